This is an optimization exercise on Yosys and OpenROAD, whose aim is small area, not a production implementation.
RTL that was checked went through simulation tests only; none was proved equivalent to the original.
The runs stand in the order in which they began. Some may have run side by side, so a run need not build on the results above it, and the first need not be the original design.
Some runs may be left out. An edit can pass the tests and still lose a function that they never use.
The RTL of runs 5, 6 and 9 was laid out without a check of its function.
No driver is modelled on the clock port, so clock power and skew are understated where the tree is cut down; a real chip needs a root buffer or a tree.

## design/flow/design.v

```verilog
module psdsqrt(
    input clock,
    input reset,
    input start,
    input stop,
    input [NBITS-1:0] xin,
    output reg [NBITS/2-1:0] sqrt
);
parameter NBITS = 32;
reg [NBITS-1:0] reg_xin;
reg [NBITS/2-1:0] tempsqrt_A, tempsqrt_B;
wire [NBITS-1:0] sqtestsqrt;
wire [NBITS/2-1:0] mux1, mux2, mux3, testsqrt;
wire comparator;
assign mux1 = comparator ? testsqrt : tempsqrt_A;
assign mux2 = start ? 'h0 : mux1;
assign mux3 = start ? (1<<NBITS/2-1) : (tempsqrt_B >> 1);
assign testsqrt = tempsqrt_A | tempsqrt_B;
assign sqtestsqrt = testsqrt * testsqrt;
assign comparator = (reg_xin >= sqtestsqrt);
always @(posedge clock) begin
    if(reset) begin
        tempsqrt_B <= 'b0;
        tempsqrt_A <= 'b0;
    end
    else begin
        tempsqrt_A <= mux2;
        tempsqrt_B <= mux3;
    end
end
always @(posedge clock) begin
    if(reset)
        reg_xin <= 'b0;
    else if (start)
        reg_xin <= xin;
end
always @(posedge clock) begin
    if(reset)
        sqrt <= 'b0;
    else if (stop)
        sqrt <= tempsqrt_A;
end
endmodule
```

## design/flow/run.sh

```bash
#!/bin/bash
# synth_recipe.tcl (not shown) runs the flow's synth.tcl, then flattens the netlist and writes it again
# the make line also repeats each setting of config.mk as NAME=value (left out here)
make -C /OpenROAD-flow-scripts/flow DESIGN_CONFIG=/design/flow/config.mk WORK_HOME=/design/flow/orfs CLKGATE_MAP_FILE= SYNTH_SCRIPT=/design/flow/synth_recipe.tcl finish
```

## design/flow/config.mk

```make
export PLATFORM = sky130hd
export DESIGN_NAME = psdsqrt
export DESIGN_NICKNAME = psdsqrt
export VERILOG_FILES = /design/flow/design.v
export SDC_FILE = /design/flow/constraint.sdc
export NUM_CORES = 4
export LEC_CHECK = 0
export CAP_MARGIN = 20
export CORE_MARGIN = 2
export CORE_UTILIZATION = 40
export SLEW_MARGIN = 20
```

## design/flow/constraint.sdc

```tcl
create_clock -name core_clock -period 9.0 [get_ports {clock}]
set_input_delay 1.8000 -clock core_clock [delete_from_list [all_inputs] [get_ports {clock}]]
set_output_delay 1.8000 -clock core_clock [all_outputs]
set_load 0.01 [all_outputs]
```

==> impl_results.md, run 1 <==
* Outcome: timing/DRC/antenna clean
* Initial antenna violation count at 0
* Cts bufs inserted at 9
* Crit-path max cell delay at around 0.54 ns
* Setup slack, reg-to-reg at roughly 0.85 ns
* Yosys reg bits at 80
* CP Data Arrival Time at approximately 8.4 ns
* Setup Viol. Count Final at 0
* Register area share after synthesis at about 15%
* Crit path time final at 8.15 ns
* Gr ovfl total at 0
* CP delay by family, top: adder cells
* DRT Wirelength at approximately 25000 um
* Post-synth ARST share at 0%
* DP HPWL at 20800 um
* Drt wl/cell at about 16 um
* Slowest cell on crit path: fa_1
* Initial DRT Pass Iterations at 5
* Max-cap violations at 0
* Mux contribution to synthesized area at under 10%
* Nets at approximately 1500
* P&R area growth vs syn at 11.5%
* IO Port Bufs at 51
* Simple-Gate Fraction of Synth Area at 12.1%
* Core area at 25800 um2
* Critical R2R Capture: tempsqrt_A[9]
* Antenna-violating nets left at 0
* Sum Neg Setup Slack at 0 ns
* Main synth FF type: dfxtp_1
* Clk slew on worst S/H paths at 0.06 ns
* WP buf/inv at 7
* I/O Pins at 52
* H-tree Lvls at 3
* Vias at between 7000 and 8000
* CTS tree: yes
* Slew HR at 33.7%
* Setup repair bufs after CTS at 0
* HP Start: tempsqrt_B[7]
* Max Slew Vio Count at 0
* FP Rows at 59
* Adder-Cell Fraction of Synth Area at 46.2%
* R2R cell count at 31
* Cells taking the most area after synthesis: fa_1 (31%), ha_1 (16%), dfxtp_1 (15%)
* WHS Endpoint: tempsqrt_B[6]
* Filler instances at 2581
* CTS Hold Bufs at 0
* Clock latency (worst-skew pair) at approximately 0.34 ns
* Hold Crit Depth at 1
* Avg Inst Size Synth at 9.11 um2
* Largest net degree at the start of global routing at 51
* Endpoints failing hold at 0
* Post-synth EDFFs at 0
* Buffer depth of the longest clock path at 2
* Residual DRC at 0
* GRT Total Usage at between 10% and 20%
* Synth top area share at between 30 and 40%
* Unrepaired setup endpoints after global routing: false
* CP Max Fanout at 15
* Clock sinks at 80
* Routed vias/inst at roughly 5.0
* Synth Net Count at ~1500
* RR Startpoint: tempsqrt_A[8]
* Synth cell types at 58
* Most common cell in the netlist: inv_1
* FMAX at approximately 0.12 GHz
* Largest family of logic cells by synthesized area: adder cells
* First-pass GRT wire length at between 40000 and 50000 um
* Die height at 165 um
* Post-Syn Area at 10400 um2
* Clock Skew at 0.0103 ns
* Kind of capture point of the worst setup path: register
* Die Area at 27400 um2
* Root Buffer: clkbuf_16
* Kind of critical path: register to register
* CTS resizes at 0
* Final worst path period share at about nine tenths
* Share of layout cells above drive strength 1 at 5.03%
* Syn Inst Count at approximately 1100
* CP required at just over 9 ns
* Slew @ Worst Pin at 0.991 ns
* Complex-gate fraction of the synthesized area at 8.60%
* Syn. warnings at 1
* DRT iter0 DRCs at roughly 450
* Starting density of the core at 40.4%
* Startpoint types: register
* Die W at 165 um
* Hold/Removal Path Class: register to register
* Post-synth top area cell: fa_1
* RePlAce Congestion at 0.903
* Synth Area in XOR/XNOR at under 10%
* Top cells by count, synth: inv_1 (230), fa_1 (159), nor2_1 (137)
* Number of global-route vias before repair at ~8000
* Diode count at 0
layout make-up:
cell class,count,area [um2],area share (%)
multi-input combinational,794,7800,67.2
sequential,80,1600,13.8
inverter,236,886,7.62
timing repair buffer,66,613,5.28
tap,335,419,3.61
clock buffer,10,229,1.97
clock inverter,6,68.8,0.592
how the worst max path moves through the flow:
stage	slack, ns	startpoint	cells after the start	endpoint
after floorplan	1.60	tempsqrt_A[3]	33	tempsqrt_A[10]
after global placement	1.06	tempsqrt_A[13]	29	tempsqrt_A[1]
after detailed placement	0.88	tempsqrt_A[8]	31	tempsqrt_A[4]
after CTS	0.87	tempsqrt_A[8]	31	tempsqrt_A[9]
after global routing	0.31	tempsqrt_A[8]	31	tempsqrt_A[4]
final	0.85	tempsqrt_A[8]	31	tempsqrt_A[9]
logic make-up after synthesis:
| logic type | count (synthesis) |
|---|---|
| xor+xnor | 39 |
| fa+ha+maj | 290 |
| mux | 48 |
| buf+inv | 270 |
| flops | 80 |
| compound gates | 124 |
| simple gates | 293 |
placed cells by master (no fill, tap or decap), types with 6 or more instances in the layout:
master and count:
xor2_1 17, xnor2_1 22, nand4_1 7, dfxtp_1 80
nor2_1 137, clkbuf_16 9, clkinv_1 6, a21oi_2 6
buf_4 15, or2_2 9, fa_1 159, a21o_1 12
ha_1 130, nor2b_1 6, nand3_1 10, and2_1 17
clkdlybuf4s50_1 49, mux2i_1 48, a21oi_1 35, inv_1 230
o21ai_0 14, nand2_1 90, a22o_1 15
state kept, by name, indices dropped and copies added, names as in the netlist:
signal / flops
reg_xin: 32
tempsqrt_B: 16
tempsqrt_A: 16
sqrt: 16
per-layer routing:
metal / part of all wire [%] / track usage [%] / vias to the layer above
met5: 0 / 0 / -
met4: 1.6 / 3.57 / 0
met3: 4.2 / 2.40 / 33
met2: 49 / 33.0 / 175
met1: 45 / 26.4 / 3801
li1: - / - / 3677
per-stage QoR:
stage,instance area [um2],cells,util [%],hold slack [ns],setup WS (ns)
3_5_place_dp,11300,1511,43.8,0.466,0.885
5_1_grt,11600,1527,45.0,0.497,0.310
4_1_cts,11600,1527,45.0,0.476,0.872
2_1_floorplan,10400,1144,-,0.445,1.60
6_report,11600,1527,45.0,0.476,0.851
3_3_place_gp,11300,1511,43.8,0.455,1.06
Power of run 1 is not shown: the default activity estimate is doubtful for this run.
==> run 2, diff against run 1 <==
==> design/flow/design.v (replaced) <==
module psdsqrt(
    input clock,
    input reset,
    input start,
    input stop,
    input [31:0] xin,
    output reg [15:0] sqrt
);
reg [32:1] w;
reg [15:0] ql;
reg [3:0]  cnt;          
integer i;
wire [14:0] dec;
genvar g;
generate for (g = 0; g < 15; g = g + 1) begin : gdec
    assign dec[g] = (cnt == g);
end endgenerate
wire [16:0] d;
assign d[16:15] = ql[15:14];
generate for (g = 0; g < 15; g = g + 1) begin : gd
    if (g == 0) begin : z
        assign d[0] = dec[14];
    end else begin : nz
        assign d[g] = ql[g-1] | dec[14-g];
    end
end endgenerate
wire [17:0] diff = {1'b0, w[32:15]} - {1'b0, d};
wire s = ~diff[17] | w[32];
wire [31:15] sel = s ? diff[16:0] : w[31:15];
wire s0 = xin[31] | xin[30];
always @(posedge clock) begin
    if (start) begin
        w   <= {xin[31] & xin[30], xin[31] & ~xin[30], xin[29:0]};
        ql  <= {s0, 15'b0};
        cnt <= 4'd0;
    end else begin
        w   <= {sel, w[14:1], 1'b0};
        if (cnt != 4'd15)
            cnt <= cnt + 4'd1;
        for (i = 0; i < 15; i = i + 1)
            if (dec[14-i]) ql[i] <= s;
    end
end
always @(posedge clock) begin
    if (reset)
        sqrt <= 16'b0;
    else if (stop)
        sqrt <= ql;
end
endmodule
==> run 2 against run 1 <==
  * Register-to-register slack gained 4.3 ns
  * Hold slack lost 0.019 ns
  * Synthesized cell count shrank 65%
  * First-iteration DRC count shrank 75%
  * Die area shrank 64%
  * Via count shrank 62%
==> impl_results.md, run 2 <==
* Outcome: timing/DRC/antenna clean
* Kind of capture point of the worst setup path: register
* Startpoint types: register
* Die height at 99.3 um (-40%)
* Cts bufs inserted at 9 (unchanged)
* Max-cap violations at 0 (unchanged)
* Die W at 99.3 um (-40%)
* Synth Net Count at 460 (-69%)
* Gr ovfl total at 0 (unchanged)
* Post-Syn Area at 3630 um2 (-65%)
* Slew @ Worst Pin at 0.992 ns (+0.00106 ns)
* Commonest non-fill, non-tap cell in the layout: dfxtp_1
* P&R area growth vs syn at 20.2%
* Largest registers: w (32), ql (16), sqrt (16)
* GRT met3 Usage at 3.87% (+1.5 points)
* Syn Inst Count at 402 (-65%)
* Clock sinks at 68 (-15%)
* R2R cell count at 9 (-71%)
* FP Rows at 34 (-42%)
* Synth cell types at 54 (-6.9%)
* Avg Inst Size Synth at 9.04 um2 (-0.79%)
* Kind of critical path: register to register
* Design area at 4370 um2 (-62%)
* Nets at 496 (-67%)
* CP delay by family, top: compound AO/OA/AOI/OAI gates
* Max Slew Vio Count at 0 (unchanged)
* Setup Viol. Count Final at 0 (unchanged)
* Vias at 2917 (-62%)
* Cells taking the most area after synthesis: dfxtp_1 (37%), mux2i_1 (7.4%), ha_1 (7.2%)
* Clock Skew at 0.0101 ns (-0.000164 ns)
* Slowest cell on crit path: a31oi_4
* Max reg flops at 32 (unchanged)
* Commonest cells after routing, fill and taps aside: dfxtp_1 (67), clkdlybuf4s50_1 (50), nand2_1 (46)
* Register area share after synthesis at 37.7% (+22 points)
* First-pass GRT wire length at 13600 um (-67%)
* Simple-Gate Fraction of Synth Area at 16.1% (+4.0 points)
* Final worst path period share at 42.7% (-48 points)
* DRT Wirelength at 8010 um (-67%)
* Routed vias/inst at 5.29 (+5.2%)
* Mux contribution to synthesized area at 11.8% (+7.2 points)
* Worst hold slack at 0.457 ns (-0.0191 ns)
* Share of layout cells above drive strength 1 at 12.2% (+7.2 points)
* WHS Endpoint: w[4]
* Yosys reg bits at 68 (-15%)
* Largest Register: w
* Hold/Removal Path Class: register to register
* HP Start: w[3]
* Number of global-route vias before repair at 2896 (-64%)
* Synth Area in XOR/XNOR at 3.13% (-0.14 points)
* Root Buffer: clkbuf_8
* DP HPWL at 5750 um (-72%)
* Residual DRC at 0 (unchanged)
* CTS resizes at 0 (unchanged)
* CP Max Fanout at 29 (+14)
* Met1 Use GR at 23.1% (-3.2 points)
* Synth top area share at 36.9% (+6.4 points)
* Top cells by count, synth: dfxtp_1 (67), nand2_1 (46), nor2_1 (35)
* H-tree Lvls at 3 (unchanged)
* Die Area at 9870 um2 (-64%)
* Crit path time final at 3.84 ns (-4.31 ns)
* Largest net degree at the start of global routing at 60 (+18%)
* IO Port Bufs at 51 (unchanged)
* Most common cell in the netlist: dfxtp_1
* Buffer depth of the longest clock path at 2 (unchanged)
* Sum Neg Setup Slack at 0 ns (unchanged)
* Complex-gate fraction of the synthesized area at 18.7% (+10 points)
* Setup repair bufs after CTS at 0 (unchanged)
* I/O Pins at 52 (unchanged)
* Drt wl/cell at 14.5 um (-9.4%)
* Main synth FF type: dfxtp_1
* Core area at 8760 um2 (-66%)
* Crit-path cells: nor2b_1 -> a21oi_1 -> ha_1 -> nand4_1 -> o22ai_1 -> a211oi_4 -> a31oi_4 -> nand2_1 -> o211ai_1
* Clock latency (worst-skew pair) at 0.35 ns (about the same)
* Area after DPL at 4140 um2 (-63%)
* CP Data Arrival Time at 4.11 ns (-4.26 ns)
* Largest family of logic cells by synthesized area: compound AO/OA/AOI/OAI gates
* Clk slew on worst S/H paths at 0.07 ns (about the same)
* Crit-path max cell delay at 0.79 ns (+0.25 ns)
* Endpoints failing hold at 0 (unchanged)
* Initial antenna violation count at 0 (unchanged)
* Post-synth ARST share at 0% (unchanged)
* Post-synth top area cell: dfxtp_1
* Syn. warnings at 1 (unchanged)
* Diode count at 0 (unchanged)
* DRT iter0 DRCs at 115 (-75%)
* Slew HR at 33.9% (+0.14 points)
* Initial DRT Pass Iterations at 5 (unchanged)
* RR Startpoint: cnt[2]
* Grt peak-use layer: met2
* Unrepaired setup endpoints after global routing: false
* CTS Hold Bufs at 0 (unchanged)
* FMAX at 0.260 GHz (+110%)
* Adder-Cell Fraction of Synth Area at 7.78% (-38 points)
* RePlAce Congestion at 0.943 (+4.4%)
* Post-synth EDFFs at 1 (+1)
* Antenna-violating nets left at 0 (unchanged)
* Critical R2R Capture: w[29]
* WP buf/inv at 0 (-7)
* Setup slack, reg-to-reg at 5.16 ns (+4.31 ns)
* CTS tree: yes
* Starting density of the core at 41.5% (+1.1 points)
* Routing usage on met2 at 26.9% (-6.0 points)
* GRT Total Usage at 17.2% (-2.1 points)
* Hold Crit Depth at 1 (unchanged)
* CP required at 9.27 ns (+0.05 ns)
run 2: changes by cell type after synthesis, sizes merged, moves of 21 or more:
cell / before / now
ha: 130 / 21
nor2: 137 / 35
nand2: 91 / 46
mux2i: 48 / 27
inv: 230 / 9
fa: 159 / 1
run 2: how the worst max path moves through the flow:
stage | cells past startpoint | start | end | slack, ns
after floorplan | 4 | stop | sqrt[10] | 6.15
after CTS | 9 | cnt[2] | w[29] | 5.16
final | 9 | cnt[2] | w[29] | 5.16
after global routing | 9 | cnt[2] | w[29] | 4.81
after detailed placement | 9 | cnt[2] | w[32] | 5.21
after global placement | 9 | cnt[2] | w[28] | 5.33
run 2: stage by stage:
step	worst slack, ns	utilization, %	cells
global placement	5.33	47.3	535
finish	5.16	49.8	551
global route	4.81	49.8	551
floorplan	6.15	-	402
detailed placement	5.21	47.3	535
CTS	5.16	49.8	551
run 2: cell type report:
cell class | instances | area, um2
multi-input combinational | 298 | 2090
inverter | 9 | 33.8
timing repair buffer | 52 | 513
clock inverter | 6 | 86.3
clock buffer | 10 | 138
tap | 108 | 135
sequential | 68 | 1370
fill | 871 | 4400
run 2: cells by family (layout without fill, tap and decap cells):
logic type	Yosys count	after routing
xor+xnor	13	13
buf+inv	36	77
fa+ha+maj	22	22
flops	68	68
simple gates	125	125
mux	41	41
compound gates	97	97
run 2: worst register-to-register path: cells and delay by family (launching register included):
family          cells  cell delay [ns]
compound gates      5             1.58
simple gates        3             1.14
flops               1             0.52
fa+ha+maj           1             0.52
run 2: layer usage:
metal / share of wire [%] / wire, um / vias to the layer above
li1: - / - / 1505
met1: 49 / 3920 / 1340
met2: 46 / 3660 / 60
met3: 3.7 / 295 / 12
met4: 1.7 / 133 / 0
met5: 0 / 0 / -
Power of run 2 is not shown: the default activity estimate is doubtful for this run.
==> run 3, diff against run 2 <==
==> design/flow/design.v (replaced) <==
module psdsqrt(
    input clock,
    input reset,
    input start,
    input stop,
    input [31:0] xin,
    output reg [15:0] sqrt
);
reg [32:1] w;
reg [17:0] dm;           
wire [17:0] y;           
assign y[0] = 1'b1;
genvar g;
generate for (g = 1; g < 18; g = g + 1) begin : gy
    assign y[g] = y[g-1] & ~dm[g-1];
end endgenerate
wire [16:0] d = dm[17:1];
wire [17:0] sa = w[32:15];
wire [17:0] sb = ~{1'b0, d};
wire [18:0] cy;
wire [17:0] diff;
assign cy[0] = 1'b1;
generate for (g = 0; g < 18; g = g + 1) begin : gsub
    assign diff[g] = sa[g] ^ sb[g] ^ cy[g];
    assign cy[g+1] = (sa[g] & sb[g]) | (sa[g] & cy[g]) | (sb[g] & cy[g]);
end endgenerate
wire s = cy[18];
wire [31:15] sel = s ? diff[16:0] : w[31:15];
wire s0 = xin[31] | xin[30];
reg [17:0] dn;
integer i;
always @* begin
    dn[0] = dm[0] | dm[1];
    for (i = 1; i < 18; i = i + 1)
        dn[i] = y[i] ? (i < 17 ? dm[i+1] : 1'b0) : (y[i-1] ? s : dm[i]);
end
always @(posedge clock) begin
    if (start) begin
        w  <= {xin[31] & xin[30], xin[31] & ~xin[30], xin[29:0]};
        dm <= {s0, 1'b0, 1'b1, 15'b0};
    end else begin
        w  <= {sel, w[14:1], 1'b0};
        dm <= dn;
    end
end
always @(posedge clock) begin
    if (reset)
        sqrt <= 16'b0;
    else if (stop)
        sqrt <= dm[17:2];
end
endmodule
==> run 3 against run 2 <==
  * Final cell count shrank 14%
  * Critical path type unchanged
  * Via count shrank 22%
  * Hold slack lost 0.0016 ns
  * Die area shrank 16%
  * First-iteration DRC count shrank 31%
  * Flip-flop and latch count shrank 2
  * Routed wire length shrank 28%
  * Still clean
  * Synthesized area shrank 16%
  * Clock skew is essentially flat
  * Maximum frequency shrank 49%
  * Critical path depth grew 13
==> impl_results.md, run 3 <==
* Outcome: timing/DRC/antenna clean
* Endpoints failing hold at 0 (unchanged)
* DRT Wirelength at 5750 um (-28%)
* Synth cell types at 38 (-30%)
* Hold/Removal Path Class: register to register
* Final worst path period share at 83.3% (+41 points)
* Kind of critical path: register to register
* Synth Net Count at 379 (-18%)
* Max reg flops at 32 (unchanged)
* Unrepaired setup endpoints after global routing: false
* Setup repair bufs after CTS at 0 (unchanged)
* Antenna-violating nets left at 0 (unchanged)
* DP HPWL at 3960 um (-31%)
* Initial DRT Pass Iterations at 4 (-1)
* Die W at 91.2 um (-8.2%)
* Yosys reg bits at 66 (-2.9%)
* CP required at 9.26 ns (about the same)
* Hold Crit Depth at 1 (unchanged)
* Post-synth top area cell: dfxtp_1
* RR Startpoint: dm[1]
* Setup Viol. Count Final at 0 (unchanged)
* Diode count at 0 (unchanged)
* Vias at 2285 (-22%)
* Clock latency (worst-skew pair) at 0.34 ns (about the same)
* Post-synth ARST share at 0% (unchanged)
* Max-cap violations at 0 (unchanged)
* Commonest non-fill, non-tap cell in the layout: dfxtp_1
* CP Data Arrival Time at 7.75 ns (+3.64 ns)
* Clock sinks at 66 (-2.9%)
* H-tree Lvls at 3 (unchanged)
* Main synth FF type: dfxtp_1
* I/O Pins at 52 (unchanged)
* RePlAce Congestion at 0.765 (-19%)
* Synth top area share at 42.8% (+5.9 points)
* Slew @ Worst Pin at 0.917 ns (-0.0746 ns)
* Crit path time final at 7.49 ns (+3.65 ns)
* Buffer depth of the longest clock path at 2 (unchanged)
* Clk slew on worst S/H paths at 0.07 ns (about the same)
* Core area at 7290 um2 (-17%)
* Commonest cells after routing, fill and taps aside: dfxtp_1 (65), clkdlybuf4s50_1 (50), nor2_1 (41)
* Drt wl/cell at 12.2 um (-16%)
* Largest Register: w
* CP Max Fanout at 19 (-34%)
* Residual DRC at 0 (unchanged)
* Crit path capture: dm[6]
* Post-synth EDFFs at 1 (unchanged)
* Gr ovfl total at 0 (unchanged)
* CTS tree: yes
* FP Rows at 31 (-8.8%)
* Number of global-route vias before repair at 2135 (-26%)
* First-pass GRT wire length at 9870 um (-27%)
* Die Area at 8320 um2 (-16%)
* Top cells by count, synth: dfxtp_1 (65), nor2_1 (41), nand2_1 (40)
* Clock Skew at 0.00962 ns (-0.000493 ns)
* DRT iter0 DRCs at 79 (-31%)
* P&R area growth vs syn at 25.7%
* Die height at 91.2 um (-8.2%)
* Nets at 421 (-15%)
* Post-Syn Area at 3040 um2 (-16%)
* Start point of the critical path: dm[1]
* Kind of capture point of the worst setup path: register
* GRT Total Usage at 14.8% (-2.4 points)
* Starting density of the core at 41.7% (+0.24 points)
* Register area share after synthesis at 43.8% (+6.0 points)
* Most common cell in the netlist: dfxtp_1
* IO Port Bufs at 51 (unchanged)
* Startpoint types: register
* Initial antenna violation count at 0 (unchanged)
* Largest net degree at the start of global routing at 74 (+23%)
* Slew HR at 38.6% (+4.8 points)
* CTS resizes at 0 (unchanged)
* Largest registers: w (32), dm (18), sqrt (16)
* Critical R2R Capture: dm[6]
* Cts bufs inserted at 9 (unchanged)
* CTS Hold Bufs at 0 (unchanged)
* R2R cell count at 22 (+13)
* Share of layout cells above drive strength 1 at 10.2% (-2.0 points)
* Root Buffer: clkbuf_8
* Syn Inst Count at 326 (-19%)
* Avg Inst Size Synth at 9.33 um2 (+3.2%)
* Syn. warnings at 1 (unchanged)
* Max Slew Vio Count at 0 (unchanged)
* Setup slack, reg-to-reg at 1.51 ns (-3.65 ns)
* Routed vias/inst at 4.84 (-8.6%)
* Cells taking the most area after synthesis: dfxtp_1 (43%), fa_1 (11%), mux2i_1 (7.2%)
* FMAX at 0.133 GHz (-49%)
* Sum Neg Setup Slack at 0 ns (unchanged)
-- run 3: cell types whose count changed after synthesis, sizes merged, moves of 9 or more --
cell,change
o21ai,+27
a21oi,-26
ha,-20
nand3,-17
fa,+15
buf,-12
a31oi,-10
inv,+9
-- run 3: through the flow --
step	hold WS [ns]	std cells	setup slack (ns)	instance area [um2]	utilization, %
4_1_cts	0.458	472	1.48	3820	52.4
3_3_place_gp	0.437	456	1.61	3600	49.4
2_1_floorplan	0.434	326	1.81	3040	-
3_5_place_dp	0.444	456	1.51	3600	49.4
6_report	0.455	472	1.51	3820	52.4
5_1_grt	0.472	472	1.15	3820	52.4
-- run 3: routing by layer --
metal	global-route usage (%)	vias to the layer above	routed length [um]
met2	23.3	27	2770
li1	-	1187	-
met5	0	-	0
met3	4.32	9	187
met4	6.06	0	86
met1	19.0	1062	2710
-- run 3: worst max-delay path, cell delays in order (launching register included) --
cell,delay (ns)
dfxtp_1,0.39
ha_1,0.24
fa_1,0.37
fa_1,0.38
fa_1,0.39
fa_1,0.38
fa_1,0.39
fa_1,0.38
fa_1,0.38
fa_1,0.38
fa_1,0.38
fa_1,0.39
fa_1,0.38
fa_1,0.38
fa_1,0.38
fa_1,0.39
fa_1,0.37
inv_1,0.07
fa_1,0.18
nor2_1,0.05
buf_4,0.19
a2111o_1,0.42
a21oi_1,0.13
-- run 3: final cells by class --
cell class / instances / area, um2
Timing Repair Buffer: 53 / 520
Inverter: 18 / 67.6
Tap cell: 99 / 124
Clock buffer: 11 / 141
Sequential cell: 66 / 1330
Multi-Input combinational cell: 220 / 1560
Clock inverter: 5 / 77.6
Fill cell: 723 / 3470
-- run 3: logic make-up after synthesis --
family / synth area share [%]
mux: 12.4
flops: 43.8
simple gates: 15.1
buf+inv: 4.94
compound gates: 12.9
fa+ha+maj: 10.9
-- run 3: how the worst min path moves through the flow --
| stage | endpoint | from | slack (ns) |
|---|---|---|---|
| global route | w[13] | w[12] | 0.47 |
| CTS | w[5] | w[4] | 0.46 |
| floorplan | w[10] | w[9] | 0.43 |
| global placement | w[12] | w[11] | 0.44 |
| detailed placement | w[6] | w[5] | 0.44 |
| finish | w[7] | w[6] | 0.45 |
Power of run 3 is not shown: the default activity estimate is doubtful for this run.
==> run 4, diff against run 3 <==
--- a/design/flow/config.mk
+++ b/design/flow/config.mk
@@ -8,4 +8,5 @@
 export CAP_MARGIN = 20
 export CORE_MARGIN = 2
 export CORE_UTILIZATION = 40
+export CTS_BUF_LIST = sky130_fd_sc_hd__clkbuf_2 sky130_fd_sc_hd__clkbuf_4
 export SLEW_MARGIN = 20
==> run 4 against run 3 <==
  * Largest cell class unchanged
  * Count of clock-buffer cells in the layout fell by 1
  * Clock skew rose by 0.00080 ns
  * Global-route usage fell by 0.053 points
  * Worst setup slack got worse by 0.0056 ns
  * Maximum frequency barely moved
  * Non-clock buffer count did not move
  * Utilization fell by 0.86 points
  * Synthesized cell count did not move
  * Hold slack improved by 0.010 ns
  * Die area did not move
  * Still clean on timing, DRC and antenna
  * Register-to-register slack barely moved
==> impl_results.md, run 4 <==
* Outcome: timing/DRC/antenna clean
* Crit path time final at 7.50 ns (+0.00557 ns)
* Share of layout cells above drive strength 1 at 10.2% (unchanged)
* CP required at 9.34 ns (+0.08 ns)
* Setup Viol. Count Final at 0 (unchanged)
* Starting density of the core at 41.7% (unchanged)
* Synth cell types at 38 (unchanged)
* RR Startpoint: dm[1]
* Clock latency (worst-skew pair) at 0.41 ns (+0.07 ns)
* Slew @ Worst Pin at 0.914 ns (-0.00361 ns)
* Slew HR at 38.9% (+0.24 points)
* Post-synth top area cell: dfxtp_1
* Largest net degree at the start of global routing at 74 (unchanged)
* P&R area growth vs syn at 23.6%
* CTS tree: yes
* Syn Inst Count at 326 (unchanged)
* IO Port Bufs at 51 (unchanged)
* Buffer depth of the longest clock path at 2 (unchanged)
* Endpoints failing hold at 0 (unchanged)
* DP HPWL at 3960 um (unchanged)
* Die W at 91.2 um (unchanged)
* CTS Hold Bufs at 0 (unchanged)
* RePlAce Congestion at 0.765 (unchanged)
* Drt wl/cell at 12.2 um (-0.31%)
* Startpoint types: register
* Hold/Removal Path Class: register to register
* I/O Pins at 52 (unchanged)
* Vias at 2298 (+0.57%)
* Syn. warnings at 1 (unchanged)
* CTS resizes at 0 (unchanged)
* Max-cap violations at 0 (unchanged)
* DRT iter0 DRCs at 60 (-24%)
* Core area at 7290 um2 (unchanged)
* Clock sinks at 66 (unchanged)
* Main synth FF type: dfxtp_1
* GRT Total Usage at 14.7% (-0.053 points)
* Residual DRC at 0 (unchanged)
* Largest registers: w (32), dm (18), sqrt (16)
* Yosys reg bits at 66 (unchanged)
* FP Rows at 31 (unchanged)
* Initial DRT Pass Iterations at 4 (unchanged)
* Max Slew Vio Count at 0 (unchanged)
* Gr ovfl total at 0 (unchanged)
* R2R cell count at 22 (unchanged)
* Setup slack, reg-to-reg at 1.50 ns (about the same)
* Cts bufs inserted at 9 (unchanged)
* H-tree Lvls at 3 (unchanged)
* Final worst path period share at 83.3% (about the same)
* CP Data Arrival Time at 7.83 ns (+0.08 ns)
* Cells taking the most area after synthesis: dfxtp_1 (43%), fa_1 (11%), mux2i_1 (7.2%)
* Top cells by count, synth: dfxtp_1 (65), nor2_1 (41), nand2_1 (40)
* Die height at 91.2 um (unchanged)
* Die Area at 8320 um2 (unchanged)
* Max reg flops at 32 (unchanged)
* Crit path capture: dm[6]
* Kind of critical path: register to register
* Clk slew on worst S/H paths at 0.10 ns (+0.03 ns)
* Start point of the critical path: dm[1]
* Final core occ at 51.6% (-0.86 points)
* Most common cell in the netlist: dfxtp_1
* FMAX at 0.133 GHz (about the same)
* Nets at 421 (unchanged)
* DRT Wirelength at 5740 um (-0.31%)
* Synth top area share at 42.8% (unchanged)
* Clock Skew at 0.0104 ns (+0.000804 ns)
* Critical R2R Capture: dm[6]
* Number of global-route vias before repair at 2117 (-0.84%)
* Post-Syn Area at 3040 um2 (unchanged)
* Sum Neg Setup Slack at 0 ns (unchanged)
* Post-synth EDFFs at 1 (unchanged)
* Diode count at 0 (unchanged)
* Register area share after synthesis at 43.8% (unchanged)
* Routed vias/inst at 4.87 (+0.57%)
* Commonest cells after routing, fill and taps aside: dfxtp_1 (65), clkdlybuf4s50_1 (50), nor2_1 (41)
* Initial antenna violation count at 0 (unchanged)
* Synth Net Count at 379 (unchanged)
* Commonest non-fill, non-tap cell in the layout: dfxtp_1
* Kind of capture point of the worst setup path: register
* CP Max Fanout at 19 (unchanged)
* Antenna-violating nets left at 0 (unchanged)
* Avg Inst Size Synth at 9.33 um2 (unchanged)
* Largest Register: w
* Setup repair bufs after CTS at 0 (unchanged)
* Post-synth ARST share at 0% (unchanged)
* First-pass GRT wire length at 9760 um (-1.1%)
* Root Buffer: clkbuf_4
* Unrepaired setup endpoints after global routing: false
==> run 4: cell counts after synthesis <==
Identical to the previous run, type by type.
==> run 4: stage by stage <==
stage               setup WS (ns)  instance area [um2]  std cells  hold WS [ns]
floorplan                    1.81                 3040        326         0.434
global placement             1.61                 3600        456         0.437
detailed placement           1.51                 3600        456         0.444
CTS                          1.47                 3760        472         0.464
global route                 1.14                 3760        472         0.475
finish                       1.50                 3760        472         0.465
==> run 4: layer usage <==
metal / global-route usage, % / part of all wire, %
met2: 22.7 / 47
met4: 6.06 / 1.6
met3: 4.81 / 3.5
met1: 19.0 / 48
met5: 0 / 0
==> run 4: worst min path at each step <==
stage	start	endpoint	slack [ns]	cells past startpoint
2_1_floorplan	w[9]	w[10]	0.43	1
3_3_place_gp	w[11]	w[12]	0.44	1
3_5_place_dp	w[5]	w[6]	0.44	1
4_1_cts	w[4]	w[5]	0.46	1
5_1_grt	w[7]	w[8]	0.47	1
6_report	w[6]	w[7]	0.46	1
==> run 4: kinds of logic after synthesis <==
group,Yosys count,share of synthesized area (%)
adder cells (fa/ha/maj),17,10.9
flip-flops,66,43.8
AO/OA/AOI/OAI,67,12.9
multiplexers,36,12.4
buffers and inverters,40,4.94
AND/OR/NAND/NOR,100,15.1
==> run 4: worst max-delay path, stage by stage, from the launching register on <==
cell and delay, ns:
dfxtp_1 0.40, ha_1 0.24, fa_1 0.37, fa_1 0.38, fa_1 0.39, fa_1 0.38
fa_1 0.39, fa_1 0.38, fa_1 0.38, fa_1 0.38, fa_1 0.38, fa_1 0.39
fa_1 0.38, fa_1 0.38, fa_1 0.38, fa_1 0.39, fa_1 0.37, inv_1 0.07
fa_1 0.18, nor2_1 0.05, buf_4 0.19, a2111o_1 0.41, a21oi_1 0.13
==> run 4: cell type report <==
type	count	area [um2]
tap	99	124
fill	724	3530
timing repair buffer	53	520
clock buffer	10	75.1
sequential	66	1330
clock inverter	6	81.3
inverter	18	67.6
multi-input combinational	220	1560
Power of run 4 is not shown: the default activity estimate is doubtful for this run.
==> run 5, diff against run 4 <==
==> design/flow/design.v (replaced) <==
module psdsqrt(
    input clock,
    input reset,
    input start,
    input stop,
    input [31:0] xin,
    output reg [15:0] sqrt
);
reg [32:0] w;
reg [15:0] ql;
wire [15:0] z;
wire [14:0] m;
assign z[0] = 1'b1;
genvar g;
generate for (g = 0; g < 15; g = g + 1) begin : gm
    assign m[g]   = w[g] & z[g];
    assign z[g+1] = z[g] & ~w[g];
end endgenerate
wire [16:0] d;
assign d[0] = m[14];
generate for (g = 1; g < 15; g = g + 1) begin : gd
    assign d[g] = ql[g-1] | m[14-g];
end endgenerate
assign d[16:15] = ql[15:14];
wire [17:0] sa = w[32:15];
wire [17:0] sb = ~{1'b0, d};
wire [18:0] cy;
wire [17:0] diff;
assign cy[0] = 1'b1;
generate for (g = 0; g < 18; g = g + 1) begin : gsub
    assign diff[g]  = sa[g] ^ sb[g] ^ cy[g];
    assign cy[g+1] = (sa[g] & sb[g]) | (sa[g] & cy[g]) | (sb[g] & cy[g]);
end endgenerate
wire s = cy[18];
wire [31:15] sel = s ? diff[16:0] : w[31:15];
wire s0 = xin[31] | xin[30];
integer i;
always @(posedge clock) begin
    if (start) begin
        w  <= {xin[31] & xin[30], xin[31] & ~xin[30], xin[29:0], 1'b1};
        ql <= {s0, 15'b0};
    end else begin
        w  <= {sel, w[14:0], 1'b0};
        for (i = 0; i < 15; i = i + 1)
            if (m[14-i]) ql[i] <= s;
    end
end
always @(posedge clock) begin
    if (reset)
        sqrt <= 16'b0;
    else if (stop)
        sqrt <= ql;
end
endmodule
==> design/flow/flow/run.sh (new file) <==
#!/bin/bash
# Standard ORFS layout with two changes: port buffers use the smallest buffer
# cell, and clock tree synthesis uses small clock buffers and no dummy loads.
# Settings are in flow/extra.mk, appended to the standard flow's config.mk.
set -e
cat flow/extra.mk >> config.mk
bash standard.sh > standard.log 2>&1
==> design/flow/flow/extra.mk (new file) <==
export BUFFER_PORTS_ARGS = -buffer_cell sky130_fd_sc_hd__buf_1
export CTS_ARGS = -sink_clustering_enable -repair_clock_nets -buf_list sky130_fd_sc_hd__clkbuf_4 -root_buf sky130_fd_sc_hd__clkbuf_4 -sink_clustering_size 25 -sink_clustering_max_diameter 200 -dont_use_dummy_load
==> design/flow/standard.sh (new file) <==
#!/bin/bash
# synth_recipe.tcl (not shown) runs the flow's synth.tcl, then flattens the netlist and writes it again
# the make line also repeats each setting of config.mk as NAME=value (left out here)
make -C /OpenROAD-flow-scripts/flow DESIGN_CONFIG=/design/flow/config.mk WORK_HOME=/design/flow/orfs CLKGATE_MAP_FILE= SYNTH_SCRIPT=/design/flow/synth_recipe.tcl "${@:-finish}"
--- a/design/flow/config.mk
+++ b/design/flow/config.mk
@@ -8,5 +8,6 @@
 export CAP_MARGIN = 20
 export CORE_MARGIN = 2
 export CORE_UTILIZATION = 40
-export CTS_BUF_LIST = sky130_fd_sc_hd__clkbuf_2 sky130_fd_sc_hd__clkbuf_4
 export SLEW_MARGIN = 20
+export BUFFER_PORTS_ARGS = -buffer_cell sky130_fd_sc_hd__buf_1
+export CTS_ARGS = -sink_clustering_enable -repair_clock_nets -buf_list sky130_fd_sc_hd__clkbuf_4 -root_buf sky130_fd_sc_hd__clkbuf_4 -sink_clustering_size 25 -sink_clustering_max_diameter 200 -dont_use_dummy_load
removed: design/flow/run.sh
==> run 5 against run 4 <==
  * Critical path depth increased by 5
  * Flip-flop and latch count is 1 lower
  * Via count down 6.3%
  * Synthesized cell count down 14%
  * Worst setup slack got worse by 1.2 ns
  * Still clean
  * Design area is 8.0% lower
  * Critical path type unchanged
  * Critical endpoint is now w[31]
  * Clock skew grew 0.0071 ns
  * Hold slack better by 0.034 ns
  * Non-clock buffer count increased by 13
==> impl_results.md, run 5 <==
* Outcome: timing/DRC/antenna clean
* CP delay by family, top: adder cells
* FP Rows at 31 (unchanged)
* DRT iter0 DRCs at 143 (+140%)
* Nets at 394 (-6.4%)
* IO Port Bufs at 51 (unchanged)
* Die W at 90.6 um (-0.71%)
* Slew @ Worst Pin at 0.881 ns (-0.0325 ns)
* Vias at 2153 (-6.3%)
* Number of cells after detailed placement at 427 (-6.4%)
* CP required at 9.25 ns (-0.09 ns)
* HP Start: sqrt[8]
* Drt wl/cell at 14.5 um (+20%)
* Kind of critical path: register to register
* Largest Register: w
* Synth top area share at 42.8% (about the same)
* Share of layout cells above drive strength 1 at 18.3% (+8.1 points)
* Residual DRC at 0 (unchanged)
* Filler instances at 734 (+1.4%)
* I/O Pins at 52 (unchanged)
* H-tree Lvls at 3 (unchanged)
* Clk slew on worst S/H paths at 0.09 ns (about the same)
* Cells taking the most area after synthesis: dfxtp_1 (43%), mux2i_1 (12%), fa_1 (11%)
* Area after DPL at 3320 um2 (-7.7%)
* Gr ovfl total at 0 (unchanged)
* Syn. warnings at 1 (unchanged)
* RR Startpoint: w[4]
* DP HPWL at 4420 um (+12%)
* Commonest non-fill, non-tap cell in the layout: dfxtp_1
* Antenna-violating nets left at 0 (unchanged)
* FMAX at 0.115 GHz (-13%)
* Initial DRT Pass Iterations at 4 (unchanged)
* Clock Skew at 0.0176 ns (+0.00714 ns)
* Diode count at 0 (unchanged)
* Slew HR at 41.2% (+2.4 points)
* Startpoint types: register
* Root Buffer: clkbuf_4
* Cts bufs inserted at 9 (unchanged)
* DRT Wirelength at 6360 um (+11%)
* Core area at 7250 um2 (-0.53%)
* Setup Viol. Count Final at 0 (unchanged)
* Die Area at 8200 um2 (-1.4%)
* Largest net degree at the start of global routing at 68 (-8.1%)
* RePlAce Congestion at 0.778 (+1.7%)
* Design area at 3460 um2 (-8.0%)
* Max reg flops at 33 (+3.1%)
* Syn Inst Count at 281 (-14%)
* GRT Total Usage at 16.4% (+1.7 points)
* Endpoints failing hold at 0 (unchanged)
* Max Slew Vio Count at 0 (unchanged)
* Main synth FF type: dfxtp_1
* Post-Syn Area at 3000 um2 (-1.5%)
* Yosys reg bits at 65 (-1.5%)
* Post-synth EDFFs at 1 (unchanged)
* Top cells by count, synth: dfxtp_1 (64), mux2i_1 (36), nor2_1 (27)
* Slowest cell on crit path: or4_4
* Starting density of the core at 41.3% (-0.40 points)
* Register area share after synthesis at 43.8% (about the same)
* CP Max Fanout at 3 (-16)
* P&R area growth vs syn at 15.5%
* Final core occ at 47.7% (-3.8 points)
* Crit-path max cell delay at 0.56 ns (+0.15 ns)
* Commonest cells after routing, fill and taps aside: dfxtp_1 (64), buf_1 (50), mux2i_1 (36)
* Max-cap violations at 0 (unchanged)
* WP buf/inv at 4 (+2)
* Start point of the critical path: w[4]
* Post-synth ARST share at 0% (unchanged)
* Number of global-route vias before repair at 2122 (+0.24%)
* Post-synth top area cell: dfxtp_1
* Avg Inst Size Synth at 10.7 um2 (+14%)
* Final Instance Count excl. Fillers at 438 (-7.2%)
* Final worst path period share at 96.3% (+13 points)
* Synth Net Count at 334 (-12%)
* Buffer depth of the longest clock path at 2 (unchanged)
* Largest registers: w (33), ql (16), sqrt (16)
* Crit path time final at 8.67 ns (+1.17 ns)
* Hold/Removal Path Class: register to register
* Most common cell in the netlist: dfxtp_1
* Routed vias/inst at 4.92 (+0.96%)
* Clock latency (worst-skew pair) at 0.40 ns (about the same)
* CTS tree: yes
* Initial antenna violation count at 0 (unchanged)
* Die height at 90.6 um (-0.71%)
* First-pass GRT wire length at 10500 um (+7.6%)
* Synth cell types at 37 (-2.6%)
* Clock sinks at 65 (-1.5%)
* CP Data Arrival Time at 8.92 ns (+1.09 ns)
* Kind of capture point of the worst setup path: register
==> run 5: path summary, 6_finish.rpt <==
check | endpoint | slack (ns) | cells after the start
worst max-delay path | w[31] | 0.33 | 27
worst min-delay path | sqrt[8] | 0.50 | 2
worst max register to register | w[31] | 0.33 | 27
worst min register to register | sqrt[8] | 0.50 | 2
==> run 5: cell families (layout without fill, tap and decap cells) <==
logic type / Yosys count / after routing / synth area share (%)
AND/OR/NAND/NOR: 81 / 81 / 15.2
multiplexers: 51 / 51 / 17.7
adder cells (fa/ha/maj): 17 / 17 / 11.1
flip-flops: 65 / 65 / 43.8
buffers and inverters: 24 / 82 / 3.76
AO/OA/AOI/OAI: 43 / 43 / 8.52
==> run 5: layer usage <==
| layer | track usage, % | up-vias | routed length, um |
|---|---|---|---|
| met5 | 0 | - | 0 |
| met4 | 8.85 | 0 | 152 |
| met3 | 3.26 | 12 | 178 |
| met1 | 23.4 | 1006 | 3250 |
| met2 | 23.4 | 35 | 2780 |
| li1 | - | 1100 | - |
==> run 5: area by class of cell <==
type                            count  area [um2]  area share (%)
Clock buffer                        9        67.6            1.95
Inverter                            7        26.3           0.759
Multi-Input combinational cell    192        1620            46.9
Sequential cell                    65        1310            37.9
Tap cell                           99         124            3.58
Timing Repair Buffer               66         310            8.97
==> run 5: worst min-delay path: stages (launching register included) <==
cell and delay, ns:
dfxtp_1 0.34, mux2i_1 0.06, nor2_1 0.07
==> run 5: through the flow <==
step | setup slack [ns] | hold slack [ns] | TNS [ns]
final | 0.335 | 0.499 | 0
after global routing | -0.0518 | 0.527 | -0.166
after CTS | 0.00296 | 0.506 | 0
after detailed placement | -0.0424 | 0.479 | -0.186
after global placement | 0.0405 | 0.470 | 0
after floorplan | 0.0302 | 0.464 | 0
==> run 5: timing repair <==
| action | in CTS | in global routing |
|---|---|---|
| endpoints found under the setup margin | 18 | 32 |
| gates resized for setup | 3 | 13 |
| pin swaps | 2 | 1 |
| hold buffers | 0 | 0 |
| gates cloned | 0 | 1 |
| buffers inserted | 1 | 0 |
Power of run 5 is not shown: the default activity estimate is doubtful for this run.
==> run 6, diff against run 5 <==
==> design/flow/flow/extra.mk (replaced) <==
export BUFFER_PORTS_ARGS = -buffer_cell sky130_fd_sc_hd__buf_1
export CTS_ARGS = -sink_clustering_enable -repair_clock_nets -buf_list sky130_fd_sc_hd__clkbuf_4 -root_buf sky130_fd_sc_hd__clkbuf_4 -dont_use_dummy_load
==> design/flow/config.mk (replaced) <==
export PLATFORM = sky130hd
export DESIGN_NAME = psdsqrt
export DESIGN_NICKNAME = psdsqrt
export VERILOG_FILES = /design/flow/design.v
export SDC_FILE = /design/flow/constraint.sdc
export NUM_CORES = 4
export LEC_CHECK = 0
export CAP_MARGIN = 20
export CORE_MARGIN = 2
export CORE_UTILIZATION = 40
export SLEW_MARGIN = 20
export BUFFER_PORTS_ARGS = -buffer_cell sky130_fd_sc_hd__buf_1
export CTS_ARGS = -sink_clustering_enable -repair_clock_nets -buf_list sky130_fd_sc_hd__clkbuf_4 -root_buf sky130_fd_sc_hd__clkbuf_4 -dont_use_dummy_load
==> run 6 against run 5 <==
  * Worst setup slack unchanged
  * Critical endpoint unchanged
  * Hold slack unchanged
  * Flip-flop and latch count unchanged
  * Via count unchanged
  * Non-clock buffer count unchanged
  * Maximum frequency unchanged
  * Utilization unchanged
  * Clock skew unchanged
  * Critical path depth unchanged
  * Still clean
==> impl_results.md, run 6 <==
* Commonest non-fill, non-tap cell in the layout: dfxtp_1
* Largest Register: w
* GRT Total Usage at 16.4% (unchanged)
* Die W at 90.6 um (unchanged)
* Commonest cells after routing, fill and taps aside: dfxtp_1 (64), buf_1 (50), mux2i_1 (36)
* Final core occ at 47.7% (unchanged)
* Buffer depth of the longest clock path at 2 (unchanged)
* Startpoint types: register
* Final Instance Count excl. Fillers at 438 (unchanged)
* Antenna-violating nets left at 0 (unchanged)
* Max-cap violations at 0 (unchanged)
* CP Max Fanout at 3 (unchanged)
* CTS tree: yes
* Top cells by count, synth: dfxtp_1 (64), mux2i_1 (36), nor2_1 (27)
* Clk slew on worst S/H paths at 0.09 ns (about the same)
* Largest net degree at the start of global routing at 68 (unchanged)
* Max reg flops at 33 (unchanged)
* Cells taking the most area after synthesis: dfxtp_1 (43%), mux2i_1 (12%), fa_1 (11%)
* FMAX at 0.115 GHz (unchanged)
* Routed vias/inst at 4.92 (unchanged)
* RePlAce Congestion at 0.778 (unchanged)
* Nets at 394 (unchanged)
* Core area at 7250 um2 (unchanged)
* Yosys reg bits at 65 (unchanged)
* Setup Viol. Count Final at 0 (unchanged)
* Largest registers: w (33), ql (16), sqrt (16)
* Kind of capture point of the worst setup path: register
* Synth top area share at 42.8% (unchanged)
* Worst slack, placed at -0.0424 ns (unchanged)
* Starting density of the core at 41.3% (unchanged)
* Clock sinks at 65 (unchanged)
* IO Port Bufs at 51 (unchanged)
* Number of cells after detailed placement at 427 (unchanged)
* Diode count at 0 (unchanged)
* Synth cell types at 37 (unchanged)
* Synth Net Count at 334 (unchanged)
* Post-synth EDFFs at 1 (unchanged)
* Drt wl/cell at 14.5 um (unchanged)
* Vias at 2153 (unchanged)
* Syn. warnings at 1 (unchanged)
* Root Buffer: clkbuf_4
* First-pass GRT wire length at 10500 um (unchanged)
* Clock Skew at 0.0176 ns (unchanged)
* Residual DRC at 0 (unchanged)
* Number of global-route vias before repair at 2122 (unchanged)
* Slew @ Worst Pin at 0.881 ns (unchanged)
* Outcome: timing/DRC/antenna clean
* Cts bufs inserted at 9 (unchanged)
* Slew HR at 41.2% (unchanged)
* Endpoints failing hold at 0 (unchanged)
* Clock latency (worst-skew pair) at 0.40 ns (about the same)
* P&R area growth vs syn at 15.5% (unchanged)
* H-tree Lvls at 3 (unchanged)
* Post-Syn Area at 3000 um2 (unchanged)
* DP HPWL at 4420 um (unchanged)
* FP Rows at 31 (unchanged)
* Die height at 90.6 um (unchanged)
* Syn Inst Count at 281 (unchanged)
* Avg Inst Size Synth at 10.7 um2 (unchanged)
* Most common cell in the netlist: dfxtp_1
* Worst hold slack at 0.499 ns (unchanged)
* Main synth FF type: dfxtp_1
* Initial DRT Pass Iterations at 4 (unchanged)
* Register area share after synthesis at 43.8% (unchanged)
* Kind of critical path: register to register
* Crit path time final at 8.67 ns (unchanged)
* Hold/Removal Path Class: register to register
* Initial antenna violation count at 0 (unchanged)
* DRT iter0 DRCs at 143 (unchanged)
* Die Area at 8200 um2 (unchanged)
* Post-synth top area cell: dfxtp_1
* DRT Wirelength at 6360 um (unchanged)
* Share of layout cells above drive strength 1 at 18.3% (unchanged)
* CP required at 9.25 ns (about the same)
* CP Data Arrival Time at 8.92 ns (about the same)
* Final worst path period share at 96.3% (unchanged)
* Gr ovfl total at 0 (unchanged)
* Max Slew Vio Count at 0 (unchanged)
* Post-synth ARST share at 0% (unchanged)
* I/O Pins at 52 (unchanged)
* Final WS setup at 0.335 ns (unchanged)
## run 6: cell counts after synthesis
No cell type changed its count.
## run 6: cells by family after synthesis
family | count (synthesis) | synth area share, %
compound gates | 43 | 8.52
simple gates | 81 | 15.2
flops | 65 | 43.8
mux | 51 | 17.7
fa+ha+maj | 17 | 11.1
buf+inv | 24 | 3.76
## run 6: final cells by class
| class | instances | area (um2) |
|---|---|---|
| Fill cell | 734 | 3790 |
| Multi-Input combinational cell | 192 | 1620 |
| Sequential cell | 65 | 1310 |
| Timing Repair Buffer | 66 | 310 |
| Tap cell | 99 | 124 |
| Clock buffer | 9 | 67.6 |
| Inverter | 7 | 26.3 |
## run 6: repair_timing
| item | CTS | global route |
|---|---|---|
| setup buffers | 1 | 0 |
| hold buffers | 0 | 0 |
| setup endpoints to repair | 18 | 32 |
| gates cloned | 0 | 1 |
| resized for setup | 3 | 13 |
| pin swaps | 2 | 1 |
## run 6: final timing paths
check,startpoint,to,slack (ns),cells past startpoint
worst min register to register,sqrt[8],sqrt[8],0.50,2
worst max-delay path,w[4],w[31],0.33,27
worst max register to register,w[4],w[31],0.33,27
worst min-delay path,sqrt[8],sqrt[8],0.50,2
## run 6: through the flow
stage	TNS [ns]	instance area [um2]
2_1_floorplan	0	3000
3_3_place_gp	0	3320
5_1_grt	-0.166	3460
6_report	0	3460
3_5_place_dp	-0.186	3320
4_1_cts	0	3410
## run 6: worst max-delay path: stages, from the launching register on
cell	delay (ns)
dfxtp_1	0.33
or4_4	0.56
nor4_4	0.29
and4_1	0.23
ha_1	0.14
inv_1	0.05
fa_1	0.41
fa_2	0.39
fa_2	0.38
fa_1	0.43
fa_2	0.38
fa_2	0.37
fa_1	0.43
fa_2	0.38
fa_2	0.38
fa_2	0.38
fa_1	0.42
fa_1	0.42
fa_1	0.42
fa_1	0.39
inv_1	0.07
fa_1	0.15
inv_1	0.05
fa_2	0.36
buf_4	0.15
or2_2	0.34
o21ai_1	0.14
o21ai_0	0.08
## run 6: metal layers
layer  part of all wire (%)  wire [um]  vias up  GRT usage, %
li1                       -          -     1100             -
met1                     51       3250     1006          23.4
met2                     44       2780       35          23.4
met3                    2.8        178       12          3.26
met4                    2.4        152        0          8.85
met5                      0          0        -             0
Power of run 6 is not shown: the default activity estimate is doubtful for this run.
==> run 7, diff against run 6 <==
==> design/flow/design.v (replaced) <==
module psdsqrt(
    input clock,
    input reset,
    input start,
    input stop,
    input [31:0] xin,
    output reg [15:0] sqrt
);
reg [32:1] w;
reg [17:0] dm;           
wire [17:0] y;           
assign y[0] = 1'b1;
genvar g;
generate for (g = 1; g < 18; g = g + 1) begin : gy
    assign y[g] = y[g-1] & ~dm[g-1];
end endgenerate
wire [16:0] d = dm[17:1];
wire [17:0] sa = w[32:15];
wire [17:0] sb = ~{1'b0, d};
wire [18:0] cy;
wire [17:0] diff;
assign cy[0] = 1'b1;
generate for (g = 0; g < 18; g = g + 1) begin : gsub
    assign diff[g] = sa[g] ^ sb[g] ^ cy[g];
    assign cy[g+1] = (sa[g] & sb[g]) | (sa[g] & cy[g]) | (sb[g] & cy[g]);
end endgenerate
wire s = cy[18];
wire [31:15] sel = s ? diff[16:0] : w[31:15];
wire s0 = xin[31] | xin[30];
reg [17:0] dn;
integer i;
always @* begin
    dn[0] = dm[0] | dm[1];
    for (i = 1; i < 18; i = i + 1)
        dn[i] = y[i] ? (i < 17 ? dm[i+1] : 1'b0) : (y[i-1] ? s : dm[i]);
end
always @(posedge clock) begin
    if (start) begin
        w  <= {xin[31] & xin[30], xin[31] & ~xin[30], xin[29:0]};
        dm <= {s0, 1'b0, 1'b1, 15'b0};
    end else begin
        w  <= {sel, w[14:1], 1'b0};
        dm <= dn;
    end
end
always @(posedge clock) begin
    if (reset)
        sqrt <= 16'b0;
    else if (stop)
        sqrt <= dm[17:2];
end
endmodule
==> run 7 against run 6 <==
  * Still clean on timing, DRC and antenna
  * First-iteration DRC count decreased by 51%
  * Count of clock-buffer cells in the layout did not move
  * Critical path type unchanged
  * Critical path depth shrank 5
  * Largest cell class unchanged
  * Utilization down 1.6 points
  * Worst setup slack gained 1.2 ns
  * Synthesized area is 1.5% higher
==> impl_results.md, run 7 <==
* Die Area at 8320 um2 (+1.4%)
* Cells taking the most area after synthesis: dfxtp_1 (43%), fa_1 (11%), mux2i_1 (7.2%)
* Post-synth EDFFs at 1 (unchanged)
* I/O Pins at 52 (unchanged)
* Clock latency (worst-skew pair) at 0.40 ns (about the same)
* Initial DRT Pass Iterations at 4 (unchanged)
* CTS tree: yes
* Residual DRC at 0 (unchanged)
* Starting density of the core at 41.7% (+0.40 points)
* CTS resizes at 0 (-3)
* Max reg flops at 32 (-3.0%)
* Slew HR at 53.3% (+12 points)
* Hold/Removal Path Class: register to register
* Vias at 2266 (+5.2%)
* DRT Wirelength at 5730 um (-9.9%)
* Clock sinks at 66 (+1.5%)
* First-pass GRT wire length at 9580 um (-8.9%)
* RePlAce Congestion at 0.819 (+5.2%)
* CP required at 9.31 ns (+0.06 ns)
* Cts bufs inserted at 9 (unchanged)
* FP Rows at 31 (unchanged)
* Slew @ Worst Pin at 0.701 ns (-0.181 ns)
* Drt wl/cell at 12.3 um (-15%)
* Routed vias/inst at 4.87 (-0.86%)
* DRT iter0 DRCs at 70 (-51%)
* Post-synth top area cell: dfxtp_1
* Kind of critical path: register to register
* Buffer depth of the longest clock path at 2 (unchanged)
* Root Buffer: clkbuf_4
* FMAX at 0.133 GHz (+15%)
* Syn. warnings at 1 (unchanged)
* Top cells by count, synth: dfxtp_1 (65), nor2_1 (41), nand2_1 (40)
* Synth top area share at 42.8% (about the same)
* Final worst path period share at 83.5% (-13 points)
* Diode count at 0 (unchanged)
* CTS Hold Bufs at 0 (unchanged)
* Endpoints failing hold at 0 (unchanged)
* Share of layout cells above drive strength 1 at 9.02% (-9.3 points)
* FF+latch area at 1330 um2 (+1.5%)
* Max-cap violations at 0 (unchanged)
* Avg Inst Size Synth at 9.33 um2 (-13%)
* CP Max Fanout at 19 (+16)
* Die W at 91.2 um (+0.71%)
* Commonest cells after routing, fill and taps aside: dfxtp_1 (65), buf_1 (49), nor2_1 (41)
* Number of global-route vias before repair at 2051 (-3.3%)
* Largest Register: w
* Crit path time final at 7.51 ns (-1.15 ns)
* Max Slew Vio Count at 0 (unchanged)
* Startpoint types: register
* Filler instances at 790 (+7.6%)
* Synth Net Count at 379 (+13%)
* Post-synth ARST share at 0% (unchanged)
* Antenna-violating nets left at 0 (unchanged)
* Setup repair bufs after CTS at 0 (-1)
* Core area at 7290 um2 (+0.53%)
* Largest registers: w (32), dm (18), sqrt (16)
* Clk slew on worst S/H paths at 0.10 ns (about the same)
* Main synth FF type: dfxtp_1
* Post-Syn Area at 3040 um2 (+1.5%)
* Clock Skew at 0.0268 ns (+0.00921 ns)
* Gr ovfl total at 0 (unchanged)
* Initial antenna violation count at 0 (unchanged)
* Synth cell types at 38 (+2.7%)
* Nets at 421 (+6.9%)
* Unrepaired setup endpoints after global routing: false
* Sum Neg Setup Slack at 0 ns (unchanged)
* Kind of capture point of the worst setup path: register
* H-tree Lvls at 3 (unchanged)
* CP Data Arrival Time at 7.82 ns (-1.10 ns)
* Setup Viol. Count Final at 0 (unchanged)
* Most common cell in the netlist: dfxtp_1
* Outcome: timing/DRC/antenna clean
* P&R area growth vs syn at 10.4%
* Largest net degree at the start of global routing at 74 (+8.8%)
* GRT Total Usage at 14.6% (-1.9 points)
* Yosys reg bits at 66 (+1.5%)
* Syn Inst Count at 326 (+16%)
* Multi-input gate area at 1560 um2 (-3.8%)
* DP HPWL at 3990 um (-9.7%)
* Die height at 91.2 um (+0.71%)
* Register area share after synthesis at 43.8% (about the same)
* IO Port Bufs at 51 (unchanged)
* Commonest non-fill, non-tap cell in the layout: dfxtp_1
run 7: cell types whose count changed after synthesis, moves of 6 or more:
cell	before	now
mux2i_1	36	22
nand2_1	15	40
inv_1	7	18
nor2_1	27	41
clkbuf_1	8	17
o21ai_0	19	37
buf_2	6	0
run 7: cells by family after synthesis:
kind of cell    count (synthesis)  synth area share (%)
fa+ha+maj                      17                  10.9
simple gates                  100                  15.1
compound gates                 67                  12.9
mux                            36                  12.4
flops                          66                  43.8
buf+inv                        40                  4.94
run 7: critical path, stage by stage, from the launching register on:
cell,delay (ns)
dfxtp_1,0.39
ha_1,0.24
fa_1,0.37
fa_1,0.39
fa_1,0.38
fa_1,0.38
fa_1,0.39
fa_1,0.38
fa_1,0.38
fa_1,0.38
fa_1,0.39
fa_1,0.40
fa_1,0.39
fa_1,0.39
fa_1,0.38
fa_1,0.38
fa_1,0.36
inv_1,0.08
fa_1,0.17
nor2_1,0.05
buf_4,0.20
a2111o_1,0.41
a21oi_1,0.13
run 7: final cells by class:
| cell class | instances | share of cell area [%] |
|---|---|---|
| inverters | 18 | 2.01 |
| repair buffers | 53 | 6.22 |
| well taps | 99 | 3.69 |
| clock buffers | 9 | 2.01 |
| flip-flops and latches | 66 | 39.6 |
| multi-input cells | 220 | 46.4 |
run 7: per-stage QoR:
step / instances / hold slack [ns] / area, um2 / utilization, % / setup WS [ns]
after floorplan: 326 / 0.434 / 3040 / - / 1.81
after global placement: 456 / 0.437 / 3290 / 45.1 / 1.60
after detailed placement: 456 / 0.444 / 3290 / 45.1 / 1.46
after CTS: 465 / 0.457 / 3360 / 46.1 / 1.45
after global routing: 465 / 0.477 / 3360 / 46.1 / 1.09
final: 465 / 0.452 / 3360 / 46.1 / 1.49
run 7: per-layer routing:
| metal | global-route usage, % | wire length [um] | up-vias |
|---|---|---|---|
| met5 | 0 | 0 | - |
| met4 | 8.71 | 104 | 0 |
| met3 | 3.24 | 188 | 10 |
| met2 | 22.2 | 2710 | 31 |
| met1 | 18.9 | 2730 | 1042 |
| li1 | - | - | 1183 |
run 7: path summary, 6_finish.rpt:
path                end  slack, ns  depth (start not counted)  startpoint
hold reg to reg   w[10]       0.45                          1        w[9]
setup / recovery  dm[6]       1.49                         22       dm[1]
hold / removal    w[10]       0.45                          1        w[9]
setup reg to reg  dm[6]       1.49                         22       dm[1]
Power of run 7 is not shown: the default activity estimate is doubtful for this run.
==> run 8, diff against run 7 <==
==> design/flow/design.v (replaced) <==
module psdsqrt(
    input clock,
    input reset,
    input start,
    input stop,
    input [31:0] xin,
    output reg [15:0] sqrt
);
reg [32:1] w;
reg [15:0] ql;
reg [3:0]  cnt;          
integer i;
wire [14:0] dec;
genvar g;
generate for (g = 0; g < 15; g = g + 1) begin : gdec
    assign dec[g] = (cnt == g);
end endgenerate
wire [16:0] d;
assign d[16:15] = ql[15:14];
generate for (g = 0; g < 15; g = g + 1) begin : gd
    if (g == 0) begin : z
        assign d[0] = dec[14];
    end else begin : nz
        assign d[g] = ql[g-1] | dec[14-g];
    end
end endgenerate
wire [17:0] sa = w[32:15];
wire [17:0] sb = ~{1'b0, d};
wire [18:0] cy;
wire [17:0] diff;
assign cy[0] = 1'b1;
generate for (g = 0; g < 18; g = g + 1) begin : gsub
    assign diff[g] = sa[g] ^ sb[g] ^ cy[g];
    assign cy[g+1] = (sa[g] & sb[g]) | (sa[g] & cy[g]) | (sb[g] & cy[g]);
end endgenerate
wire s = cy[18];
wire [31:15] sel = s ? diff[16:0] : w[31:15];
wire s0 = xin[31] | xin[30];
always @(posedge clock) begin
    if (start) begin
        w   <= {xin[31] & xin[30], xin[31] & ~xin[30], xin[29:0]};
        ql  <= {s0, 15'b0};
        cnt <= 4'd0;
    end else begin
        w   <= {sel, w[14:1], 1'b0};
        if (cnt != 4'd15)
            cnt <= cnt + 4'd1;
        for (i = 0; i < 15; i = i + 1)
            if (dec[14-i]) ql[i] <= s;
    end
end
always @(posedge clock) begin
    if (reset)
        sqrt <= 16'b0;
    else if (stop)
        sqrt <= ql;
end
endmodule
==> run 8 against run 7 <==
  * Synthesized cell count is 13% lower
  * Still clean
  * Critical path depth is 3 higher
  * First-iteration DRC count is 37% higher
  * Non-clock buffer count stayed put
  * Count of clock-buffer cells in the layout stayed put
  * Register-to-register slack worse by 0.75 ns
  * Final cell count is 8.2% lower
  * Worst setup slack worse by 0.75 ns
  * Hold slack better by 0.0039 ns
==> impl_results.md, run 8 <==
* CTS Hold Bufs at 0 (unchanged)
* Commonest non-fill, non-tap cell in the layout: dfxtp_1
* RePlAce Congestion at 0.815 (-0.49%)
* Final worst path period share at 91.8% (+8.4 points)
* Most common cell in the netlist: dfxtp_1
* Commonest cells after routing, fill and taps aside: dfxtp_1 (67), buf_1 (49), nor2_1 (48)
* Residual DRC at 0 (unchanged)
* Number of cells after detailed placement at 418 (-8.3%)
* I/O Pins at 52 (unchanged)
* Setup Viol. Count Final at 0 (unchanged)
* CTS resizes at 0 (unchanged)
* Cells taking the most area after synthesis: dfxtp_1 (44%), mux2i_1 (11%), fa_1 (11%)
* Syn. warnings at 1 (unchanged)
* Buffer depth of the longest clock path at 2 (unchanged)
* FMAX at 0.121 GHz (-9.1%)
* Synth Net Count at 339 (-11%)
* Kind of critical path: register to register
* Antenna-violating nets left at 0 (unchanged)
* WHS Endpoint: w[9]
* Clock latency (worst-skew pair) at 0.41 ns (about the same)
* Core area at 7290 um2 (unchanged)
* Cts bufs inserted at 9 (unchanged)
* Largest net degree at the start of global routing at 69 (-6.8%)
* RR Startpoint: cnt[2]
* Initial antenna violation count at 0 (unchanged)
* Critical R2R Capture: w[31]
* Max reg flops at 32 (unchanged)
* Slew @ Worst Pin at 0.725 ns (+0.0242 ns)
* Nets at 387 (-8.1%)
* H-tree Lvls at 3 (unchanged)
* Largest registers: w (32), ql (16), sqrt (16)
* Synth top area share at 44.1% (+1.3 points)
* Vias at 2003 (-12%)
* Diode count at 0 (unchanged)
* Clk slew on worst S/H paths at 0.10 ns (about the same)
* CTS tree: yes
* DP HPWL at 3900 um (-2.4%)
* Sum Neg Setup Slack at 0 ns (unchanged)
* Startpoint types: register
* Setup slack, reg-to-reg at 0.73 ns (-0.75 ns)
* GRT Total Usage at 14.6% (about the same)
* R2R cell count at 25 (+14%)
* Main synth FF type: dfxtp_1
* Die Area at 8320 um2 (about the same)
* Max-cap violations at 0 (unchanged)
* Filler instances at 743 (-5.9%)
* Slew HR at 51.7% (-1.6 points)
* Clock Skew at 0.0247 ns (-0.00204 ns)
* Post-synth EDFFs at 1 (unchanged)
* Final Instance Count excl. Fillers at 427 (-8.2%)
* Yosys reg bits at 68 (+3.0%)
* P&R area growth vs syn at 9.99%
* Synth cell types at 30 (-21%)
* Die W at 91.2 um (about the same)
* Unrepaired setup endpoints after global routing: false
* Post-synth ARST share at 0% (unchanged)
* Kind of capture point of the worst setup path: register
* Endpoints failing hold at 0 (unchanged)
* Register area share after synthesis at 45.1% (+1.3 points)
* IO Port Bufs at 51 (unchanged)
* Most common cell on crit path: fa_1
* HP Start: w[8]
* Routed vias/inst at 4.69 (-3.7%)
* Crit path time final at 8.27 ns (+0.752 ns)
* Initial DRT Pass Iterations at 4 (unchanged)
* Hold/Removal Path Class: register to register
* Share of layout cells above drive strength 1 at 11.9% (+2.9 points)
* Post-Syn Area at 3040 um2 (about the same)
* CP Max Fanout at 32 (+13)
* DRT iter0 DRCs at 96 (+37%)
* Starting density of the core at 41.7% (about the same)
* First-pass GRT wire length at 9350 um (-2.4%)
* DRT Wirelength at 5480 um (-4.4%)
* Die height at 91.2 um (about the same)
* Syn Inst Count at 282 (-13%)
* CP Data Arrival Time at 8.59 ns (+0.77 ns)
* FP Rows at 31 (unchanged)
* Root Buffer: clkbuf_4
* Number of global-route vias before repair at 1930 (-5.9%)
* Clock sinks at 68 (+3.0%)
* CP required at 9.33 ns (+0.02 ns)
* Top cells by count, synth: dfxtp_1 (67), nor2_1 (48), mux2i_1 (33)
* Avg Inst Size Synth at 10.8 um2 (+16%)
* Drt wl/cell at 12.8 um (+4.1%)
* Slowest cell on crit path: dfxtp_1
* Outcome: timing/DRC/antenna clean
* Hold Crit Depth at 1 (unchanged)
* Setup repair bufs after CTS at 0 (unchanged)
* Post-synth top area cell: dfxtp_1
* Gr ovfl total at 0 (unchanged)
* Crit-path max cell delay at 0.66 ns (+0.25 ns)
* Largest Register: w
* Max Slew Vio Count at 0 (unchanged)
## run 8: cell type report
cell class                 count  area (um2)  area share (%)
tap                           99         124            3.70
timing repair buffer          53         209            6.24
sequential                    68        1370            41.0
clock buffer                   9        67.6            2.02
inverter                       8        30.0           0.897
multi-input combinational    190        1550            46.2
## run 8: cells by family after synthesis
logic type / share of synthesized area (%)
AND/OR/NAND/NOR: 14.1
flip-flops: 45.1
multiplexers: 16.8
AO/OA/AOI/OAI: 7.07
buffers and inverters: 4.15
adder cells (fa/ha/maj): 12.6
XOR/XNOR: 0.288
## run 8: stage by stage
| stage | cell area, um2 | util, % | hold slack [ns] | worst slack, ns |
|---|---|---|---|---|
| after floorplan | 3040 | - | 0.434 | 1.34 |
| after global placement | 3280 | 45.0 | 0.436 | 0.878 |
| after detailed placement | 3280 | 45.0 | 0.444 | 0.732 |
| after CTS | 3350 | 45.9 | 0.457 | 0.688 |
| after global routing | 3350 | 45.9 | 0.470 | 0.364 |
| final | 3350 | 45.9 | 0.456 | 0.734 |
## run 8: metal layers
layer  track usage [%]  routed length, um  up-vias
li1                  -                  -     1044
met1              19.2               2730      910
met2              20.7               2390       42
met3              7.14                276        7
met4              4.92                 84        0
met5                 0                  0        -
## run 8: worst max-delay path by stage
stage | startpoint | end | cells past startpoint
2_1_floorplan | cnt[0] | w[22] | 27
3_3_place_gp | cnt[2] | w[31] | 25
3_5_place_dp | cnt[2] | w[31] | 25
4_1_cts | cnt[2] | w[31] | 25
5_1_grt | cnt[2] | w[31] | 25
6_report | cnt[2] | w[31] | 25
## run 8: worst max-delay path: cells and delay by family (launching register included)
kind,cells,cell delay [ns]
AO/OA/AOI/OAI,1,0.11
adder cells (fa/ha/maj),17,6.03
buffers and inverters,4,0.56
flip-flops,1,0.66
multiplexers,1,0.39
AND/OR/NAND/NOR,2,0.39
Power of run 8 is not shown: the default activity estimate is doubtful for this run.
==> run 9, diff against run 8 <==
==> design/flow/design.v (replaced) <==
module psdsqrt(
    input clock,
    input reset,
    input start,
    input stop,
    input [31:0] xin,
    output reg [15:0] sqrt
);
reg [32:15] w;
reg [15:0]  qx;
reg [3:0]   cnt;         
wire [14:0] e, v;
genvar g;
generate for (g = 0; g < 15; g = g + 1) begin : gdec
    assign e[g] = (cnt == 14 - g);
    assign v[g] = (cnt >= 15 - g);
end endgenerate
wire [16:0] d;
assign d[0] = e[0];
generate for (g = 1; g < 15; g = g + 1) begin : gd
    assign d[g] = (qx[g-1] & v[g-1]) | e[g];
end endgenerate
assign d[16:15] = {qx[15], qx[14] & v[14]};
wire [17:0] sa = w[32:15];
wire [17:0] sb = ~{1'b0, d};
wire [18:0] cy;
wire [17:0] diff;
assign cy[0] = 1'b1;
generate for (g = 0; g < 18; g = g + 1) begin : gsub
    assign diff[g]  = sa[g] ^ sb[g] ^ cy[g];
    assign cy[g+1] = (sa[g] & sb[g]) | (sa[g] & cy[g]) | (sb[g] & cy[g]);
end endgenerate
wire s = cy[18];
wire [31:15] sel = s ? diff[16:0] : w[31:15];
wire rd = ~|(e & qx[14:0]);    
wire s0 = xin[31] | xin[30];
integer i;
always @(posedge clock) begin
    if (start) begin
        w   <= {xin[31] & xin[30], xin[31] & ~xin[30], xin[29:14]};
        qx  <= {s0, ~xin[13:0], 1'b0};
        cnt <= 4'd0;
    end else begin
        w   <= {sel[31:16], sel[15], rd};
        if (cnt != 4'd15)
            cnt <= cnt + 4'd1;
        for (i = 0; i < 15; i = i + 1)
            if (e[i]) qx[i] <= s;
    end
end
always @(posedge clock) begin
    if (reset)
        sqrt <= 16'b0;
    else if (stop)
        sqrt <= qx;
end
endmodule
==> design/flow/flow/run.sh (replaced) <==
#!/bin/bash
# Standard ORFS layout with three changes:
#  - port buffers use the smallest buffer cell (flow/extra.mk),
#  - clock tree synthesis adds no dummy loads (flow/extra.mk),
#  - after CTS, flow/clk.tcl removes the root clock buffer when it only drives
#    the four leaf buffers and sizes each clock buffer to the smallest cell that
#    keeps the flip-flop clock slew below target.
# Each tool's output goes to a log file of its own in this folder.
set -e
cat flow/extra.mk >> config.mk
bash standard.sh cts > standard_to_cts.log 2>&1
RES=orfs/results/sky130hd/psdsqrt/base
cat > clk_run.tcl <<TCL
read_liberty $FLOW_HOME/platforms/sky130hd/lib/sky130_fd_sc_hd__tt_025C_1v80.lib
read_db $RES/4_cts.odb
read_sdc $RES/4_cts.sdc
source $FLOW_HOME/platforms/sky130hd/setRC.tcl
source flow/clk.tcl
detailed_placement
check_placement -verbose
write_db $RES/4_cts.odb
TCL
CLK_SLEW_TARGET=0.115 openroad -no_init -exit clk_run.tcl > clk_trim.log 2>&1
bash standard.sh finish > standard_finish.log 2>&1
==> design/flow/flow/clk.tcl (new file) <==
proc clk_bufs {} {
  set r {}
  foreach i [[ord::get_db_block] getInsts] {
    if {[string match *clkbuf* [[$i getMaster] getName]] && [string match clkbuf_*clock* [$i getName]]} { lappend r $i }
  }
  return $r
}
proc out_net {i} { foreach it [$i getITerms] { if {[$it isOutputSignal]} { return [$it getNet] } } }
proc in_net {i} { foreach it [$i getITerms] { if {[$it isInputSignal]} { return [$it getNet] } } }
set block [ord::get_db_block]
set clk [$block findNet clock]
foreach b [clk_bufs] {
  if {[in_net $b] != $clk} continue
  set on [out_net $b]
  set loads {}
  foreach it [$on getITerms] { if {[$it getInst] != $b} { lappend loads $it } }
  set nbuf 0
  foreach it $loads { if {[string match *clkbuf* [[[$it getInst] getMaster] getName]]} { incr nbuf } }
  if {$nbuf == [llength $loads] && $nbuf <= 4} {
    puts "removing root [$b getName] ($nbuf loads)"
    foreach it $loads { $it disconnect; $it connect $clk }
    foreach it [$b getITerms] { $it disconnect }
    odb::dbInst_destroy $b
    odb::dbNet_destroy $on
  }
}
estimate_parasitics -placement
proc worst_slew {b} {
  set w 0
  foreach it [[out_net $b] getITerms] {
    if {[$it getInst] == $b} continue
    set p [get_pins [[$it getInst] getName]/[[$it getMTerm] getName]]
    set s [get_property $p slew_max]
    if {$s > $w} { set w $s }
  }
  return $w
}
set lib_sizes {sky130_fd_sc_hd__clkbuf_2 sky130_fd_sc_hd__clkbuf_4 sky130_fd_sc_hd__clkbuf_8 sky130_fd_sc_hd__clkbuf_16}
foreach b [clk_bufs] {
  set name [$b getName]
  foreach m $lib_sizes {
    replace_cell [get_cells $name] [get_lib_cells */$m]
    estimate_parasitics -placement
    set w [worst_slew [[ord::get_db_block] findInst $name]]
    if {$w < $::env(CLK_SLEW_TARGET)} break
  }
  puts "buffer $name -> $m (slew $w)"
}
==> design/flow/flow/extra.mk (replaced) <==
export BUFFER_PORTS_ARGS = -buffer_cell sky130_fd_sc_hd__buf_1
export CTS_ARGS = -sink_clustering_enable -repair_clock_nets -dont_use_dummy_load -root_buf sky130_fd_sc_hd__clkbuf_8 -buf_list sky130_fd_sc_hd__clkbuf_8
--- a/design/flow/config.mk
+++ b/design/flow/config.mk
@@ -10,4 +10,4 @@
 export CORE_UTILIZATION = 40
 export SLEW_MARGIN = 20
 export BUFFER_PORTS_ARGS = -buffer_cell sky130_fd_sc_hd__buf_1
-export CTS_ARGS = -sink_clustering_enable -repair_clock_nets -buf_list sky130_fd_sc_hd__clkbuf_4 -root_buf sky130_fd_sc_hd__clkbuf_4 -dont_use_dummy_load
+export CTS_ARGS = -sink_clustering_enable -repair_clock_nets -dont_use_dummy_load -root_buf sky130_fd_sc_hd__clkbuf_8 -buf_list sky130_fd_sc_hd__clkbuf_8
==> run 9 against run 8 <==
  * Flip-flop and latch count decreased by 14
  * Non-clock buffer count up 5
  * Die area decreased by 2.8%
  * Global-route usage up 1.1 points
  * Register-to-register slack worse by 0.13 ns
  * Final cell count increased by 1.2%
  * Routed wire length grew 12%
  * Count of clock-buffer cells in the layout down 5
  * Synthesized cell count is 5.3% higher
  * Synthesized area shrank 2.9%
  * Utilization decreased by 0.81 points
==> impl_results.md, run 9 <==
* Unrepaired setup endpoints after global routing: false
* RePlAce Congestion at 0.835 (+2.5%)
* DRT Wirelength at 6160 um (+12%)
* Kind of capture point of the worst setup path: register
* CP Data Arrival Time at 8.43 ns (-0.16 ns)
* Slew @ Worst Pin at 1.08 ns (+0.356 ns)
* Synth top area share at 26.4% (-18 points)
* CP required at 9.04 ns (-0.29 ns)
* IO Port Bufs at 51 (unchanged)
* Synth Net Count at 354 (+4.4%)
* Avg Inst Size Synth at 9.95 um2 (-7.8%)
* Initial DRT Pass Iterations at 4 (unchanged)
* Register area share after synthesis at 41.7% (-3.4 points)
* Largest registers: w (18), qx (16), sqrt (16)
* Share of layout cells above drive strength 1 at 6.31% (-5.6 points)
* Most common cell on crit path: fa_1
* Clock Skew at 0.0250 ns (+0.000237 ns)
* Drt wl/cell at 14.3 um (+11%)
* Slew HR at 28.0% (-24 points)
* Post-synth ARST share at 0% (unchanged)
* Final worst path period share at 93.3% (+1.4 points)
* Post-synth top area cell: dfxtp_1
* I/O Pins at 52 (unchanged)
* Synth cell types at 39 (+30%)
* FMAX at 0.119 GHz (-1.5%)
* Clock latency (worst-skew pair) at 0.16 ns (-0.25 ns)
* FP Rows at 31 (unchanged)
* Number of cells after detailed placement at 428 (+2.4%)
* Max Slew Vio Count at 0 (unchanged)
* Initial antenna violation count at 0 (unchanged)
* Core area at 7210 um2 (-1.1%)
* Crit path time final at 8.39 ns (+0.129 ns)
* Gr ovfl total at 0 (unchanged)
* Endpoints failing hold at 0 (unchanged)
* CTS resizes at 0 (unchanged)
* Most common cell in the netlist: dfxtp_1
* Post-Syn Area at 2960 um2 (-2.9%)
* Hold/Removal Path Class: register to register
* Post-synth EDFFs at 15 (+14)
* Starting density of the core at 41.0% (-0.77 points)
* CTS Hold Bufs at 0 (unchanged)
* Commonest non-fill, non-tap cell in the layout: buf_1
* P&R area growth vs syn at 10.1% (about the same)
* Diode count at 0 (unchanged)
* First-pass GRT wire length at 10300 um (+11%)
* Largest Register: w
* Antenna-violating nets left at 0 (unchanged)
* GRT Total Usage at 15.7% (+1.1 points)
* Die W at 90.0 um (-1.4%)
* Sum Neg Setup Slack at 0 ns (unchanged)
* Number of global-route vias before repair at 2043 (+5.9%)
* Kind of critical path: register to register
* Die Area at 8090 um2 (-2.8%)
* Syn. warnings at 1 (unchanged)
* Outcome: timing/DRC/antenna clean
* Largest net degree at the start of global routing at 70 (+1.4%)
* Vias at 2161 (+7.9%)
* Clk slew on worst S/H paths at 0.10 ns (about the same)
* Yosys reg bits at 54 (-21%)
* Die height at 90.0 um (-1.4%)
* Residual DRC at 0 (unchanged)
* Commonest cells after routing, fill and taps aside: buf_1 (50), dfxtp_1 (39), mux2i_1 (34)
* Slowest cell on crit path: dfxtp_1
* Setup repair bufs after CTS at 0 (unchanged)
* Cells taking the most area after synthesis: dfxtp_1 (26%), edfxtp_1 (15%), mux2i_1 (12%)
* DP HPWL at 4550 um (+17%)
* Startpoint types: register
* Max reg flops at 18 (-44%)
* DRT iter0 DRCs at 164 (+71%)
* Clock sinks at 54 (-21%)
* Crit-path max cell delay at 0.55 ns (-0.11 ns)
* Routed vias/inst at 5.00 (+6.6%)
* Setup Viol. Count Final at 0 (unchanged)
* CP Max Fanout at 20 (-38%)
* Max-cap violations at 0 (unchanged)
* Final Instance Count excl. Fillers at 432 (+1.2%)
* Main synth FF type: dfxtp_1
* Syn Inst Count at 297 (+5.3%)
* Top cells by count, synth: dfxtp_1 (39), mux2i_1 (34), nand2_1 (26)
* Nets at 392 (+1.3%)
==> run 9: logic make-up after synthesis <==
| kind of cell | Yosys count | synth area share (%) |
|---|---|---|
| AO/OA/AOI/OAI | 79 | 17.0 |
| XOR/XNOR | 1 | 0.296 |
| adder cells (fa/ha/maj) | 21 | 13.0 |
| buffers and inverters | 37 | 5.55 |
| flip-flops | 54 | 41.7 |
| multiplexers | 36 | 12.3 |
| AND/OR/NAND/NOR | 69 | 10.3 |
==> run 9: layout make-up <==
| class | instances | area [um2] |
|---|---|---|
| sequential | 54 | 1230 |
| tap | 99 | 124 |
| clock buffer | 4 | 48.8 |
| multi-input combinational | 206 | 1560 |
| timing repair buffer | 58 | 245 |
| fill | 754 | 3960 |
| inverter | 11 | 41.3 |
==> run 9: final timing paths <==
check | startpoint | end | slack (ns) | depth (start not counted)
max | cnt[1] | w[16] | 0.61 | 26
min | sqrt[0] | sqrt[0] | 0.50 | 2
max reg2reg | cnt[1] | w[16] | 0.61 | 26
min reg2reg | sqrt[0] | sqrt[0] | 0.50 | 2
==> run 9: critical path: cells and delay by family (launching register included) <==
kind	cells	cell delay [ns]
flops	1	0.55
simple gates	2	0.40
mux	1	0.27
fa+ha+maj	17	6.28
buf+inv	4	0.60
compound gates	2	0.21
==> run 9: per-layer routing <==
layer / GRT usage, % / routed length, um / up-vias
met5: 0 / 0 / -
met4: 4.87 / 134 / 0
met3: 3.02 / 269 / 9
met2: 22.3 / 2640 / 43
met1: 24.0 / 3120 / 1007
li1: - / - / 1102
==> run 9: per-stage QoR <==
step	hold WS, ns	setup WS (ns)	utilization, %	instance area (um2)
final	0.502	0.606	45.1	3250
after floorplan	0.483	0.768	-	2960
after global placement	0.474	0.782	44.4	3200
after CTS	0.505	0.587	45.4	3270
after global routing	0.533	0.175	45.1	3250
after detailed placement	0.483	0.637	44.4	3200
Power of run 9 is not shown: the default activity estimate is doubtful for this run.
==> run 10, diff against run 9 <==
--- a/design/flow/design.v
+++ b/design/flow/design.v
@@ -7,7 +7,8 @@
     output reg [15:0] sqrt
 );
 reg [32:15] w;
-reg [15:0]  qx;
+reg [15:0]  qn;           
+wire [15:0] qx = ~qn;
 reg [3:0]   cnt;         
 wire [14:0] e, v;
 genvar g;
@@ -32,20 +33,20 @@
 end endgenerate
 wire s = cy[18];
 wire [31:15] sel = s ? diff[16:0] : w[31:15];
-wire rd = ~|(e & qx[14:0]);    
+wire rd = |(e & qx[14:0]);
 wire s0 = xin[31] | xin[30];
 integer i;
 always @(posedge clock) begin
     if (start) begin
         w   <= {xin[31] & xin[30], xin[31] & ~xin[30], xin[29:14]};
-        qx  <= {s0, ~xin[13:0], 1'b0};
+        qn  <= ~{s0, xin[13:0], 1'b0};
         cnt <= 4'd0;
     end else begin
         w   <= {sel[31:16], sel[15], rd};
         if (cnt != 4'd15)
             cnt <= cnt + 4'd1;
         for (i = 0; i < 15; i = i + 1)
-            if (e[i]) qx[i] <= s;
+            if (e[i]) qn[i] <= ~s;
     end
 end
 always @(posedge clock) begin
==> run 10 against run 9 <==
  * Routed wire length rose by 7.2%
  * First-iteration DRC count rose by 32%
  * Die area fell by 0.44%
  * Maximum frequency fell by 1.3%
  * Still clean
==> impl_results.md, run 10 <==
* Outcome: timing/DRC/antenna clean
* FMAX at 0.118 GHz (-1.3%)
* Main synth FF type: dfxtp_1
* Startpoint types: register
* Complex-gate fraction of the synthesized area at 16.8% (-0.13 points)
* Synth cell types at 39 (unchanged)
* Die height at 89.8 um (-0.22%)
* Synth Area in XOR/XNOR at 0.298% (+0.0014 points)
* Synth top area share at 25.9% (-0.56 points)
* Max reg flops at 18 (unchanged)
* Core area at 7180 um2 (-0.54%)
* Residual DRC at 0 (unchanged)
* Largest registers: w (18), qn (16), sqrt (16)
* Final core occ at 44.8% (-0.24 points)
* CP Data Arrival Time at 8.58 ns (+0.15 ns)
* DP HPWL at 4980 um (+9.3%)
* Crit path time final at 8.51 ns (+0.113 ns)
* Starting density of the core at 41.0% (about the same)
* Diode count at 0 (unchanged)
* Sum Neg Setup Slack at 0 ns (unchanged)
* P&R area growth vs syn at 9.40%
* CP required at 9.07 ns (+0.03 ns)
* Post-synth ARST share at 0% (unchanged)
* Adder-Cell Fraction of Synth Area at 13.0% (+0.061 points)
* Die W at 89.8 um (-0.22%)
* DRT Wirelength at 6600 um (+7.2%)
* CTS resizes at 0 (unchanged)
* Commonest non-fill, non-tap cell in the layout: buf_1
* Setup repair bufs after CTS at 0 (unchanged)
* Simple-Gate Fraction of Synth Area at 14.1% (+3.8 points)
* Max Slew Vio Count at 0 (unchanged)
* Final worst path period share at 94.5% (+1.3 points)
* Syn. warnings at 1 (unchanged)
* Synth Net Count at 366 (+3.4%)
* Max-cap violations at 0 (unchanged)
* Mux contribution to synthesized area at 6.85% (-5.4 points)
* Post-Syn Area at 2940 um2 (-0.47%)
* I/O Pins at 52 (unchanged)
* Crit-path max cell delay at 0.44 ns (-0.11 ns)
* Clock sinks at 54 (unchanged)
* Initial antenna violation count at 0 (unchanged)
* GRT Total Usage at 16.3% (+0.66 points)
* Cells taking the most area after synthesis: dfxtp_1 (26%), edfxtp_1 (16%), fa_1 (11%)
* Nets at 407 (+3.8%)
* Setup Viol. Count Final at 0 (unchanged)
* Clock Skew at 0.0122 ns (-0.0127 ns)
* Most common cell in the netlist: nand2_1
* Gr ovfl total at 0 (unchanged)
* Avg Inst Size Synth at 9.52 um2 (-4.3%)
* Endpoints failing hold at 0 (unchanged)
* Top cells by count, synth: nand2_1 (41), dfxtp_1 (38), o21ai_0 (36)
* Largest net degree at the start of global routing at 43 (-39%)
* FP Rows at 31 (unchanged)
* Most common cell on crit path: fa_1
* Commonest cells after routing, fill and taps aside: buf_1 (50), nand2_1 (41), dfxtp_1 (38)
* Setup slack, reg-to-reg at 0.49 ns (-0.11 ns)
* Routed vias/inst at 5.04 (+0.80%)
* DRT iter0 DRCs at 217 (+32%)
* Number of global-route vias before repair at 2179 (+6.7%)
* Register area share after synthesis at 42.2% (+0.54 points)
* Hold/Removal Path Class: register to register
* Largest Register: w
* Die Area at 8060 um2 (-0.44%)
* CTS Hold Bufs at 0 (unchanged)
* First-pass GRT wire length at 10700 um (+3.0%)
* Clock latency (worst-skew pair) at 0.15 ns (about the same)
* Kind of critical path: register to register
* Syn Inst Count at 309 (+4.0%)
* Post-synth EDFFs at 16 (+1)
* Yosys reg bits at 54 (unchanged)
* Antenna-violating nets left at 0 (unchanged)
* CP Max Fanout at 12 (-40%)
* Clk slew on worst S/H paths at 0.09 ns (about the same)
* Largest family of logic cells by synthesized area: compound AO/OA/AOI/OAI gates
* Post-synth top area cell: dfxtp_1
* Unrepaired setup endpoints after global routing: false
* Vias at 2254 (+4.3%)
* Drt wl/cell at 14.8 um (+3.6%)
* Slowest cell on crit path: fa_1
* Share of layout cells above drive strength 1 at 4.60% (-1.7 points)
* IO Port Bufs at 51 (unchanged)
* Slew HR at 45.0% (+17 points)
* Slew @ Worst Pin at 0.823 ns (-0.257 ns)
* RePlAce Congestion at 0.898 (+7.5%)
* Kind of capture point of the worst setup path: register
* Initial DRT Pass Iterations at 4 (unchanged)
==> run 10: changes by cell type after synthesis, moves of 3 or more <==
| cell | previous run | this run |
|---|---|---|
| a21oi_1 | 18 | 10 |
| buf_2 | 8 | 3 |
| buf_1 | 4 | 0 |
| o22ai_1 | 2 | 9 |
| inv_1 | 11 | 14 |
| a21o_1 | 15 | 0 |
| a211oi_1 | 1 | 17 |
| nand2_1 | 26 | 41 |
| o21ai_0 | 25 | 36 |
| a31oi_1 | 3 | 0 |
| mux2i_1 | 34 | 19 |
| nor2_1 | 25 | 30 |
==> run 10: routing by layer <==
metal / vias to the layer above / share of wire [%] / GRT usage (%) / routed length [um]
met3: 10 / 5.3 / 2.77 / 351
met4: 0 / 1.6 / 4.36 / 108
met2: 70 / 47 / 26.2 / 3090
met5: - / 0 / 0 / 0
met1: 1028 / 46 / 23.0 / 3060
li1: 1146 / - / - / -
==> run 10: final timing paths <==
check	startpoint	to	cells after the start
setup / recovery	cnt[1]	w[16]	27
hold / removal	sqrt[13]	sqrt[13]	2
hold reg to reg	sqrt[13]	sqrt[13]	2
setup reg to reg	cnt[1]	w[16]	27
==> run 10: cells by family (layout without fill, tap and decap cells) <==
kind of cell,Yosys count,after routing
and+or+nand+nor,94,94
AOI/OAI and AO/OA,82,82
DFF,54,54
buffers and inverters,37,76
adders and majority gates,21,21
muxes,20,20
xor gates and xnor gates,1,1
==> run 10: through the flow <==
step / std cells / cell area [um2] / worst slack (ns) / hold slack, ns
after floorplan: 309 / 2940 / 1.04 / 0.443
after detailed placement: 443 / 3160 / 0.513 / 0.470
after global placement: 443 / 3160 / 0.708 / 0.468
final: 447 / 3220 / 0.493 / 0.481
after CTS: 448 / 3230 / 0.493 / 0.483
after global routing: 447 / 3220 / 0.0573 / 0.504
==> run 10: cell type report <==
class	instances	area, um2
fill	734	3960
timing repair buffer	57	238
clock buffer	4	55.1
tap	99	124
sequential	54	1240
inverter	15	56.3
multi-input combinational	218	1500
==> run 10: worst max-delay path: cells and delay by family (launching register included) <==
| kind | cells | cell delay [ns] |
|---|---|---|
| multiplexers | 1 | 0.33 |
| adder cells (fa/ha/maj) | 17 | 6.37 |
| AO/OA/AOI/OAI | 2 | 0.24 |
| buffers and inverters | 5 | 0.70 |
| flip-flops | 1 | 0.42 |
| AND/OR/NAND/NOR | 2 | 0.37 |
Power of run 10 is not shown: the default activity estimate is doubtful for this run.
==> run 11, diff against run 10 <==
--- a/design/flow/config.mk
+++ b/design/flow/config.mk
@@ -5,9 +5,10 @@
 export SDC_FILE = /design/flow/constraint.sdc
 export NUM_CORES = 4
 export LEC_CHECK = 0
-export CAP_MARGIN = 20
+export CAP_MARGIN = 0
 export CORE_MARGIN = 2
 export CORE_UTILIZATION = 40
-export SLEW_MARGIN = 20
+export GPL_TIMING_DRIVEN = 0
+export SLEW_MARGIN = 0
 export BUFFER_PORTS_ARGS = -buffer_cell sky130_fd_sc_hd__buf_1
 export CTS_ARGS = -sink_clustering_enable -repair_clock_nets -dont_use_dummy_load -root_buf sky130_fd_sc_hd__clkbuf_8 -buf_list sky130_fd_sc_hd__clkbuf_8
==> run 11 against run 10 <==
  * Final cell count is 3.8% higher
  * Non-clock buffer count is 17 higher
  * Critical endpoint is now qn[8]
  * Die area stayed put
  * Critical path depth is 1 higher
  * Highest routed layer unchanged
  * Count of clock-buffer cells in the layout stayed put
  * Still clean on timing, DRC and antenna
  * Utilization is 1.5 points higher
  * Hold slack hardly changed
==> impl_results.md, run 11 <==
* Routed wl met2 at 3340 um (+8.0%)
* FP Rows at 31 (unchanged)
* HP Start: sqrt[14]
* Final core occ at 46.3% (+1.5 points)
* Commonest cells after routing, fill and taps aside: buf_1 (50), nand2_1 (41), dfxtp_1 (38)
* Setup slack, reg-to-reg at 0.49 ns (about the same)
* Post-Syn Area at 2940 um2 (unchanged)
* Clock sinks at 54 (unchanged)
* Max-cap violations at 0 (unchanged)
* Post-synth top area cell: dfxtp_1
* IO Port Bufs at 50 (-2.0%)
* Number of global-route vias before repair at 2234 (+2.5%)
* CP required at 8.99 ns (-0.08 ns)
* Setup Viol. Count Final at 0 (unchanged)
* Initial DRT Pass Iterations at 4 (unchanged)
* Register area share after synthesis at 42.2% (unchanged)
* Post-synth EDFFs at 16 (unchanged)
* Final worst path period share at 94.6% (about the same)
* I/O Pins at 52 (unchanged)
* Routed vias/inst at 5.11 (+1.3%)
* Multi-input gate area at 1500 um2 (unchanged)
* Slowest cell on crit path: fa_1
* Startpoint types: register
* Max Slew Vio Count at 0 (unchanged)
* Filler instances at 715 (-2.6%)
* Share of layout cells above drive strength 1 at 5.75% (+1.2 points)
* Gr ovfl total at 0 (unchanged)
* Main synth FF type: dfxtp_1
* Cells taking the most area after synthesis: dfxtp_1 (26%), edfxtp_1 (16%), fa_1 (11%)
* Syn. warnings at 1 (unchanged)
* Clk slew on worst S/H paths at 0.09 ns (about the same)
* Kind of capture point of the worst setup path: register
* CP Data Arrival Time at 8.50 ns (-0.08 ns)
* Clock latency (worst-skew pair) at 0.15 ns (about the same)
* Unrepaired setup endpoints after global routing: false
* Nets at 424 (+4.2%)
* Top sig layer: met4
* Commonest non-fill, non-tap cell in the layout: buf_1
* Largest net degree at the start of global routing at 16 (-63%)
* Syn Inst Count at 309 (unchanged)
* Routed metal-1 wirelength at 3270 um (+7.1%)
* Core area at 7180 um2 (unchanged)
* Residual DRC at 0 (unchanged)
* RePlAce Congestion at 0.931 (+3.7%)
* Hold/Removal Path Class: register to register
* Vias at 2369 (+5.1%)
* FF+latch area at 1240 um2 (unchanged)
* Drt wl/cell at 15.3 um (+3.4%)
* CP Max Fanout at 10 (-2)
* DRT Wirelength at 7090 um (+7.3%)
* Post-synth ARST share at 0% (unchanged)
* Antenna-violating nets left at 0 (unchanged)
* Synth top area share at 25.9% (unchanged)
* RR Startpoint: cnt[1]
* DRT iter0 DRCs at 140 (-35%)
* GRT Total Usage at 18.1% (+1.7 points)
* Die Area at 8060 um2 (unchanged)
* Clock Skew at 0.0102 ns (-0.00204 ns)
* Sum Neg Setup Slack at 0 ns (unchanged)
* FMAX at 0.118 GHz (about the same)
* Crit-path max cell delay at 0.44 ns (about the same)
* Slew HR at 64.6% (+20 points)
* Crit path time final at 8.51 ns (+0.00272 ns)
* Endpoints failing hold at 0 (unchanged)
* P&R area growth vs syn at 13.0%
* Diode count at 0 (unchanged)
* First-pass GRT wire length at 11600 um (+8.9%)
* Die W at 89.8 um (unchanged)
* Yosys reg bits at 54 (unchanged)
* Die height at 89.8 um (unchanged)
* CTS resizes at 0 (unchanged)
* Initial antenna violation count at 0 (unchanged)
* Largest Register: w
* Most common cell in the netlist: nand2_1
* Starting density of the core at 41.0% (unchanged)
* Synth cell types at 39 (unchanged)
* Top cells by count, synth: nand2_1 (41), dfxtp_1 (38), o21ai_0 (36)
* Most common cell on crit path: fa_1
* DP HPWL at 5520 um (+11%)
* Synth Net Count at 366 (unchanged)
* Outcome: timing/DRC/antenna clean
* Max reg flops at 18 (unchanged)
* Avg Inst Size Synth at 9.52 um2 (unchanged)
* Largest registers: w (18), qn (16), sqrt (16)
* Worst hold slack at 0.481 ns (-0.000474 ns)
* Wire length on met3 at 394 um (+12%)
* Start point of the critical path: cnt[1]
* Slew @ Worst Pin at 0.531 ns (-0.292 ns)
* Kind of critical path: register to register
[run 11: cell count changes in the layout (fill, tap and decap cells not counted)]
cell,before,now
clkbuf_8,4,6
buf_6,0,4
clkbuf_2,1,0
buf_4,6,3
clkbuf_1,0,12
buf_2,0,3
[run 11: layout make-up]
cell class	instances	area share [%]
Buffer	22	4.22
Clock buffer	4	1.66
Inverter	15	1.69
Multi-Input combinational cell	218	45.3
Sequential cell	54	37.3
Tap cell	99	3.73
Timing Repair Buffer	52	6.10
[run 11: final timing paths]
check                           cells past startpoint       end
worst max register to register                     28     qn[8]
worst min-delay path                                2  sqrt[14]
worst max-delay path                               28     qn[8]
worst min register to register                      2  sqrt[14]
[run 11: cell families (layout without fill, tap and decap cells)]
kind of cell / after synthesis / count (layout) / synth area share (%)
compound gates: 82 / 82 / 16.8
fa+ha+maj: 21 / 21 / 13.0
xor+xnor: 1 / 1 / 0.298
mux: 20 / 20 / 6.85
simple gates: 94 / 94 / 14.1
flops: 54 / 54 / 42.2
buf+inv: 37 / 93 / 6.68
[run 11: per-stage QoR]
step                      cells  instance area, um2  worst slack [ns]
after floorplan             309                2940              1.04
after global placement      458                3250             0.262
after detailed placement    458                3250             0.235
after CTS                   463                3320             0.199
after global routing        464                3320            0.0280
final                       464                3320             0.490
[run 11: what timing repair did]
action	in CTS	in global routing
hold buffers	0	0
setup endpoints to repair	0	19
setup buffers	0	2
[run 11: critical path: cells and delay by family (launching register included)]
kind	cells	cell delay [ns]
AOI/OAI and AO/OA	2	0.25
DFF	1	0.34
buffers and inverters	6	0.89
adders and majority gates	17	6.39
and+or+nand+nor	3	0.45
[run 11: routing by layer]
layer | vias to the layer above | global-route usage [%]
li1 | 1190 | -
met1 | 1105 | 26.1
met2 | 66 | 28.9
met3 | 8 | 2.51
met4 | 0 | 4.36
met5 | - | 0
Power of run 11 is not shown: the default activity estimate is doubtful for this run.

## port drivers added, routing unchanged
Ports are ideal in the flow. The routed layouts listed here were re-timed in OpenROAD.
Step 1: set_driving_cell puts a clkbuf_16 on clock and a buf_2 on each other input, an assumption about the parent block.
Step 2 adds t to the input delays and takes it off the output delays; t is the mean of the earliest and latest rising clock arrival at the registers after step 1. Input paths then give back, and output paths get back, about the clock's delay inside the block.
a / b / c = no drivers / after step 1 / after step 2; a / b = the first two.
| run | t (ns) | setup slack, ns | worst setup path after step 2 | worst slew at a driven data input, ns | pins driven straight from the clock port |
|---|---|---|---|---|---|
| run 1 | 0.369 | 0.851 / 0.851 / 0.851 | register to register | 0.05 | 1 |
| run 2 | 0.374 | 5.158 / 5.158 / 5.158 | register to register | 0.04 | 1 |
| run 3 | 0.359 | 1.507 / 1.507 / 1.507 | register to register | 0.04 | 1 |
| run 4 | 0.427 | 1.501 / 1.501 / 1.501 | register to register | 0.04 | 1 |
| run 5 | 0.421 | 0.335 / 0.335 / 0.335 | register to register | 0.03 | 1 |
| run 6 | 0.421 | 0.335 / 0.335 / 0.335 | register to register | 0.03 | 1 |
| run 7 | 0.416 | 1.487 / 1.487 / 1.487 | register to register | 0.03 | 1 |
| run 8 | 0.427 | 0.734 / 0.734 / 0.734 | register to register | 0.04 | 1 |
| run 9 | 0.206 | 0.606 / 0.606 / 0.606 | register to register | 0.04 | 4 |
| run 10 | 0.202 | 0.493 / 0.493 / 0.493 | register to register | 0.03 | 4 |
| run 11 | 0.203 | 0.490 / 0.490 / 0.490 | register to register | 0.03 | 4 |
After both steps setup and hold are still met in every run listed.
